Context: an optimization exercise on an open-source flow, tuned for small area. The choices shown serve that exercise and are no tape-out recipe. RTL that was checked went through simulation tests only; none was proved equivalent to the original. Order is by start time. A run may have started before the one above it ended, and the first run may already hold edits. The series may have gaps, and a smaller design here may also do less where the tests do not look. Function not checked in runs 1, 2 and 6 to 8: the RTL went through the layout flow alone. Power and IR drop assume default switching activity.

**design.v**
```verilog
module fb_vin_path (
    input  logic         rstn_i,
    input  logic         vin_clk_i,
    input  logic         vin_hsync_i,
    input  logic         vin_vsync_i,
    input  logic         vin_de_i,
    input  logic         vin_ce_i,
    input  logic [7:0]   vin_r_i,
    input  logic [7:0]   vin_g_i,
    input  logic [7:0]   vin_b_i,
    input  logic [9:0]   vin_width_i,
    input  logic [8:0]   vin_height_i,
    output logic         pack_wr_o,
    output logic [127:0] pack_data_o,
    output logic [9:0]   vin_buf_start_pixel_o,
    output logic [9:0]   vin_buf_start_word_o,
    output logic [8:0]   vin_buf_line_o,
    output logic         vin_buf_data_ready_o,
    output logic         vin_buf_data_flush_o,
    output logic [9:0]   vin_line_length_o,
    output logic [1:0]   vin_frame_slot_o
);
logic       hs1, vs1;
logic [5:0] pos;         
logic       bz;          
logic [8:0] line;        
logic [5:0] spo;         
wire hs_rise  = vin_hsync_i & ~hs1;
wire vs_rise  = vin_vsync_i & ~vs1;
wire acc      = vin_de_i & vin_ce_i;
wire pos_nz   = |pos;
wire burst    = acc & (pos == 6'd47);
wire fl_next  = hs_rise & pos_nz;
wire evt      = burst | fl_next;
wire [5:0] spc = bz ? 6'd0 : spo + 6'd3;
wire [9:0] swc = bz ? 10'd0 : vin_buf_start_word_o + 10'd9;
wire line_inc  = hs_rise & (pos_nz | (~bz & (spo != 6'd61)));
assign vin_buf_start_pixel_o = {spo, 4'b0000};
always_ff @(posedge vin_clk_i or negedge rstn_i) begin
    if (!rstn_i) begin
        hs1 <= 1'b0;
        vs1 <= 1'b0;
        pos <= '0;
        bz <= 1'b1;
        line <= '0;
        spo <= '0;
        vin_buf_start_word_o <= '0;
        vin_buf_line_o <= '0;
        vin_buf_data_ready_o <= 1'b0;
        vin_buf_data_flush_o <= 1'b0;
        vin_line_length_o <= '0;
        vin_frame_slot_o <= '0;
    end else begin
        hs1 <= vin_hsync_i;
        vs1 <= vin_vsync_i;
        vin_buf_data_ready_o <= burst;
        vin_buf_data_flush_o <= fl_next;
        if (hs_rise)
            pos <= '0;
        else if (acc)
            pos <= (pos == 6'd47) ? 6'd0 : pos + 6'd1;
        if (hs_rise)
            bz <= 1'b1;
        else if (burst)
            bz <= 1'b0;
        if (evt) begin
            spo <= spc;
            vin_buf_start_word_o <= swc;
            vin_buf_line_o <= line;
        end
        if (vs_rise)
            line <= '0;
        else if (line_inc)
            line <= line + 9'd1;
        if (line_inc)
            vin_line_length_o <= swc + (pos_nz ? 10'd9 : 10'd0);
        if (vs_rise && (line == vin_height_i))
            vin_frame_slot_o <= (vin_frame_slot_o == 2'd3) ? 2'd1 : vin_frame_slot_o + 2'd1;
    end
end
logic        pw;         
logic [23:0] pix;        
logic [3:0]  align;      
logic        ovf;        
logic [15:0] ovf_data;   
logic        clr;        
wire flush_go = vin_buf_data_flush_o & (align != 4'd0);
wire [3:0] align_next = flush_go ? 4'd0 : (pw ? align + 4'd3 : align);
logic [1:0] rot;
always_comb begin
    case (align_next)
        4'd0, 4'd3, 4'd6, 4'd9, 4'd12, 4'd15: rot = 2'd0;
        4'd1, 4'd4, 4'd7, 4'd10, 4'd13:       rot = 2'd1;
        default:                              rot = 2'd2;
    endcase
end
always_ff @(posedge vin_clk_i or negedge rstn_i) begin
    if (!rstn_i) begin
        pw <= 1'b0;
        align <= '0;
        ovf <= 1'b0;
        pack_wr_o <= 1'b0;
        clr <= 1'b1;
    end else begin
        pw <= acc;
        align <= align_next;
        ovf <= pw & (align > 4'd13);
        pack_wr_o <= (pw & (align >= 4'd13)) | flush_go;
        clr <= 1'b0;
    end
end
always_ff @(posedge vin_clk_i) begin
    case (rot)
        2'd0:    pix <= {vin_r_i, vin_g_i, vin_b_i};
        2'd1:    pix <= {vin_g_i, vin_b_i, vin_r_i};
        default: pix <= {vin_b_i, vin_r_i, vin_g_i};
    endcase
    ovf_data <= pix[23:8];
end
wire [23:0] lane = clr ? 24'd0 : pix;
genvar j;
generate
    for (j = 0; j < 16; j = j + 1) begin : g_byte
        wire we = clr | (pw & (align <= j) & (align + 3 > j));
        if (j < 2) begin : g_wrap
            wire cp = ovf & (align > j);
            always_ff @(posedge vin_clk_i) begin
                if (cp)
                    pack_data_o[j*8 +: 8] <= ovf_data[j*8 +: 8];
                else if (we)
                    pack_data_o[j*8 +: 8] <= lane[(j%3)*8 +: 8];
            end
        end else begin : g_plain
            always_ff @(posedge vin_clk_i) begin
                if (we)
                    pack_data_o[j*8 +: 8] <= lane[(j%3)*8 +: 8];
            end
        end
    end
endgenerate
endmodule
```
**run.sh**
```bash
#!/bin/bash
# synth_recipe.tcl (not shown) runs the flow's synth.tcl, then flattens the netlist and writes it again
# the make line also repeats each setting of config.mk as NAME=value (left out here)
make -C /OpenROAD-flow-scripts/flow DESIGN_CONFIG=/design/flow/config.mk WORK_HOME=/design/flow/orfs CLKGATE_MAP_FILE= SYNTH_SCRIPT=/design/flow/synth_recipe.tcl finish
```
**config.mk**
```make
export PLATFORM = sky130hd
export DESIGN_NAME = fb_vin_path
export DESIGN_NICKNAME = fb_vin_path
export VERILOG_FILES = /design/flow/design.v
export SDC_FILE = /design/flow/constraint.sdc
export NUM_CORES = 4
export LEC_CHECK = 0
export ABC_AREA = 1
export CAP_MARGIN = 20
export CORE_MARGIN = 2
export CORE_UTILIZATION = 40
export SLEW_MARGIN = 20
```
**constraint.sdc**
```tcl
create_clock -name core_clock -period 8.0 [get_ports {vin_clk_i}]
set_input_delay 1.6000 -clock core_clock [delete_from_list [all_inputs] [get_ports {vin_clk_i}]]
set_output_delay 1.6000 -clock core_clock [all_outputs]
set_load 0.01 [all_outputs]
```
==> impl_metrics.csv, run 1 <==
group,metric,value,unit
run_status,run_status,"complete, no violations",
placement,io_buffers,206,
synth,ys_async_sr_fraction,27.9,%
worst_setup_path,reg2reg_to,"pix[16]",
power_and_ir_drop,leakage,5.24,nW
clocking,ctsResizeCount,0,
worst_setup_path,worstSetupPathType,"reg2reg",
timing,worst_pin_slew,0.969,ns
timing,slew_viol_final,0,
job,drv_cap,0,
worst_setup_path,critPathRequiredTime,8.34,ns
synth,synth_cells,866,
die,rows,56,
synth,synth_edf_count,128,
synth,synth_common_cells,"nand2_1 (159), edfxtp_1 (128), nand3_1 (94), inv_1 (92), nor2_1 (66)",
die,die_w,159,microns
synth,yosysSeqAreaShare,65.5,%
worst_setup_path,crit_arrival,4.07,ns
timing,rsz0062_at_grt,"false",
worst_setup_path,rrSetupSlack,4.27,ns
synth,avgSynthCellArea,11.1,sq um
global_route,grt_max_degree,66,
route,drc,0,
die,fp.dieH,159,microns
route,ant_nets,0,
synth,syn_area,9580,sq um
clocking,cts_buffer_depth,3,
synth,yosysMostFrequentCell,"nand2_1",
synth,synthTopCellsByArea,"edfxtp_1 (40%), dfrtp_1 (16%), dfxtp_1 (8.4%)",
global_route,grt_pass1_vias,6649,
power_and_ir_drop,ir_worst_vdd,0.161,mV
global_route,grt_use_total,18.6,%
worst_setup_path,startpoint,"align[0]",
worst_setup_path,start_kind,"flip-flop",
clocking,cts_root_buf,"clkbuf_16",
die,dieArea,25200,sq um
route,drt_iter0_drc,330,
route,post_drt_wl_per_cell,16.6,microns
clocking,post_cts_buffers,0,
synth,yosys.area.top_type,"edfxtp_1",
synth,synth-seq-cells,233,
clocking,clk_pin_slew_worst_paths,0.06,ns
worst_setup_path,cpPeakStageDelay,0.68,ns
synth,synth_top_area_share,40.1,%
worst_setup_path,cp-endpoint,"pix[16]",
timing,fmax,268,MHz
clocking,cts.sinks,233,
route,first_pass_iters,5,
route,vias_per_cell,4.86,
final_layout,num-nets-final,1150,
final_layout,nFillCells,2034,
timing,skew,0.0109,ns
global_route,overflow,0,
worst_setup_path,crit_chain,"inv_1 > ha_1 > nand2_4 > nor2_4 > nor2_4 > a21oi_1 > inv_1 > ha_1 > nand2_1 > nand3_1 > nand2_2 > inv_2 > nand2_1 > nand3_1",
final_layout,finish.utilization,54.2,%
final_layout,drive_gt1_share,8.92,%
synth,synth_warnings,1,
clocking,h-tree-depth,1,
worst_setup_path,reg2reg_depth,14,
clocking,cts_buffers,24,
timing,post-route-period-util,46.6,%
clocking,ctsHoldBuffers,0,
global_route,grt_pass1_wl,37400,microns
timing,period_needed,3.73,ns
placement,place_hpwl,16800,microns
timing,setup_viol,0,
clocking,cts_tree,"done",
timing,hold_viol,0,
worst_setup_path,cp_max_fo,49,
worst_setup_path,r2r-start,"align[0]",
die,initial_core_util,40.8,%
placement,place.gp.congestion,0.896,
global_route,antenna_found_initial,1,
placement,dpl.cell_count,1375,
synth,synth_cell_types,44,
final_layout,stdcell_count,1419,
clocking,clock_latency,0.51,ns
route,vias,6899,
worst_hold_path,min_path_type,"reg2reg",
worst_setup_path,cp-end-kind,"flip-flop",
synth,synth_flop_cell,"edfxtp_1",
final_layout,area_delta_synth_final,32.8,%
die,coreArea,23500,sq um
timing,slew_headroom,35.0,%
route,totalWireLength,23600,microns
timing,setup-tns-final,0,ns
worst_setup_path,critPathSlowestCell,"nand2_2",
die,io_pins,221,
power_and_ir_drop,power.density,320,nW/um^2
==> flip-flops by register name, summed over array words and instances (netlist names) <==
register and count:
align 4, bz 1, clr 1, hs1 1, line 9, ovf 1
ovf_data 16, pack_data_o 128, pack_wr_o 1, pix 24, pos 6, pw 1
spo 6, vin_buf_data_flush_o 1, vin_buf_data_ready_o 1, vin_buf_line_o 9, vin_buf_start_word_o 10, vin_frame_slot_o 2
vin_line_length_o 10, vs1 1
==> worst max-delay path, delay by kind of cell (launching register included) <==
family | cells | cell delay (ns)
AOI/OAI and AO/OA | 1 | 0.29
adders and majority gates | 2 | 0.63
buffers and inverters | 3 | 0.73
DFF | 1 | 0.47
and+or+nand+nor | 8 | 1.44
==> cell type report <==
type | count | area [sq um] | area share (%)
Clock inverter | 16 | 128 | 1.00
Multi-Input combinational cell | 512 | 2800 | 22.0
Tap cell | 319 | 399 | 3.14
Inverter | 96 | 360 | 2.83
Clock buffer | 27 | 633 | 4.98
Sequential cell | 233 | 6270 | 49.3
Timing Repair Buffer | 215 | 2120 | 16.7
Antenna cell | 1 | 2.50 | 0.0197
==> metal layers <==
metal	vias to the layer above	share of wire, %	GRT usage, %
met1	3257	43	24.5
li1	3370	-	-
met2	236	49	32.0
met5	-	0	0
met3	36	5.1	3.03
met4	0	2.6	5.13
==> cells by family after synthesis <==
kind of cell / Yosys count / synth area share, %
compound gates: 90 / 5.44
xor+xnor: 10 / 0.915
fa+ha+maj: 19 / 2.48
buf+inv: 125 / 5.74
flops: 233 / 65.5
mux: 16 / 1.88
other cells: 1 / 0.0392
simple gates: 372 / 18.0
==> power by group <==
group          internal (mW)  switching [mW]  total [mW]
Combinational          0.508           0.741        1.25
Sequential              1.63           0.118        1.75
Clock                  0.631           0.443        1.07
Total                   2.77            1.30        4.07
==> placed cells by master (no fill, tap or decap), types with 3 or more instances in the layout <==
cell	Yosys	routed
a21oi_1	19	19
a31oi_1	4	4
buf_4	5	9
clkbuf_16	0	25
clkdlybuf4s50_1	0	205
clkinv_1	1	8
clkinv_2	0	3
conb_1	1	5
dfrtp_1	63	63
dfxtp_1	40	40
edfxtp_1	128	128
ha_1	19	19
inv_1	92	92
inv_2	3	3
mux2_2	16	16
nand2_1	159	159
nand2_2	4	4
nand2_4	3	3
nand3_1	94	94
nand3_2	15	15
nand4_1	10	10
nor2_1	66	66
nor3_1	9	9
nor3b_1	3	3
o211ai_1	3	3
o21ai_0	47	47
o31ai_1	4	3
xnor2_1	6	6
xor2_1	4	4
==> metrics by stage <==
stage | setup WS (ns) | power, mW | cell area, sq um | hold WS, ns
after floorplan | 5.31 | 2.51 | 9590 | 0.331
after global placement | 3.81 | 3.01 | 11900 | 0.335
after detailed placement | 3.81 | 3.04 | 11900 | 0.335
after CTS | 4.24 | 4.12 | 12700 | 0.347
after global routing | 3.89 | 4.32 | 12700 | 0.354
final | 4.27 | 4.07 | 12700 | 0.348
==> worst min-delay path by stage <==
| stage | startpoint | end | slack, ns | cells past startpoint |
|---|---|---|---|---|
| after floorplan | pix[8] | ovf_data[0] | 0.33 | 0 |
| after global placement | pix[22] | ovf_data[14] | 0.33 | 0 |
| after detailed placement | pix[8] | ovf_data[0] | 0.33 | 0 |
| after CTS | pix[12] | ovf_data[4] | 0.35 | 0 |
| after global routing | pix[14] | ovf_data[6] | 0.35 | 0 |
| final | pix[8] | ovf_data[0] | 0.35 | 0 |
==> run 2, diff against run 1 <==
--- a/design.v
+++ b/design.v
@@ -24,7 +24,6 @@
 logic [5:0] pos;         
 logic       bz;          
 logic [8:0] line;        
-logic [5:0] spo;         
 wire hs_rise  = vin_hsync_i & ~hs1;
 wire vs_rise  = vin_vsync_i & ~vs1;
 wire acc      = vin_de_i & vin_ce_i;
@@ -32,9 +31,10 @@
 wire burst    = acc & (pos == 6'd47);
 wire fl_next  = hs_rise & pos_nz;
 wire evt      = burst | fl_next;
-wire [5:0] spc = bz ? 6'd0 : spo + 6'd3;
 wire [9:0] swc = bz ? 10'd0 : vin_buf_start_word_o + 10'd9;
-wire line_inc  = hs_rise & (pos_nz | (~bz & (spo != 6'd61)));
+wire line_inc  = hs_rise & (pos_nz | (~bz & (vin_buf_start_word_o[5:0] != 6'd55)));
+wire [5:0] sw6 = vin_buf_start_word_o[5:0];
+wire [5:0] spo = sw6 + {sw6[4:0], 1'b0} + {sw6[2:0], 3'b000} + {sw6[0], 5'b00000};
 assign vin_buf_start_pixel_o = {spo, 4'b0000};
 always_ff @(posedge vin_clk_i or negedge rstn_i) begin
     if (!rstn_i) begin
@@ -43,7 +43,6 @@
         pos <= '0;
         bz <= 1'b1;
         line <= '0;
-        spo <= '0;
         vin_buf_start_word_o <= '0;
         vin_buf_line_o <= '0;
         vin_buf_data_ready_o <= 1'b0;
@@ -64,7 +63,6 @@
         else if (burst)
             bz <= 1'b0;
         if (evt) begin
-            spo <= spc;
             vin_buf_start_word_o <= swc;
             vin_buf_line_o <= line;
         end
==> flow/run.sh (new file) <==
#!/bin/bash
set -o pipefail
cp standard.sh standard_sh_copy.log
export BUFFER_PORTS_ARGS="-buffer_cell sky130_fd_sc_hd__buf_1"
export CTS_ARGS="-sink_clustering_enable -repair_clock_nets -dont_use_dummy_load -buf_list {sky130_fd_sc_hd__clkbuf_4 sky130_fd_sc_hd__clkbuf_8}"
bash standard.sh > standard.log 2>&1
==> standard.sh (new file) <==
#!/bin/bash
# synth_recipe.tcl (not shown) runs the flow's synth.tcl, then flattens the netlist and writes it again
# the make line also repeats each setting of config.mk as NAME=value (left out here)
make -C /OpenROAD-flow-scripts/flow DESIGN_CONFIG=/design/flow/config.mk WORK_HOME=/design/flow/orfs CLKGATE_MAP_FILE= SYNTH_SCRIPT=/design/flow/synth_recipe.tcl "${@:-finish}"
removed: run.sh
==> run 2 against run 1 <==
Effect of this change:
- die area is 0.76% higher
- sequential share of layout area increased by 5.2 points
- utilization fell by 6.6 points
- register-to-register slack improved by 0.37 ns
- critical endpoint is now vin_buf_start_pixel_o[9]
- total power shrank 11%
- still clean
- clock skew is 0.034 ns higher
- largest cell class unchanged
- synthesized area increased by 0.78%
- largest power group unchanged
- fmax fell by 20%
==> impl_metrics.csv, run 2 <==
group,metric,value,unit
run_status,run_status,"complete, no violations",
final_layout,drive_gt1_share,11.1,%
route,totalWireLength,22200,microns
timing,post-route-period-util,58.5,%
clocking,cts_tree,"done",
timing,period_needed,4.68,ns
clocking,clock_latency,0.53,ns
final_layout,stdcell_count,1409,
synth,yosys.area.top_type,"edfxtp_1",
die,rows,56,
worst_setup_path,reg2reg_depth,13,
clocking,ctsResizeCount,0,
worst_setup_path,cp-end-kind,"primary output",
worst_setup_path,crit_arrival,3.08,ns
worst_setup_path,r2r-start,"align[0]",
synth,yosysMostFrequentCell,"nand2_1",
route,vias_per_cell,4.85,
worst_setup_path,critPathRequiredTime,6.40,ns
global_route,grt_pass1_wl,35100,microns
clocking,cts_root_buf,"clkbuf_8",
clocking,cts.sinks,227,
timing,setup-tns-final,0,ns
worst_setup_path,cp_max_fo,9,
route,wl_met3,1510,microns
final_layout,multi_input_area,2970,sq um
final_layout,top_register,"pack_data_o",
route,vias,6827,
worst_setup_path,critical_path.top_delay_family,"adder cells",
worst_hold_path,worstHoldEndpoint,"ovf_data[13]",
clocking,h-tree-depth,2,
synth,synthTopCellsByArea,"edfxtp_1 (40%), dfrtp_1 (15%), dfxtp_1 (8.3%)",
synth,synth-seq-cells,227,
final_layout,seq_area,6120,sq um
worst_hold_path,min_path_type,"reg2reg",
worst_hold_path,hp-start,"pix[21]",
worst_hold_path,whs_path_depth,0,
timing,worst_pin_slew,1.05,ns
timing,rsz0062_at_grt,"false",
synth,synth_edf_count,128,
final_layout,final_cell_mix,"buf_1 (205), nand2_1 (137), edfxtp_1 (128)",
route,dr_wl_met2,10000,microns
synth,synth_cells,863,
synth,synth_flop_cell,"edfxtp_1",
power_and_ir_drop,ir_worst_vdd,0.145,mV
timing,slew_viol_final,0,
worst_setup_path,critPathSlowestCell,"fa_1",
route,dr.max_layer_used,"met4",
clocking,clk_pin_slew_worst_paths,0.06,ns
die,dieArea,25400,sq um
final_layout,top_regs,"pack_data_o x128, pix x24, ovf_data x16",
worst_setup_path,worstSetupPathType,"reg2out",
clocking,ctsHoldBuffers,0,
timing,setup_viol,0,
placement,dpl.cell_count,1369,
synth,yosysSeqAreaShare,63.5,%
timing,hold_viol,0,
job,drv_cap,0,
timing,fmax,214,MHz
global_route,grt_max_degree,60,
route,drt-met1-wl,10100,microns
timing,slew_headroom,29.6,%
route,first_pass_iters,5,
die,coreArea,23600,sq um
placement,io_buffers,206,
worst_setup_path,cpPeakStageDelay,0.52,ns
synth,ys_async_sr_fraction,26.0,%
global_route,grt_pass1_vias,6486,
worst_setup_path,cp_num_buf_inv,2,
synth,synth_cell_types,45,
synth,synth_common_cells,"nand2_1 (137), edfxtp_1 (128), nand3_1 (105), inv_1 (94), nor2_1 (59)",
worst_setup_path,crit_chain,"fa_1 > ha_1 > ha_1 > inv_1 > fa_1 > xnor2_1 > xor2_1 > xor2_1 > buf_1",
final_layout,nFillCells,2252,
placement,place.gp.congestion,0.879,
global_route,grt_use_total,17.4,%
power_and_ir_drop,power.density,322,nW/um^2
route,post_drt_wl_per_cell,15.8,microns
timing,skew,0.0450,ns
placement,place_hpwl,15800,microns
power_and_ir_drop,leakage,4.72,nW
clocking,post_cts_buffers,0,
worst_setup_path,reg2reg_to,"pix[2]",
global_route,overflow,0,
final_layout,num-nets-final,1166,
clocking,cts_buffer_depth,3,
die,initial_core_util,40.9,%
final_layout,largest_reg_flops,128,
clocking,cts_buffers,39,
final_layout,final_common_cell,"buf_1",
worst_setup_path,rrSetupSlack,4.64,ns
global_route,antenna_found_initial,0,
synth,synth_warnings,1,
route,drt_iter0_drc,377,
final_layout,area_delta_synth_final,16.4,%
synth,synth_top_area_share,39.8,%
route,drc,0,
worst_setup_path,start_kind,"flip-flop",
synth,syn_area,9650,sq um
route,ant_nets,0,
synth,avgSynthCellArea,11.2,sq um
die,die_w,159,microns
die,fp.dieH,159,microns
die,io_pins,221,
==> run 2: worst register-to-register path, cell delays in order, from the launching register on <==
cell     delay [ns]
dfrtp_1        0.49
inv_2          0.16
ha_1           0.31
nand2_2        0.15
nand2_4        0.15
inv_1          0.05
a21oi_1        0.31
inv_1          0.12
ha_1           0.35
nand2_2        0.10
nand3_4        0.27
nand2_4        0.55
nand3_1        0.19
nand3_2        0.12
==> run 2: where the power goes <==
part | internal [mW] | switching (mW) | leakage [nW] | total, mW
Clock | 0.429 | 0.395 | 0.280 | 0.824
Sequential | 1.60 | 0.134 | 2.44 | 1.74
Combinational | 0.307 | 0.743 | 2.00 | 1.05
==> run 2: worst max-delay path by stage <==
stage                                  startpoint                       end  slack [ns]  cells after the start
after floorplan           vin_buf_start_word_o[0]  vin_buf_start_pixel_o[9]        4.02                      8
after global placement    vin_buf_start_word_o[0]  vin_buf_start_pixel_o[9]        3.85                      9
after detailed placement  vin_buf_start_word_o[0]  vin_buf_start_pixel_o[9]        3.82                      9
after CTS                 vin_buf_start_word_o[0]  vin_buf_start_pixel_o[9]        3.27                      9
after global routing      vin_buf_start_word_o[0]  vin_buf_start_pixel_o[9]        3.09                      9
final                     vin_buf_start_word_o[0]  vin_buf_start_pixel_o[9]        3.32                      9
==> run 2: through the flow <==
| stage | power (mW) | hold WS [ns] | setup slack, ns | instance area, sq um | util (%) |
|---|---|---|---|---|---|
| floorplan | 2.53 | 0.331 | 4.02 | 9670 | - |
| global placement | 2.80 | 0.336 | 3.85 | 10700 | 45.3 |
| detailed placement | 2.81 | 0.337 | 3.82 | 10700 | 45.3 |
| CTS | 3.64 | 0.337 | 3.27 | 11200 | 47.6 |
| global route | 3.84 | 0.350 | 3.09 | 11200 | 47.6 |
| finish | 3.61 | 0.333 | 3.32 | 11200 | 47.6 |
==> run 2: cells by family (layout without fill, tap and decap cells) <==
kind of cell    Yosys count  after routing  share of synthesized area, %
mux                      16             16                          1.87
xor+xnor                 12             12                          1.09
other cells               1              6                        0.0389
flops                   227            227                          63.5
simple gates            375            375                          19.5
fa+ha+maj                26             26                          3.60
compound gates           77             77                          4.40
buf+inv                 129            351                          6.02
==> run 2: cell type report <==
type,instances,share of cell area (%)
Multi-Input combinational cell,511,26.4
Timing Repair Buffer,212,7.30
Inverter,100,3.39
Tap cell,319,3.55
Antenna cell,1,0.0223
Clock buffer,39,4.78
Sequential cell,227,54.5
==> run 2: routing by layer <==
metal  vias up  GRT usage (%)
met5         -              0
met4         0           6.86
met3        45           4.40
met2       225           26.9
met1      3201           23.6
li1       3356              -
==> run 3, diff against run 2 <==
--- a/design.v
+++ b/design.v
@@ -83,15 +83,18 @@
 logic [15:0] ovf_data;   
 logic        clr;        
 wire flush_go = vin_buf_data_flush_o & (align != 4'd0);
-wire [3:0] align_next = flush_go ? 4'd0 : (pw ? align + 4'd3 : align);
-logic [1:0] rot;
+logic [2:0] rsel;
 always_comb begin
-    case (align_next)
-        4'd0, 4'd3, 4'd6, 4'd9, 4'd12, 4'd15: rot = 2'd0;
-        4'd1, 4'd4, 4'd7, 4'd10, 4'd13:       rot = 2'd1;
-        default:                              rot = 2'd2;
+    case (align)
+        4'd0, 4'd3, 4'd6, 4'd9, 4'd12, 4'd15: rsel = 3'b001;
+        4'd1, 4'd4, 4'd7, 4'd10, 4'd13:       rsel = 3'b010;
+        default:                              rsel = 3'b100;
     endcase
+    rsel = rsel & {3{~clr}};
 end
+wire [23:0] lane = ({24{rsel[0]}} & pix)
+                 | ({24{rsel[1]}} & {pix[15:0], pix[23:16]})
+                 | ({24{rsel[2]}} & {pix[7:0], pix[23:8]});
 always_ff @(posedge vin_clk_i or negedge rstn_i) begin
     if (!rstn_i) begin
         pw <= 1'b0;
@@ -101,21 +104,16 @@
         clr <= 1'b1;
     end else begin
         pw <= acc;
-        align <= align_next;
+        align <= flush_go ? 4'd0 : (pw ? align + 4'd3 : align);
         ovf <= pw & (align > 4'd13);
         pack_wr_o <= (pw & (align >= 4'd13)) | flush_go;
         clr <= 1'b0;
     end
 end
 always_ff @(posedge vin_clk_i) begin
-    case (rot)
-        2'd0:    pix <= {vin_r_i, vin_g_i, vin_b_i};
-        2'd1:    pix <= {vin_g_i, vin_b_i, vin_r_i};
-        default: pix <= {vin_b_i, vin_r_i, vin_g_i};
-    endcase
-    ovf_data <= pix[23:8];
+    pix <= {vin_r_i, vin_g_i, vin_b_i};
+    ovf_data <= lane[23:8];
 end
-wire [23:0] lane = clr ? 24'd0 : pix;
 genvar j;
 generate
     for (j = 0; j < 16; j = j + 1) begin : g_byte
==> flow/run.sh (replaced) <==
#!/bin/bash
set -o pipefail
export BUFFER_PORTS_ARGS="-buffer_cell sky130_fd_sc_hd__buf_1"
export CTS_ARGS="-sink_clustering_enable -repair_clock_nets -dont_use_dummy_load -buf_list {sky130_fd_sc_hd__clkbuf_8} -sink_clustering_size 15 -sink_clustering_max_diameter 60"
bash standard.sh > standard.log 2>&1
==> run 3 against run 2 <==
Effect of this change:
- die area shrank 5.1%
- total power grew 1.2%
- design area shrank 6.4%
- count of clock-buffer cells in the layout shrank 19
- sequential cell count is the same
- final cell count shrank 8.2%
- critical path type unchanged
==> impl_metrics.csv, run 3 <==
group,metric,value,unit
run_status,run_status,"complete, no violations",
die,io_pins,221,
synth,yosys.area.top_type,"edfxtp_1",
clocking,cts_buffers,20,
worst_setup_path,critPathRequiredTime,6.40,ns
synth,synth_edf_count,128,
route,ant_nets,0,
global_route,grt_max_degree,60,
final_layout,final_cell_mix,"buf_1 (205), nand2_1 (189), edfxtp_1 (128)",
global_route,grt_pass1_vias,6045,
die,coreArea,22600,sq um
clocking,cts_buffer_depth,3,
final_layout,multi_input_area,2580,sq um
global_route,antenna_found_initial,0,
final_layout,final_common_cell,"buf_1",
worst_setup_path,worstSetupPathType,"reg2out",
clocking,h-tree-depth,1,
clocking,clock_latency,0.52,ns
die,die_w,155,microns
global_route,overflow,0,
worst_setup_path,cp_max_fo,9,
placement,place.gp.congestion,0.897,
timing,fmax,224,MHz
worst_setup_path,crit_arrival,2.87,ns
timing,rsz0062_at_grt,"false",
timing,skew,0.0533,ns
synth,avgSynthCellArea,11.6,sq um
worst_setup_path,reg2reg_to,"pack_data_o[74]",
die,initial_core_util,40.5,%
power_and_ir_drop,ir_worst_vdd,0.149,mV
worst_hold_path,min_path_type,"reg2reg",
final_layout,largest_reg_flops,128,
synth,synth_common_cells,"nand2_1 (189), edfxtp_1 (128), inv_1 (78), dfrtp_1 (57), o21ai_0 (46)",
worst_hold_path,worstHoldEndpoint,"vin_line_length_o[0]",
final_layout,num-nets-final,1083,
final_layout,nFillCells,2125,
route,vias,6374,
synth,synth_cells,788,
final_layout,seq_area,6120,sq um
final_layout,antenna_cells,0,
clocking,clk_pin_slew_worst_paths,0.06,ns
synth,synth-seq-cells,227,
worst_setup_path,reg2reg_depth,12,
worst_hold_path,hp-start,"vin_line_length_o[0]",
die,dieArea,24100,sq um
power_and_ir_drop,leakage,4.31,nW
final_layout,finish.utilization,46.6,%
final_layout,top_regs,"pack_data_o x128, pix x24, ovf_data x16",
route,vias_per_cell,4.93,
synth,syn_area,9140,sq um
synth,synth_flop_cell,"edfxtp_1",
power_and_ir_drop,power.density,348,nW/um^2
timing,worst_pin_slew,1.02,ns
worst_setup_path,cp-end-kind,"primary output",
global_route,grt_use_total,17.8,%
synth,synth_cell_types,49,
timing,slew_headroom,31.3,%
clocking,ctsResizeCount,0,
clocking,post_cts_buffers,0,
synth,synth_warnings,1,
timing,slew_viol_final,0,
timing,post-route-period-util,55.8,%
route,first_pass_iters,4,
route,drt_iter0_drc,394,
timing,setup-tns-final,0,ns
timing,period_needed,4.47,ns
synth,ys_async_sr_fraction,26.0,%
clocking,cts.sinks,227,
clocking,cts_tree,"done",
synth,yosysMostFrequentCell,"nand2_1",
worst_setup_path,r2r-start,"align[0]",
final_layout,drive_gt1_share,8.33,%
synth,synth_top_area_share,42.0,%
job,drv_cap,0,
synth,yosysSeqAreaShare,67.0,%
worst_hold_path,whs_path_depth,2,
placement,place_hpwl,15500,microns
route,totalWireLength,21800,microns
die,rows,55,
route,post_drt_wl_per_cell,16.8,microns
clocking,ctsHoldBuffers,0,
synth,synthTopCellsByArea,"edfxtp_1 (42%), dfrtp_1 (16%), dfxtp_1 (8.8%)",
placement,io_buffers,206,
global_route,grt_pass1_wl,33500,microns
worst_setup_path,start_kind,"flip-flop",
timing,hold_viol,0,
timing,setup_viol,0,
final_layout,top_register,"pack_data_o",
route,drc,0,
worst_setup_path,rrSetupSlack,5.00,ns
final_layout,area_delta_synth_final,15.0,%
die,fp.dieH,155,microns
clocking,cts_root_buf,"clkbuf_8",
==> run 3: cell count changes after synthesis, moves of 7 or more <==
cell      delta
mux2_2      -16
o221ai_2    +13
nand2_1     +52
nand3_1     -73
o221ai_1    +10
inv_1       -16
nand3_2     -32
nor2_1      -18
o21ai_1      -7
o21ai_0      +7
==> run 3: worst max-delay path, stage by stage, from the launching register on <==
cell and delay [ns]:
dfrtp_1 0.50, fa_1 0.54, ha_1 0.29, ha_1 0.14
inv_1 0.05, fa_1 0.38, xnor2_1 0.19, xor2_1 0.15
buf_1 0.16
==> run 3: how the worst max path moves through the flow <==
stage	to	startpoint	cells past startpoint	slack, ns
after floorplan	vin_buf_start_pixel_o[9]	vin_buf_start_word_o[0]	7	4.17
after global placement	vin_buf_start_pixel_o[9]	vin_buf_start_word_o[0]	8	4.06
after detailed placement	vin_buf_start_pixel_o[9]	vin_buf_start_word_o[0]	8	4.02
after CTS	vin_buf_start_pixel_o[9]	vin_buf_start_word_o[0]	8	3.47
after global routing	vin_buf_start_pixel_o[9]	vin_buf_start_word_o[0]	8	3.35
final	vin_buf_start_pixel_o[9]	vin_buf_start_word_o[0]	8	3.53
==> run 3: power breakdown <==
| part | switching [mW] | internal (mW) |
|---|---|---|
| Combinational | 0.878 | 0.312 |
| Sequential | 0.135 | 1.76 |
| Clock | 0.342 | 0.224 |
==> run 3: per-layer routing <==
metal,up-vias,wire length [microns],GRT usage (%)
li1,3111,-,-
met1,3025,9820,24.4
met2,211,10000,29.4
met3,27,1410,3.68
met4,0,506,4.41
met5,-,0,0
==> run 3: kinds of logic (layout without fill, tap and decap cells) <==
family / count (synthesis) / count (layout) / synth area share (%)
and+or+nand+nor: 308 / 308 / 14.8
DFF: 227 / 227 / 67.0
buffers and inverters: 108 / 325 / 5.16
other: 1 / 5 / 0.0410
AOI/OAI and AO/OA: 110 / 110 / 8.58
adders and majority gates: 23 / 23 / 3.39
xor gates and xnor gates: 11 / 11 / 1.05
==> run 3: cell type report <==
type                       instances  area share [%]
sequential                       227            58.2
multi-input combinational        457            24.5
timing repair buffer             215            8.01
tap                              285            3.39
inverter                          90            3.25
clock buffer                      20            2.62
==> run 3: stage by stage <==
stage                     hold slack (ns)  std cells  total power [mW]  area [sq um]  worst slack, ns
after floorplan                     0.479        792              2.64          9160             4.17
after detailed placement            0.464       1274              3.13         10200             4.02
after CTS                           0.482       1294              3.70         10500             3.47
after global routing                0.509       1294              3.89         10500             3.35
after global placement              0.457       1274              3.12         10200             4.06
final                               0.471       1294              3.66         10500             3.53
==> run 4, diff against run 3 <==
--- a/design.v
+++ b/design.v
@@ -114,10 +114,16 @@
     pix <= {vin_r_i, vin_g_i, vin_b_i};
     ovf_data <= lane[23:8];
 end
+wire [3:0]  pos_lo = 4'b0001 << align[1:0];
+wire [3:0]  pos_hi = (4'b0001 << align[3:2]) & {4{pw}};
+wire [15:0] wpos;
 genvar j;
 generate
+    for (j = 0; j < 16; j = j + 1) begin : g_pos
+        assign wpos[j] = pos_lo[j % 4] & pos_hi[j / 4];
+    end
     for (j = 0; j < 16; j = j + 1) begin : g_byte
-        wire we = clr | (pw & (align <= j) & (align + 3 > j));
+        wire we = clr | wpos[j] | ((j >= 1) ? wpos[(j + 15) % 16] : 1'b0) | ((j >= 2) ? wpos[(j + 14) % 16] : 1'b0);
         if (j < 2) begin : g_wrap
             wire cp = ovf & (align > j);
             always_ff @(posedge vin_clk_i) begin
==> flow/run.sh (replaced) <==
#!/bin/bash
# The standard layout (standard.sh) with three changes:
#  - synthesis is synth_recipe.tcl unchanged except that ABC maps the logic
#    with flow/abc_area_map.script (area-oriented amap) instead of ORFS's
#    abc_area.script; registers are mapped before ABC, so they are the same;
#  - the port buffers use the smallest buffer cell;
#  - clock tree synthesis uses clkbuf_8 leaf buffers on clusters of up to
#    15 registers, without dummy loads.
# All of ORFS's output goes to standard.log in this folder.
set -o pipefail
HERE=$(pwd)
{
  head -n 1 synth_recipe.tcl
  cat <<'EOT'
proc abc {args} {
  set i [lsearch $args -script]
  if {$i >= 0} { set args [lreplace $args [expr {$i + 1}] [expr {$i + 1}] $::env(FLOW_ABC_SCRIPT)] }
  yosys abc {*}$args
}
EOT
  tail -n +2 synth_recipe.tcl
} > flow_synth.tcl
sed "s#SYNTH_SCRIPT=[^ ]*#SYNTH_SCRIPT=$HERE/flow_synth.tcl#" standard.sh > flow_standard.sh
export FLOW_ABC_SCRIPT="$HERE/flow/abc_area_map.script"
export BUFFER_PORTS_ARGS="-buffer_cell sky130_fd_sc_hd__buf_1"
export CTS_ARGS="-sink_clustering_enable -repair_clock_nets -dont_use_dummy_load -buf_list {sky130_fd_sc_hd__clkbuf_8} -sink_clustering_size 15 -sink_clustering_max_diameter 60"
bash flow_standard.sh > standard.log 2>&1
==> flow/abc_area_map.script (new file) <==
strash
dc2
dch -f
amap -m
topo
==> run 4 against run 3 <==
Effect of this change:
- worst hold slack improved by 0.012 ns
- clock skew decreased by 0.021 ns
- utilization increased by 1.5 points
- non-clock buffer count increased by 2
- highest routed layer unchanged
- fmax decreased by 2.4%
- wire length decreased by 13%
- synthesized cell count decreased by 22%
- count of clock-buffer cells in the layout decreased by 1
- still clean on timing, DRC and antenna
- global-route usage decreased by 0.94 points
==> impl_metrics.csv, run 4 <==
group,metric,value,unit
run_status,run_status,"complete, no violations",
synth,yosysMostFrequentCell,"edfxtp_1",
worst_setup_path,start_kind,"flip-flop",
timing,fmax,218,MHz
timing,hold_viol,0,
route,drc,0,
route,wl_met3,1570,microns
clocking,cts_root_buf,"clkbuf_8",
synth,synth_flop_cell,"edfxtp_1",
synth,synth_warnings,1,
final_layout,final_cell_mix,"buf_1 (205), edfxtp_1 (128), clkinv_1 (68)",
worst_setup_path,cp_max_fo,9,
die,rows,52,
power_and_ir_drop,power.density,340,nW/um^2
clocking,cts.sinks,227,
worst_hold_path,min_path_type,"reg2reg",
route,dr_wl_met2,8580,microns
worst_setup_path,critPathSlowestCell,"fa_1",
route,drt_iter0_drc,334,
global_route,grt_max_degree,60,
clocking,ctsHoldBuffers,0,
timing,skew,0.0325,ns
final_layout,final_common_cell,"buf_1",
placement,place_hpwl,13400,microns
final_layout,drive_gt1_share,3.90,%
clocking,post_cts_buffers,0,
synth,avgSynthCellArea,13.6,sq um
global_route,grt_pass1_vias,5224,
die,die_w,148,microns
worst_setup_path,crit_arrival,2.98,ns
synth,synth_edf_count,128,
route,dr.max_layer_used,"met4",
worst_setup_path,crit_chain,"fa_1 > ha_1 > ha_1 > clkinv_1 > fa_1 > o31ai_1 > nand2_1 > o21ai_0 > buf_1",
synth,synth-seq-cells,227,
worst_setup_path,cp_num_buf_inv,2,
timing,period_needed,4.58,ns
final_layout,num-nets-final,919,
worst_setup_path,cpPeakStageDelay,0.51,ns
worst_setup_path,critPathRequiredTime,6.40,ns
clocking,ctsResizeCount,0,
worst_setup_path,cp-end-kind,"primary output",
clocking,h-tree-depth,1,
route,ant_nets,0,
global_route,grt_pass1_wl,28700,microns
final_layout,top_regs,"pack_data_o x128, pix x24, ovf_data x16",
global_route,antenna_found_initial,0,
placement,place.gp.congestion,0.741,
die,coreArea,20400,sq um
final_layout,top_register,"pack_data_o",
clocking,cts_buffer_depth,3,
final_layout,largest_reg_flops,128,
synth,syn_area,8350,sq um
timing,slew_viol_final,0,
clocking,clock_latency,0.52,ns
synth,synth_top_area_share,46.0,%
timing,slew_headroom,38.8,%
timing,worst_pin_slew,0.918,ns
synth,synth_cells,612,
clocking,cts_buffers,19,
route,vias_per_cell,5.00,
power_and_ir_drop,ir_worst_vdd,0.121,mV
synth,synth_common_cells,"edfxtp_1 (128), clkinv_1 (68), dfrtp_1 (57), o21ai_0 (54), nand2_1 (50)",
die,io_pins,221,
worst_setup_path,critical_path.top_delay_family,"adder cells",
power_and_ir_drop,fin_total_pwr,3.33,mW
synth,yosysSeqAreaShare,73.3,%
timing,rsz0062_at_grt,"false",
timing,post-route-period-util,57.2,%
clocking,clk_pin_slew_worst_paths,0.07,ns
final_layout,area_delta_synth_final,17.2,%
timing,setup_viol,0,
global_route,overflow,0,
worst_setup_path,worstSetupPathType,"reg2out",
synth,yosys.area.top_type,"edfxtp_1",
placement,io_buffers,206,
route,drt-met1-wl,8210,microns
global_route,grt_use_total,16.9,%
die,fp.dieH,148,microns
route,post_drt_wl_per_cell,16.9,microns
timing,setup-tns-final,0,ns
route,vias,5593,
power_and_ir_drop,leakage,3.59,nW
die,initial_core_util,41.0,%
synth,synthTopCellsByArea,"edfxtp_1 (46%), dfrtp_1 (17%), dfxtp_1 (9.6%)",
synth,synth_cell_types,40,
synth,ys_async_sr_fraction,26.0,%
clocking,cts_tree,"done",
route,first_pass_iters,6,
route,totalWireLength,18900,microns
job,drv_cap,0,
die,dieArea,22000,sq um
[run 4: changes by cell type after synthesis, sizes merged, moves of 13 or more]
cell    delta
nand4     -13
nand3     -28
o221ai    -23
inv       -89
clkinv    +67
nand2    -151
a222oi    +24
[run 4: worst min-delay path: cells and delay by family, from the launching register on]
family	cells	cell delay, ns
AO/OA/AOI/OAI	1	0.06
flip-flops	1	0.35
AND/OR/NAND/NOR	1	0.04
[run 4: worst paths after layout]
kind	start	end	slack (ns)	depth (start not counted)
max	vin_buf_start_word_o[0]	vin_buf_start_pixel_o[9]	3.42	9
min	vin_buf_line_o[4]	vin_buf_line_o[4]	0.48	2
max reg2reg	align[0]	pack_data_o[48]	5.04	7
min reg2reg	vin_buf_line_o[4]	vin_buf_line_o[4]	0.48	2
max in group asynchronous	rstn_i	vin_buf_start_word_o[8]	6.26	2
min in group asynchronous	rstn_i	align[0]	1.23	2
[run 4: per-layer routing]
layer / vias up / GRT usage (%)
met5: - / 0
met2: 224 / 26.5
met1: 2602 / 23.6
met3: 38 / 4.26
met4: 0 / 4.76
li1: 2729 / -
[run 4: logic make-up after synthesis]
logic type / count (synthesis) / synth area share [%]
xor+xnor: 1 / 0.105
simple gates: 130 / 6.67
compound gates: 159 / 12.9
flops: 227 / 73.3
buf+inv: 73 / 3.51
fa+ha+maj: 21 / 3.42
other cells: 1 / 0.0449
[run 4: layout make-up]
class                   instances  area [sq um]
fillers                      1901         10600
flip-flops and latches        227          6120
multi-input cells             316          1950
repair buffers                217           857
well taps                     270           338
clock buffers                  19           262
inverters                      68           255
diodes                          1          2.50
[run 4: power breakdown]
part	internal, mW	total [mW]	switching (mW)
clock network	0.214	0.549	0.335
registers	1.74	1.87	0.123
logic	0.253	0.914	0.661
[run 4: per-stage QoR]
stage	instances	worst slack (ns)	hold slack (ns)	util, %	cell area [sq um]
2_1_floorplan	616	4.10	0.467	-	8360
3_3_place_gp	1098	3.90	0.462	46.8	9520
3_5_place_dp	1098	3.81	0.468	46.8	9520
4_1_cts	1117	3.37	0.484	48.0	9780
5_1_grt	1117	3.19	0.497	48.0	9780
6_report	1118	3.42	0.483	48.1	9790
==> run 5, diff against run 4 <==
--- a/config.mk
+++ b/config.mk
@@ -9,4 +9,5 @@
 export CAP_MARGIN = 20
 export CORE_MARGIN = 2
 export CORE_UTILIZATION = 40
+export GPL_TIMING_DRIVEN = 0
 export SLEW_MARGIN = 20
==> run 5 against run 4 <==
Effect of this change:
- still clean
- worst setup slack worse by 0.039 ns
- register-to-register slack worse by 0.51 ns
- die area stayed put
- worst hold slack better by 0.010 ns
- total power is 0.88% higher
- wire length is 2.9% higher
- fmax is 0.85% lower
- synthesized cell count stayed put
- synthesized area stayed put
- critical path depth stayed put
- largest cell class unchanged
==> impl_metrics.csv, run 5 <==
group,metric,value,unit
final_layout,antenna_cells,0,
worst_setup_path,rrSetupSlack,4.53,ns
clocking,cts_root_buf,"clkbuf_8",
synth,yosysSeqAreaShare,73.3,%
worst_setup_path,cp_max_fo,9,
timing,worst_pin_slew,0.910,ns
power_and_ir_drop,power.density,341,nW/um^2
route,post_drt_wl_per_cell,17.4,microns
timing,slew_viol_final,0,
worst_hold_path,hp-start,"vin_line_length_o[6]",
timing,slew_headroom,38.9,%
final_layout,final_common_cell,"buf_1",
clocking,cts_buffer_depth,3,
route,totalWireLength,19500,microns
global_route,grt_pass1_vias,5295,
route,drt_iter0_drc,407,
synth,ys_async_sr_fraction,26.0,%
worst_hold_path,whs_path_depth,2,
placement,io_buffers,206,
final_layout,top_register,"pack_data_o",
global_route,grt_pass1_wl,29400,microns
timing,setup-tns-final,0,ns
clocking,cts_tree,"done",
clocking,h-tree-depth,1,
global_route,overflow,0,
placement,dpl.cell_count,1101,
final_layout,final_cell_mix,"buf_1 (205), edfxtp_1 (128), clkinv_1 (68)",
clocking,clk_pin_slew_worst_paths,0.08,ns
die,io_pins,221,
placement,place.gp.congestion,0.757,
synth,synth-seq-cells,227,
timing,hold_viol,0,
worst_setup_path,cp-end-kind,"primary output",
synth,synthTopCellsByArea,"edfxtp_1 (46%), dfrtp_1 (17%), dfxtp_1 (9.6%)",
die,dieArea,22000,sq um
timing,setup_viol,0,
final_layout,top_regs,"pack_data_o x128, pix x24, ovf_data x16",
die,rows,52,
global_route,grt_use_total,17.3,%
route,ant_nets,0,
final_layout,multi_input_area,1960,sq um
clocking,clock_latency,0.52,ns
synth,synth_common_cells,"edfxtp_1 (128), clkinv_1 (68), dfrtp_1 (57), o21ai_0 (54), nand2_1 (50)",
global_route,antenna_found_initial,0,
timing,rsz0062_at_grt,"false",
synth,synth_warnings,1,
route,first_pass_iters,6,
worst_setup_path,worstSetupPathType,"reg2out",
die,fp.dieH,148,microns
timing,fmax,217,MHz
clocking,cts.sinks,227,
final_layout,nFillCells,1902,
clocking,post_cts_buffers,0,
job,drv_cap,0,
die,coreArea,20400,sq um
clocking,cts_buffers,20,
route,vias,5674,
synth,synth_cell_types,40,
die,die_w,148,microns
run_status,run_status,"complete, no violations",
synth,avgSynthCellArea,13.6,sq um
clocking,ctsHoldBuffers,0,
final_layout,largest_reg_flops,128,
final_layout,seq_area,6120,sq um
power_and_ir_drop,leakage,3.63,nW
synth,yosys.area.top_type,"edfxtp_1",
synth,synth_cells,612,
power_and_ir_drop,ir_worst_vdd,0.112,mV
worst_setup_path,critPathRequiredTime,6.40,ns
worst_setup_path,crit_arrival,3.02,ns
route,drc,0,
timing,skew,0.0424,ns
global_route,grt_max_degree,30,
placement,place_hpwl,14100,microns
worst_setup_path,r2r-start,"pos[0]",
route,vias_per_cell,5.06,
timing,period_needed,4.62,ns
die,initial_core_util,41.0,%
worst_setup_path,reg2reg_depth,13,
timing,holdWs,0.494,ns
final_layout,stdcell_count,1121,
timing,post-route-period-util,57.7,%
synth,syn_area,8350,sq um
synth,synth_flop_cell,"edfxtp_1",
worst_setup_path,reg2reg_to,"line[8]",
worst_setup_path,start_kind,"flip-flop",
clocking,ctsResizeCount,0,
final_layout,drive_gt1_share,4.58,%
synth,synth_top_area_share,46.0,%
worst_hold_path,worstHoldEndpoint,"vin_line_length_o[6]",
final_layout,area_delta_synth_final,18.1,%
synth,synth_edf_count,128,
worst_hold_path,min_path_type,"reg2reg",
final_layout,num-nets-final,923,
synth,yosysMostFrequentCell,"edfxtp_1",
-- run 5: cell count changes in the layout (fill, tap and decap cells not counted), sizes merged --
| cell | delta |
|---|---|
| buf | +4 |
| diode | -1 |
-- run 5: final cells by class --
type	count	share of cell area, %
multi-input cells	316	19.8
flip-flops and latches	227	62.1
inverters	68	2.59
well taps	270	3.43
plain buffers	5	0.381
clock buffers	20	2.79
repair buffers	215	8.87
-- run 5: cell families (layout without fill, tap and decap cells) --
| logic type | count (synthesis) | count (layout) | synth area share [%] |
|---|---|---|---|
| AOI/OAI and AO/OA | 159 | 159 | 12.9 |
| xor gates and xnor gates | 1 | 1 | 0.105 |
| adders and majority gates | 21 | 21 | 3.42 |
| buffers and inverters | 73 | 308 | 3.51 |
| DFF | 227 | 227 | 73.3 |
| other | 1 | 5 | 0.0449 |
| and+or+nand+nor | 130 | 130 | 6.67 |
-- run 5: through the flow --
step                      cell area [sq um]  power, mW  worst slack (ns)  utilization (%)
after detailed placement               9590       2.83              3.55             47.1
after global placement                 9480       2.81              3.03             46.5
after CTS                              9860       3.40              3.33             48.4
after floorplan                        8360       2.39              4.10                -
after global routing                   9860       3.56              3.19             48.4
final                                  9860       3.36              3.38             48.4
-- run 5: per-layer routing --
| layer | part of all wire (%) | vias to the layer above | global-route usage [%] |
|---|---|---|---|
| li1 | - | 2739 | - |
| met1 | 43 | 2682 | 23.1 |
| met2 | 46 | 218 | 28.1 |
| met3 | 8.2 | 35 | 4.54 |
| met4 | 2.7 | 0 | 4.86 |
| met5 | 0 | - | 0 |
-- run 5: worst max-delay path by stage --
stage | from | end
2_1_floorplan | vin_buf_start_word_o[0] | vin_buf_start_pixel_o[9]
3_3_place_gp | vin_de_i | vin_buf_start_word_o[0]
3_5_place_dp | vin_hsync_i | line[8]
4_1_cts | vin_buf_start_word_o[0] | vin_buf_start_pixel_o[9]
5_1_grt | vin_buf_start_word_o[0] | vin_buf_start_pixel_o[9]
6_report | vin_buf_start_word_o[0] | vin_buf_start_pixel_o[9]
-- run 5: power by group --
part / switching [mW] / total, mW / internal, mW / leakage [nW]
clock: 0.340 / 0.564 / 0.224 / 0.144
sequential: 0.125 / 1.87 / 1.74 / 2.43
combinational: 0.670 / 0.924 / 0.255 / 1.06
-- run 5: worst max-delay path: stages (launching register included) --
cell	delay, ns
dfrtp_1	0.50
fa_1	0.52
ha_1	0.30
ha_1	0.15
clkinv_1	0.07
fa_1	0.41
o31ai_1	0.25
nand2_1	0.07
o21ai_0	0.08
buf_1	0.17
==> run 6, diff against run 5 <==
--- a/design.v
+++ b/design.v
@@ -32,6 +32,9 @@
 wire fl_next  = hs_rise & pos_nz;
 wire evt      = burst | fl_next;
 wire [9:0] swc = bz ? 10'd0 : vin_buf_start_word_o + 10'd9;
+wire [9:0] sw_next = evt ? swc : vin_buf_start_word_o;
+logic [9:0] len9;
+assign vin_line_length_o = len9 + 10'd9;
 wire line_inc  = hs_rise & (pos_nz | (~bz & (vin_buf_start_word_o[5:0] != 6'd55)));
 wire [5:0] sw6 = vin_buf_start_word_o[5:0];
 wire [5:0] spo = sw6 + {sw6[4:0], 1'b0} + {sw6[2:0], 3'b000} + {sw6[0], 5'b00000};
@@ -47,7 +50,7 @@
         vin_buf_line_o <= '0;
         vin_buf_data_ready_o <= 1'b0;
         vin_buf_data_flush_o <= 1'b0;
-        vin_line_length_o <= '0;
+        len9 <= 10'h3f7;
         vin_frame_slot_o <= '0;
     end else begin
         hs1 <= vin_hsync_i;
@@ -62,8 +65,8 @@
             bz <= 1'b1;
         else if (burst)
             bz <= 1'b0;
+        vin_buf_start_word_o <= sw_next;
         if (evt) begin
-            vin_buf_start_word_o <= swc;
             vin_buf_line_o <= line;
         end
         if (vs_rise)
@@ -71,7 +74,7 @@
         else if (line_inc)
             line <= line + 9'd1;
         if (line_inc)
-            vin_line_length_o <= swc + (pos_nz ? 10'd9 : 10'd0);
+            len9 <= sw_next;
         if (vs_rise && (line == vin_height_i))
             vin_frame_slot_o <= (vin_frame_slot_o == 2'd3) ? 2'd1 : vin_frame_slot_o + 2'd1;
     end
--- a/config.mk
+++ b/config.mk
@@ -6,8 +6,7 @@
 export NUM_CORES = 4
 export LEC_CHECK = 0
 export ABC_AREA = 1
-export CAP_MARGIN = 20
+export CAP_MARGIN = 5
 export CORE_MARGIN = 2
 export CORE_UTILIZATION = 40
-export GPL_TIMING_DRIVEN = 0
-export SLEW_MARGIN = 20
+export SLEW_MARGIN = 5
==> run 6 against run 5 <==
Effect of this change:
- wire length down 5.9%
- total power down 3.0%
- global-route usage down 1.1 points
- worst setup slack worse by 0.21 ns
- via count down 2.3%
- critical path depth up 1
- synthesized area down 0.28%
- critical endpoint unchanged
- largest cell class unchanged
- highest routed layer unchanged
==> impl_metrics.csv, run 6 <==
group,metric,value,unit
global_route,grtUsageMet2,25.6,%
worst_setup_path,critPathRequiredTime,6.40,ns
die,coreArea,20300,sq um
route,post_drt_wl_per_cell,16.4,microns
synth,avgSynthCellArea,13.6,sq um
clocking,ctsResizeCount,0,
timing,worst_pin_slew,0.899,ns
worst_setup_path,cp_max_fo,6,
timing,period_needed,4.83,ns
synth,yosysSeqAreaShare,73.7,%
power_and_ir_drop,ir_worst_vdd,0.108,mV
clocking,cts.sinks,227,
route,drc,0,
final_layout,largest_reg_flops,128,
clocking,h-tree-depth,1,
timing,rsz0062_at_grt,"false",
worst_setup_path,cpPeakStageDelay,0.55,ns
die,dieArea,22000,sq um
clocking,clk_pin_slew_worst_paths,0.08,ns
worst_setup_path,cp_num_buf_inv,3,
final_layout,area_delta_synth_final,17.3,%
global_route,use_met3,4.29,%
route,first_pass_iters,8,
clocking,post_cts_buffers,0,
worst_setup_path,critPathSlowestCell,"fa_1",
synth,synth-seq-cells,227,
final_layout,top_regs,"pack_data_o x128, pix x24, ovf_data x16",
global_route,grt_pass1_wl,27600,microns
job,drv_cap,0,
timing,setup_viol,0,
power_and_ir_drop,leakage,3.57,nW
global_route,grt_max_degree,60,
timing,holdWs,0.492,ns
timing,slew_headroom,40.1,%
worst_hold_path,whs_path_depth,2,
synth,synth_top_area_share,46.2,%
synth,synth_edf_count,128,
synth,synth_flop_cell,"edfxtp_1",
timing,post-route-period-util,60.4,%
timing,skew,0.0261,ns
final_layout,num-nets-final,917,
synth,synthTopCellsByArea,"edfxtp_1 (46%), dfrtp_1 (14%), dfxtp_1 (9.6%)",
worst_setup_path,crit_chain,"clkinv_1 > fa_1 > clkinv_1 > ha_1 > fa_1 > a21oi_1 > xor2_1 > nor2_1 > a21oi_1 > buf_1",
global_route,met1_usage,22.1,%
synth,synth_cells,611,
run_status,run_status,"complete, no violations",
timing,hold_viol,0,
route,totalWireLength,18300,microns
clocking,cts_root_buf,"clkbuf_8",
worst_setup_path,worst-path-stages,10,
route,vias_per_cell,4.97,
die,fp.dieH,148,microns
global_route,grt.busiest_layer,"met2",
die,initial_core_util,41.0,%
worst_setup_path,cp-end-kind,"primary output",
route,ant_nets,0,
route,drt_iter0_drc,347,
synth,yosysMostFrequentCell,"edfxtp_1",
clocking,cts_buffers,20,
final_layout,final_cell_mix,"buf_1 (205), edfxtp_1 (128), clkinv_1 (78)",
synth,synth_common_cells,"edfxtp_1 (128), clkinv_1 (78), o21ai_0 (58), nand2_1 (51), dfrtp_1 (48)",
placement,io_buffers,206,
clocking,cts_buffer_depth,3,
placement,place.gp.congestion,0.817,
timing,worst_slack,3.17,ns
worst_setup_path,reg2reg_depth,12,
final_layout,drive_gt1_share,4.96,%
worst_setup_path,worstSetupPathType,"reg2out",
worst_setup_path,critical_path.top_delay_family,"adder cells",
synth,syn_area,8330,sq um
synth,synth_warnings,1,
placement,place_area,9490,sq um
timing,fmax,207,MHz
final_layout,antenna_cells,0,
global_route,overflow,0,
worst_setup_path,crit_arrival,3.23,ns
global_route,grt_use_total,16.2,%
clocking,cts_tree,"done",
route,vias,5544,
worst_setup_path,start_kind,"flip-flop",
clocking,ctsHoldBuffers,0,
global_route,grt_pass1_vias,5053,
die,die_w,148,microns
power_and_ir_drop,power.density,333,nW/um^2
clocking,clock_latency,0.51,ns
placement,place_hpwl,13100,microns
placement,post-place-ws,3.64,ns
worst_hold_path,min_path_type,"reg2reg",
final_layout,top_register,"pack_data_o",
die,io_pins,221,
die,rows,52,
global_route,antenna_found_initial,0,
final_layout,fin_area,9770,sq um
timing,setup-tns-final,0,ns
synth,ys_async_sr_fraction,26.0,%
timing,slew_viol_final,0,
synth,yosys.area.top_type,"edfxtp_1",
synth,synth_cell_types,39,
final_layout,nFillCells,1864,
final_layout,final_common_cell,"buf_1",
## run 6: cell count changes after synthesis, sizes merged, moves of 4 or more
cell | previous run | this run
a21oi | 26 | 20
a22o | 5 | 1
dfrtp | 57 | 48
clkinv | 68 | 78
nor2 | 45 | 40
dfstp | 2 | 11
o21ai | 54 | 58
## run 6: cells by family after synthesis
| kind of cell | synth area share, % |
|---|---|
| flip-flops | 73.7 |
| adder cells (fa/ha/maj) | 3.28 |
| AO/OA/AOI/OAI | 12.3 |
| XOR/XNOR | 0.210 |
| buffers and inverters | 3.97 |
| AND/OR/NAND/NOR | 6.54 |
| other | 0.0450 |
## run 6: final timing paths
path | to | from | slack [ns]
min in group asynchronous | align[2] | rstn_i | 1.25
setup reg to reg | line[8] | vin_buf_start_word_o[0] | 4.61
setup / recovery | vin_buf_start_pixel_o[9] | vin_buf_start_word_o[1] | 3.17
max in group asynchronous | vin_frame_slot_o[1] | rstn_i | 6.24
hold / removal | vin_buf_line_o[5] | vin_buf_line_o[5] | 0.49
hold reg to reg | vin_buf_line_o[5] | vin_buf_line_o[5] | 0.49
## run 6: layout make-up
| class | count | area [sq um] | share of cell area (%) |
|---|---|---|---|
| repair buffers | 216 | 850 | 8.70 |
| clock buffers | 20 | 275 | 2.82 |
| inverters | 78 | 293 | 3.00 |
| flip-flops and latches | 227 | 6130 | 62.8 |
| well taps | 270 | 338 | 3.46 |
| multi-input cells | 305 | 1880 | 19.2 |
## run 6: tightest hold or removal path, stage by stage, from the launching register on
cell	delay [ns]
dfrtp_1	0.35
nand2_1	0.04
o21ai_0	0.06
## run 6: layer usage
layer	vias up	part of all wire, %
met5	-	0
met4	0	2.3
met3	28	9.3
met2	227	44
met1	2595	44
li1	2694	-
## run 6: report_power, final
group | internal, mW | switching, mW
Combinational | 0.234 | 0.629
Sequential | 1.72 | 0.111
Clock | 0.224 | 0.335
Total | 2.18 | 1.08
## run 6: through the flow
stage	power, mW	instances	utilization (%)
2_1_floorplan	2.33	615	-
3_3_place_gp	2.73	1096	46.8
3_5_place_dp	2.74	1096	46.8
4_1_cts	3.31	1116	48.1
5_1_grt	3.46	1116	48.1
6_report	3.26	1116	48.1
==> run 7, diff against run 6 <==
--- a/flow/run.sh
+++ b/flow/run.sh
@@ -4,8 +4,8 @@
 #    with flow/abc_area_map.script (area-oriented amap) instead of ORFS's
 #    abc_area.script; registers are mapped before ABC, so they are the same;
 #  - the port buffers use the smallest buffer cell;
-#  - clock tree synthesis uses clkbuf_8 leaf buffers on clusters of up to
-#    15 registers, without dummy loads.
+#  - clock tree synthesis uses clkbuf_4 buffers on clusters of up to
+#    10 registers within 40 um, without dummy loads.
 # All of ORFS's output goes to standard.log in this folder.
 set -o pipefail
 HERE=$(pwd)
@@ -23,5 +23,5 @@
 sed "s#SYNTH_SCRIPT=[^ ]*#SYNTH_SCRIPT=$HERE/flow_synth.tcl#" standard.sh > flow_standard.sh
 export FLOW_ABC_SCRIPT="$HERE/flow/abc_area_map.script"
 export BUFFER_PORTS_ARGS="-buffer_cell sky130_fd_sc_hd__buf_1"
-export CTS_ARGS="-sink_clustering_enable -repair_clock_nets -dont_use_dummy_load -buf_list {sky130_fd_sc_hd__clkbuf_8} -sink_clustering_size 15 -sink_clustering_max_diameter 60"
+export CTS_ARGS="-sink_clustering_enable -repair_clock_nets -dont_use_dummy_load -buf_list {sky130_fd_sc_hd__clkbuf_4} -sink_clustering_size 10 -sink_clustering_max_diameter 40"
 bash flow_standard.sh > standard.log 2>&1
--- a/config.mk
+++ b/config.mk
@@ -6,7 +6,8 @@
 export NUM_CORES = 4
 export LEC_CHECK = 0
 export ABC_AREA = 1
-export CAP_MARGIN = 5
+export CAP_MARGIN = 20
 export CORE_MARGIN = 2
-export CORE_UTILIZATION = 40
-export SLEW_MARGIN = 5
+export CORE_UTILIZATION = 60
+export PLACE_DENSITY = 0.75
+export SLEW_MARGIN = 20
==> run 7 against run 6 <==
Effect of this change:
- synthesized cell count unchanged
- synthesized area did not move
- critical path depth stayed put
- still clean
- design area shrank 1.8%
- critical path type unchanged
==> impl_metrics.csv, run 7 <==
group,metric,value,unit
power_and_ir_drop,clockPowerShare,15.2,%
worst_setup_path,critPathSlowestCell,"fa_1",
power_and_ir_drop,power_frac_comb,26.9,%
timing,worst_pin_slew,0.970,ns
die,fp.dieH,122,microns
route,first_pass_iters,12,
global_route,grt_use_total,24.5,%
timing,post-route-period-util,61.8,%
clocking,clk_pin_slew_worst_paths,0.10,ns
die,die_w,122,microns
run_status,run_status,"complete, no violations",
synth,synth_top_area_share,46.2,%
power_and_ir_drop,p_switching,1.08,mW
worst_setup_path,critPathRequiredTime,6.40,ns
timing,setup-tns-final,0,ns
clocking,cts_buffers,28,
clocking,clock_latency,0.61,ns
timing,slew_headroom,35.3,%
worst_hold_path,min_path_type,"reg2reg",
power_and_ir_drop,leakage,3.55,nW
route,drt_iter0_drc,480,
synth,synth_cells,611,
timing,holdWs,0.493,ns
timing,fmax,202,MHz
final_layout,final_cell_mix,"buf_1 (205), edfxtp_1 (128), clkinv_1 (78)",
placement,dpl.cell_count,1006,
clocking,cts_tree,"done",
worst_setup_path,worstSetupPathType,"reg2out",
final_layout,area_delta_synth_final,15.2,%
clocking,cts_root_buf,"clkbuf_4",
clocking,cts.sinks,227,
worst_setup_path,critical_path.top_delay_family,"adder cells",
clocking,ctsResizeCount,0,
synth,avgSynthCellArea,13.6,sq um
clocking,cts_buffer_depth,3,
timing,slew_viol_final,0,
clocking,h-tree-depth,1,
placement,place_hpwl,13500,microns
placement,io_buffers,206,
global_route,grt_pass1_wl,27900,microns
worst_hold_path,worstHoldEndpoint,"vin_buf_line_o[3]",
worst_setup_path,cp-end-kind,"primary output",
worst_hold_path,whs_path_depth,2,
power_and_ir_drop,ir_worst_vdd,0.141,mV
power_and_ir_drop,fin_total_pwr,3.20,mW
route,ant_nets,0,
route,totalWireLength,18400,microns
synth,synthTopCellsByArea,"edfxtp_1 (46%), dfrtp_1 (14%), dfxtp_1 (9.6%)",
worst_setup_path,r2r-start,"vin_buf_start_word_o[0]",
global_route,antenna_found_initial,0,
timing,hold_viol,0,
synth,yosysSeqAreaShare,73.7,%
global_route,grt_max_degree,60,
timing,setup_viol,0,
die,initial_core_util,60.7,%
worst_setup_path,reg2reg_depth,11,
route,drc,0,
timing,period_needed,4.94,ns
synth,synth_warnings,1,
timing,rsz0062_at_grt,"false",
power_and_ir_drop,power.density,333,nW/um^2
die,coreArea,13700,sq um
final_layout,top_regs,"pack_data_o x128, pix x24, ovf_data x16",
final_layout,nFillCells,1008,
route,vias,5860,
synth,ys_async_sr_fraction,26.0,%
worst_setup_path,crit_arrival,3.34,ns
power_and_ir_drop,p_int,2.12,mW
final_layout,top_register,"pack_data_o",
final_layout,largest_reg_flops,128,
route,post_drt_wl_per_cell,17.8,microns
timing,skew,0.0413,ns
global_route,grt_pass1_vias,5443,
synth,synth_common_cells,"edfxtp_1 (128), clkinv_1 (78), o21ai_0 (58), nand2_1 (51), dfrtp_1 (48)",
final_layout,antenna_cells,0,
synth,synth_cell_types,39,
synth,yosysMostFrequentCell,"edfxtp_1",
synth,yosys.area.top_type,"edfxtp_1",
final_layout,drive_gt1_share,5.85,%
power_and_ir_drop,p_seq_share,57.9,%
global_route,overflow,0,
die,rows,43,
worst_setup_path,start_kind,"flip-flop",
worst_setup_path,reg2reg_to,"line[8]",
final_layout,num-nets-final,925,
worst_setup_path,cp_num_buf_inv,3,
worst_setup_path,crit_chain,"clkinv_1 > fa_1 > clkinv_1 > ha_1 > fa_1 > a21oi_1 > xor2_1 > nor2_1 > a21oi_1 > buf_1",
job,drv_cap,0,
worst_setup_path,cp_max_fo,6,
synth,synth_flop_cell,"edfxtp_1",
power_and_ir_drop,swShare,33.7,%
synth,synth-seq-cells,227,
synth,synth_edf_count,128,
route,vias_per_cell,5.67,
final_layout,stdcell_count,1034,
synth,syn_area,8330,sq um
placement,place.gp.congestion,0.878,
final_layout,final_common_cell,"buf_1",
clocking,ctsHoldBuffers,0,
worst_setup_path,cpPeakStageDelay,0.55,ns
clocking,post_cts_buffers,0,
die,dieArea,14800,sq um
worst_setup_path,rrSetupSlack,4.59,ns
worst_hold_path,hp-start,"vin_buf_line_o[3]",
die,io_pins,221,
-- run 7: per-stage QoR --
step                      utilization, %  area, sq um  setup WS, ns
after global routing                69.9         9590          2.79
after detailed placement            68.4         9380          3.68
after global placement              68.4         9380          3.73
final                               69.9         9590          3.06
after CTS                           69.9         9590          3.00
after floorplan                        -         8340          3.88
-- run 7: worst max path at each step --
stage / endpoint / start / depth (start not counted)
3_5_place_dp: vin_buf_start_pixel_o[9] / vin_buf_start_word_o[1] / 10
3_3_place_gp: vin_buf_start_pixel_o[9] / vin_buf_start_word_o[1] / 10
5_1_grt: vin_buf_start_pixel_o[9] / vin_buf_start_word_o[1] / 10
6_report: vin_buf_start_pixel_o[9] / vin_buf_start_word_o[1] / 10
4_1_cts: vin_buf_start_pixel_o[9] / vin_buf_start_word_o[1] / 10
2_1_floorplan: vin_buf_start_pixel_o[9] / vin_buf_start_word_o[1] / 9
-- run 7: area by class of cell --
type                       count  area [sq um]  share of cell area [%]
sequential                   227          6130                    64.0
multi-input combinational    305          1880                    19.6
clock buffer                  28           210                    2.19
tap                          180           225                    2.35
timing repair buffer         216           850                    8.86
inverter                      78           293                    3.05
-- run 7: layer usage --
layer	wire length (microns)	up-vias	global-route usage, %	share of wire (%)
met5	0	-	0	0
met1	7150	2782	31.6	39
met2	9290	313	42.9	50
met3	1520	34	3.70	8.3
li1	-	2731	-	-
met4	442	0	7.83	2.4
-- run 7: cells by family after synthesis --
family	synth area share [%]
flops	73.7
fa+ha+maj	3.28
simple gates	6.54
xor+xnor	0.210
buf+inv	3.97
compound gates	12.3
other cells	0.0450
-- run 7: power groups by stage --
stage / combinational [mW] / sequential (mW) / clock (mW)
floorplan: 0.319 / 2.01 / 0
detailed placement: 0.860 / 1.88 / 0
global placement: 0.839 / 1.86 / 0
finish: 0.860 / 1.85 / 0.486
CTS: 0.862 / 1.85 / 0.501
global route: 0.945 / 1.88 / 0.542
-- run 7: worst min-delay path, delay by kind of cell (launching register included) --
family             cells  cell delay [ns]
AOI/OAI and AO/OA      1             0.06
DFF                    1             0.35
and+or+nand+nor        1             0.05
==> run 8, diff against run 7 <==
--- a/flow/run.sh
+++ b/flow/run.sh
@@ -4,8 +4,8 @@
 #    with flow/abc_area_map.script (area-oriented amap) instead of ORFS's
 #    abc_area.script; registers are mapped before ABC, so they are the same;
 #  - the port buffers use the smallest buffer cell;
-#  - clock tree synthesis uses clkbuf_4 buffers on clusters of up to
-#    10 registers within 40 um, without dummy loads.
+#  - clock tree synthesis uses clkbuf_8 leaf buffers on clusters of up to
+#    15 registers, without dummy loads.
 # All of ORFS's output goes to standard.log in this folder.
 set -o pipefail
 HERE=$(pwd)
@@ -23,5 +23,5 @@
 sed "s#SYNTH_SCRIPT=[^ ]*#SYNTH_SCRIPT=$HERE/flow_synth.tcl#" standard.sh > flow_standard.sh
 export FLOW_ABC_SCRIPT="$HERE/flow/abc_area_map.script"
 export BUFFER_PORTS_ARGS="-buffer_cell sky130_fd_sc_hd__buf_1"
-export CTS_ARGS="-sink_clustering_enable -repair_clock_nets -dont_use_dummy_load -buf_list {sky130_fd_sc_hd__clkbuf_4} -sink_clustering_size 10 -sink_clustering_max_diameter 40"
+export CTS_ARGS="-sink_clustering_enable -repair_clock_nets -dont_use_dummy_load -buf_list {sky130_fd_sc_hd__clkbuf_8} -sink_clustering_size 15 -sink_clustering_max_diameter 60"
 bash flow_standard.sh > standard.log 2>&1
==> run 8 against run 7 <==
Effect of this change:
- register-to-register slack about the same
- worst setup slack improved by 0.12 ns
- sequential power about the same
- worst hold slack got worse by 0.00057 ns
- highest routed layer unchanged
- via count decreased by 0.77%
- wire length increased by 0.23%
- final cell count decreased by 0.87%
- largest power group unchanged
- die area unchanged
- critical path depth unchanged
- total power increased by 2.0%
==> impl_metrics.csv, run 8 <==
group,metric,value,unit
clocking,ctsHoldBuffers,0,
timing,slew_viol_final,0,
die,dieArea,14800,sq um
placement,place.gp.congestion,0.878,
clocking,cts_buffers,19,
global_route,grt_use_total,24.7,%
synth,synth_cell_types,39,
clocking,post_cts_buffers,0,
synth,synth_flop_cell,"edfxtp_1",
worst_setup_path,start_kind,"flip-flop",
power_and_ir_drop,leakage,3.56,nW
synth,synth_cells,611,
final_layout,final_common_cell,"buf_1",
clocking,h-tree-depth,1,
synth,synth_common_cells,"edfxtp_1 (128), clkinv_1 (78), o21ai_0 (58), nand2_1 (51), dfrtp_1 (48)",
route,post_drt_wl_per_cell,18.0,microns
timing,slew_headroom,35.0,%
synth,synth-seq-cells,227,
global_route,grt_pass1_wl,28000,microns
route,drt_iter0_drc,495,
synth,yosysSeqAreaShare,73.7,%
synth,synthTopCellsByArea,"edfxtp_1 (46%), dfrtp_1 (14%), dfxtp_1 (9.6%)",
die,fp.dieH,122,microns
route,vias,5815,
route,vias_per_cell,5.67,
synth,ys_async_sr_fraction,26.0,%
timing,worst_slack,3.18,ns
synth,avgSynthCellArea,13.6,sq um
timing,setup-tns-final,0,ns
timing,post-route-period-util,60.3,%
route,ant_nets,0,
power_and_ir_drop,ir_worst_vdd,0.132,mV
route,totalWireLength,18500,microns
worst_setup_path,rrSetupSlack,4.59,ns
die,rows,43,
final_layout,antenna_cells,0,
clocking,clk_pin_slew_worst_paths,0.09,ns
worst_setup_path,cp-endpoint,"vin_buf_start_pixel_o[9]",
synth,yosys.area.top_type,"edfxtp_1",
job,drv_cap,0,
timing,worst_pin_slew,0.974,ns
timing,skew,0.0226,ns
clocking,cts_tree,"done",
global_route,antenna_found_initial,0,
route,drc,0,
worst_setup_path,reg2reg_to,"line[8]",
route,first_pass_iters,7,
clocking,cts_buffer_depth,3,
power_and_ir_drop,power.density,338,nW/um^2
final_layout,nFillCells,984,
timing,fmax,207,MHz
clocking,clock_latency,0.50,ns
synth,yosysMostFrequentCell,"edfxtp_1",
global_route,grt_pass1_vias,5379,
synth,syn_area,8330,sq um
die,die_w,122,microns
worst_hold_path,min_path_type,"reg2reg",
clocking,cts_root_buf,"clkbuf_8",
final_layout,num-nets-final,916,
run_status,run_status,"complete, no violations",
worst_setup_path,crit_arrival,3.22,ns
worst_setup_path,cp_max_fo,6,
worst_setup_path,worstSetupPathType,"reg2out",
final_layout,final_cell_mix,"buf_1 (205), edfxtp_1 (128), clkinv_1 (78)",
timing,setup_viol,0,
global_route,overflow,0,
clocking,cts.sinks,227,
timing,rsz0062_at_grt,"false",
worst_setup_path,critPathRequiredTime,6.40,ns
final_layout,top_register,"pack_data_o",
worst_setup_path,reg2reg_depth,11,
synth,synth_warnings,1,
timing,period_needed,4.82,ns
placement,io_buffers,206,
synth,synth_top_area_share,46.2,%
final_layout,drive_gt1_share,4.85,%
synth,synth_edf_count,128,
die,coreArea,13700,sq um
timing,hold_viol,0,
final_layout,largest_reg_flops,128,
worst_setup_path,cp-end-kind,"primary output",
placement,post-place-ws,3.68,ns
worst_setup_path,r2r-start,"vin_buf_start_word_o[0]",
die,initial_core_util,60.7,%
clocking,ctsResizeCount,0,
final_layout,area_delta_synth_final,15.8,%
die,io_pins,221,
worst_setup_path,startpoint,"vin_buf_start_word_o[1]",
global_route,grt_max_degree,60,
final_layout,top_regs,"pack_data_o x128, pix x24, ovf_data x16",
placement,place_hpwl,13500,microns
## run 8: cell counts after synthesis
No cell type changed its count.
## run 8: cell families (layout without fill, tap and decap cells)
logic type / Yosys count / in the layout / share of synthesized area [%]
DFF: 227 / 227 / 73.7
AOI/OAI and AO/OA: 152 / 152 / 12.3
and+or+nand+nor: 126 / 126 / 6.54
buffers and inverters: 83 / 313 / 3.97
adders and majority gates: 20 / 20 / 3.28
xor gates and xnor gates: 2 / 2 / 0.210
other: 1 / 5 / 0.0450
## run 8: cell type report
type	instances	area, sq um	share of cell area [%]
clock buffer	19	262	2.71
inverter	78	293	3.04
multi-input combinational	305	1880	19.5
sequential	227	6130	63.6
tap	180	225	2.34
timing repair buffer	216	850	8.81
## run 8: how the worst min path moves through the flow
stage,end,cells after the start,startpoint,slack (ns)
after global placement,vin_buf_line_o[2],2,vin_buf_line_o[2],0.47
after global routing,len9[9],2,len9[9],0.53
after CTS,vin_buf_line_o[3],2,vin_buf_line_o[3],0.50
after detailed placement,vin_buf_line_o[0],2,vin_buf_line_o[0],0.48
after floorplan,pos[5],1,pos[5],0.46
final,vin_buf_line_o[3],2,vin_buf_line_o[3],0.49
## run 8: where the power goes
| group | internal [mW] | total [mW] | leakage (nW) | switching, mW |
|---|---|---|---|---|
| Clock | 0.214 | 0.546 | 0.137 | 0.333 |
| Combinational | 0.234 | 0.862 | 1.02 | 0.628 |
| Sequential | 1.73 | 1.85 | 2.40 | 0.127 |
| Total | 2.17 | 3.26 | 3.56 | 1.09 |
## run 8: metrics by stage
stage | area [sq um] | cells | utilization [%] | hold slack (ns) | total power, mW
2_1_floorplan | 8340 | 615 | - | 0.463 | 2.33
6_report | 9640 | 1025 | 70.3 | 0.492 | 3.26
3_5_place_dp | 9380 | 1006 | 68.4 | 0.477 | 2.74
3_3_place_gp | 9380 | 1006 | 68.4 | 0.467 | 2.70
5_1_grt | 9640 | 1025 | 70.3 | 0.526 | 3.43
4_1_cts | 9640 | 1025 | 70.3 | 0.497 | 3.27
## run 8: critical path, stage by stage, from the launching register on
cell	delay, ns
dfrtp_1	0.47
clkinv_1	0.13
fa_1	0.55
clkinv_1	0.07
ha_1	0.31
fa_1	0.44
a21oi_1	0.19
xor2_1	0.20
nor2_1	0.06
a21oi_1	0.13
buf_1	0.17
## run 8: routing by layer
| metal | track usage, % | share of wire, % | vias to the layer above |
|---|---|---|---|
| met5 | 0 | 0 | - |
| met4 | 7.90 | 2.5 | 0 |
| met3 | 3.23 | 7.4 | 37 |
| met2 | 43.2 | 50 | 284 |
| met1 | 32.4 | 40 | 2795 |
| li1 | - | - | 2699 |
==> run 9, diff against run 8 <==
--- a/design.v
+++ b/design.v
@@ -82,9 +82,9 @@
 logic        pw;         
 logic [23:0] pix;        
 logic [3:0]  align;      
-logic        ovf;        
 logic [15:0] ovf_data;   
 logic        clr;        
+wire ovf = pack_wr_o & (align[3:2] == 2'b00) & (align[1] ^ align[0]);
 wire flush_go = vin_buf_data_flush_o & (align != 4'd0);
 logic [2:0] rsel;
 always_comb begin
@@ -102,13 +102,11 @@
     if (!rstn_i) begin
         pw <= 1'b0;
         align <= '0;
-        ovf <= 1'b0;
         pack_wr_o <= 1'b0;
         clr <= 1'b1;
     end else begin
         pw <= acc;
         align <= flush_go ? 4'd0 : (pw ? align + 4'd3 : align);
-        ovf <= pw & (align > 4'd13);
         pack_wr_o <= (pw & (align >= 4'd13)) | flush_go;
         clr <= 1'b0;
     end
==> run 9 against run 8 <==
Effect of this change:
- still clean on timing, DRC and antenna
- worst hold slack lost 0.0038 ns
- global-route usage up 0.092 points
- fmax increased by 3.5%
- combinational power is 2% higher
- worst setup slack gained 0.16 ns
- utilization up 1.8 points
- register-to-register slack improved by 0.37 ns
- largest cell class unchanged
==> impl_metrics.csv, run 9 <==
group,metric,value,unit
synth,yosysMostFrequentCell,"edfxtp_1",
die,initial_core_util,62.2,%
worst_setup_path,critPathSlowestCell,"fa_1",
timing,hold_viol,0,
route,drt_iter0_drc,462,
job,drv_cap,0,
global_route,antenna_found_initial,0,
synth,yosys.area.top_type,"edfxtp_1",
final_layout,num-nets-final,917,
final_layout,antenna_cells,0,
global_route,grt_use_total,24.8,%
clocking,ctsResizeCount,0,
worst_setup_path,reg2reg_depth,12,
synth,synth_common_cells,"edfxtp_1 (128), clkinv_1 (75), o21ai_0 (54), nand2_1 (50), dfrtp_1 (47)",
final_layout,largest_reg_flops,128,
final_layout,final_cell_mix,"buf_1 (205), edfxtp_1 (128), clkinv_1 (75)",
timing,setup-tns-final,0,ns
final_layout,multi_input_area,1890,sq um
clocking,post_cts_buffers,0,
die,coreArea,13300,sq um
clocking,clk_pin_slew_worst_paths,0.09,ns
clocking,h-tree-depth,1,
die,dieArea,14800,sq um
synth,synth_flop_cell,"edfxtp_1",
route,vias,5751,
final_layout,drive_gt1_share,5.09,%
power_and_ir_drop,power.density,339,nW/um^2
clocking,cts_buffers,19,
timing,slew_viol_final,0,
worst_hold_path,whs_path_depth,2,
placement,place_hpwl,13200,microns
synth,synthTopCellsByArea,"edfxtp_1 (46%), dfrtp_1 (14%), dfxtp_1 (9.7%)",
die,rows,42,
worst_setup_path,worstSetupPathType,"reg2out",
route,drc,0,
worst_setup_path,crit_arrival,3.06,ns
timing,worst_pin_slew,1.09,ns
timing,post-route-period-util,58.2,%
run_status,run_status,"complete, no violations",
timing,setup_viol,0,
clocking,cts_root_buf,"clkbuf_8",
worst_setup_path,start_kind,"flip-flop",
placement,place.gp.congestion,0.897,
final_layout,seq_area,6110,sq um
timing,fmax,215,MHz
final_layout,top_regs,"pack_data_o x128, pix x24, ovf_data x16",
worst_hold_path,min_path_type,"reg2reg",
global_route,overflow,0,
worst_setup_path,worst-path-stages,8,
worst_setup_path,cp-end-kind,"primary output",
placement,place_area,9360,sq um
final_layout,top_register,"pack_data_o",
worst_setup_path,critical_path.top_delay_family,"adder cells",
route,ant_nets,0,
clocking,cts_tree,"done",
global_route,grt_pass1_vias,5642,
timing,period_needed,4.66,ns
timing,rsz0062_at_grt,"false",
synth,synth_edf_count,128,
synth,synth_cells,610,
worst_setup_path,cpPeakStageDelay,0.55,ns
clocking,ctsHoldBuffers,0,
global_route,grt_max_degree,59,
route,post_drt_wl_per_cell,17.9,microns
power_and_ir_drop,leakage,3.57,nW
synth,avgSynthCellArea,13.6,sq um
synth,synth-seq-cells,226,
worst_setup_path,cp_num_buf_inv,1,
route,totalWireLength,18200,microns
final_layout,final_common_cell,"buf_1",
route,vias_per_cell,5.63,
synth,synth_top_area_share,46.3,%
synth,syn_area,8300,sq um
timing,slew_headroom,27.4,%
synth,ys_async_sr_fraction,25.7,%
clocking,cts.sinks,226,
synth,synth_warnings,1,
clocking,cts_buffer_depth,3,
final_layout,area_delta_synth_final,15.9,%
clocking,clock_latency,0.49,ns
worst_setup_path,critPathRequiredTime,6.40,ns
die,io_pins,221,
synth,synth_cell_types,41,
die,fp.dieH,122,microns
die,die_w,122,microns
final_layout,nFillCells,952,
final_layout,fin_area,9620,sq um
global_route,grt_pass1_wl,28400,microns
worst_setup_path,cp_max_fo,10,
power_and_ir_drop,ir_worst_vdd,0.130,mV
worst_setup_path,crit_chain,"fa_1 > ha_1 > ha_1 > fa_1 > a21oi_1 > nor2_1 > a21oi_1 > buf_1",
timing,skew,0.0307,ns
power_and_ir_drop,fin_total_pwr,3.26,mW
route,first_pass_iters,7,
placement,io_buffers,206,
synth,yosysSeqAreaShare,73.6,%
[run 9: cell types whose count changed in the layout (fill, tap and decap cells not counted), sizes merged, moves of 2 or more]
cell / delta
o21a: -2
o21ai: -4
a21oi: +8
nor2: +5
clkinv: -3
[run 9: layout make-up]
class / count / area share, %
well taps: 176 / 2.29
inverters: 75 / 2.93
clock buffers: 19 / 2.72
repair buffers: 217 / 8.91
multi-input cells: 308 / 19.6
flip-flops and latches: 226 / 63.5
[run 9: final timing paths]
path                                               from                        to  slack [ns]
worst max-delay path            vin_buf_start_word_o[0]  vin_buf_start_pixel_o[9]        3.34
worst min-delay path                  vin_buf_line_o[8]         vin_buf_line_o[8]        0.49
worst max register to register                   pos[0]                   len9[9]        4.96
worst min register to register        vin_buf_line_o[8]         vin_buf_line_o[8]        0.49
max in group asynchronous                        rstn_i         vin_buf_line_o[0]        6.24
min in group asynchronous                        rstn_i                   line[8]        1.24
[run 9: cells by family (layout without fill, tap and decap cells)]
group | count (synthesis) | in the layout | share of synthesized area [%]
DFF | 226 | 226 | 73.6
xor gates and xnor gates | 1 | 1 | 0.106
buffers and inverters | 80 | 311 | 3.85
other | 1 | 5 | 0.0452
AOI/OAI and AO/OA | 153 | 153 | 12.3
and+or+nand+nor | 128 | 128 | 6.61
adders and majority gates | 21 | 21 | 3.44
[run 9: metrics by stage]
stage          hold WS, ns  worst slack [ns]  cells  utilization [%]
6_report             0.488              3.34   1021             72.1
5_1_grt              0.493              3.21   1021             72.1
4_1_cts              0.489              3.32   1021             72.1
3_5_place_dp         0.468              3.77   1002             70.1
3_3_place_gp         0.463              3.87   1002             70.1
2_1_floorplan        0.463              4.07    614                -
[run 9: power by group]
group	switching, mW	total (mW)	internal, mW	leakage (nW)
combinational	0.636	0.876	0.240	1.04
clock	0.328	0.541	0.214	0.137
sequential	0.119	1.84	1.72	2.39
[run 9: layer usage]
metal	vias to the layer above	wire (microns)	global-route usage, %
li1	2697	-	-
met1	2741	7050	32.0
met2	279	9020	42.4
met3	34	1790	5.99
met4	0	380	7.11
met5	-	0	0
[run 9: tightest hold or removal path, stage by stage, from the launching register on]
cell     delay (ns)
dfrtp_1        0.35
nand2_1        0.05
o21ai_0        0.06
==> run 10, diff against run 9 <==
--- a/flow/run.sh
+++ b/flow/run.sh
@@ -4,8 +4,8 @@
 #    with flow/abc_area_map.script (area-oriented amap) instead of ORFS's
 #    abc_area.script; registers are mapped before ABC, so they are the same;
 #  - the port buffers use the smallest buffer cell;
-#  - clock tree synthesis uses clkbuf_8 leaf buffers on clusters of up to
-#    15 registers, without dummy loads.
+#  - clock tree synthesis uses clkbuf_4 buffers on clusters of up to
+#    8 registers within 35 um, without dummy loads.
 # All of ORFS's output goes to standard.log in this folder.
 set -o pipefail
 HERE=$(pwd)
@@ -23,5 +23,5 @@
 sed "s#SYNTH_SCRIPT=[^ ]*#SYNTH_SCRIPT=$HERE/flow_synth.tcl#" standard.sh > flow_standard.sh
 export FLOW_ABC_SCRIPT="$HERE/flow/abc_area_map.script"
 export BUFFER_PORTS_ARGS="-buffer_cell sky130_fd_sc_hd__buf_1"
-export CTS_ARGS="-sink_clustering_enable -repair_clock_nets -dont_use_dummy_load -buf_list {sky130_fd_sc_hd__clkbuf_8} -sink_clustering_size 15 -sink_clustering_max_diameter 60"
+export CTS_ARGS="-sink_clustering_enable -repair_clock_nets -dont_use_dummy_load -buf_list {sky130_fd_sc_hd__clkbuf_4} -sink_clustering_size 8 -sink_clustering_max_diameter 35"
 bash flow_standard.sh > standard.log 2>&1
==> run 10 against run 9 <==
Effect of this change:
- largest power group unchanged
- largest cell class unchanged
- die area is the same
- clock power grew 2%
- synthesized area is the same
- synthesized cell count is the same
- first-iteration DRC count grew 9.1%
- wire length grew 1.2%
- register-to-register slack is essentially flat
==> impl_metrics.csv, run 10 <==
group,metric,value,unit
run_status,run_status,"complete, no violations",
synth,synthTopCellsByArea,"edfxtp_1 (46%), dfrtp_1 (14%), dfxtp_1 (9.7%)",
worst_setup_path,crit_arrival,3.14,ns
timing,setup_viol,0,
synth,synth_top_area_share,46.3,%
clocking,cts.sinks,226,
worst_setup_path,cp_num_buf_inv,1,
clocking,cts_buffer_depth,3,
synth,yosys.area.top_type,"edfxtp_1",
worst_setup_path,startpoint,"vin_buf_start_word_o[0]",
synth,yosysMostFrequentCell,"edfxtp_1",
clocking,post_cts_buffers,0,
synth,synth_cells,610,
clocking,ctsResizeCount,0,
global_route,grtUsageMet2,42.4,%
final_layout,top_regs,"pack_data_o x128, pix x24, ovf_data x16",
timing,slew_headroom,26.8,%
job,drv_cap,0,
global_route,overflow,0,
timing,post-route-period-util,59.3,%
synth,synth_edf_count,128,
power_and_ir_drop,swShare,33.6,%
die,io_pins,221,
die,initial_core_util,62.2,%
timing,fmax,211,MHz
timing,skew,0.0470,ns
worst_setup_path,crit_chain,"fa_1 > ha_1 > ha_1 > fa_1 > a21oi_1 > nor2_1 > a21oi_1 > buf_1",
clocking,clk_pin_slew_worst_paths,0.08,ns
placement,place_hpwl,13200,microns
final_layout,final_cell_mix,"buf_1 (205), edfxtp_1 (128), clkinv_1 (75)",
worst_setup_path,cp-end-kind,"primary output",
worst_setup_path,start_kind,"flip-flop",
timing,period_needed,4.74,ns
global_route,use_met3,7.12,%
global_route,met1_usage,32.1,%
global_route,grt_pass1_vias,5762,
synth,synth_flop_cell,"edfxtp_1",
clocking,clock_latency,0.60,ns
route,drc,0,
clocking,cts_tree,"done",
die,rows,42,
timing,slew_viol_final,0,
final_layout,largest_reg_flops,128,
route,first_pass_iters,6,
clocking,cts_buffers,36,
synth,avgSynthCellArea,13.6,sq um
synth,synth_warnings,1,
placement,place.gp.congestion,0.897,
timing,setup-tns-final,0,ns
final_layout,top_register,"pack_data_o",
power_and_ir_drop,ir_worst_vdd,0.130,mV
synth,synth_common_cells,"edfxtp_1 (128), clkinv_1 (75), o21ai_0 (54), nand2_1 (50), dfrtp_1 (47)",
power_and_ir_drop,power.density,340,nW/um^2
final_layout,num-nets-final,934,
worst_setup_path,cpPeakStageDelay,0.55,ns
clocking,cts_root_buf,"clkbuf_4",
die,coreArea,13300,sq um
power_and_ir_drop,p_seq_share,56.4,%
die,dieArea,14800,sq um
synth,syn_area,8300,sq um
route,totalWireLength,18500,microns
final_layout,finish.utilization,72.1,%
final_layout,final_common_cell,"buf_1",
clocking,ctsHoldBuffers,0,
power_and_ir_drop,clockPowerShare,16.9,%
route,drt_iter0_drc,504,
power_and_ir_drop,power_frac_comb,26.7,%
worst_setup_path,worstSetupPathType,"reg2out",
route,vias_per_cell,5.66,
global_route,grt.busiest_layer,"met2",
power_and_ir_drop,p_int,2.17,mW
worst_hold_path,min_path_type,"reg2reg",
route,post_drt_wl_per_cell,17.8,microns
worst_setup_path,critPathRequiredTime,6.40,ns
global_route,antenna_found_initial,0,
clocking,h-tree-depth,2,
final_layout,drive_gt1_share,6.96,%
global_route,grt_max_degree,59,
timing,hold_viol,0,
final_layout,area_delta_synth_final,16.0,%
die,die_w,122,microns
die,fp.dieH,122,microns
worst_setup_path,critPathSlowestCell,"fa_1",
power_and_ir_drop,leakage,3.60,nW
synth,synth-seq-cells,226,
worst_setup_path,cp_max_fo,10,
synth,yosysSeqAreaShare,73.6,%
global_route,grt_use_total,25.6,%
worst_hold_path,hp-start,"vin_buf_line_o[8]",
global_route,grt_pass1_wl,28900,microns
power_and_ir_drop,p_switching,1.10,mW
route,vias,5877,
timing,worst_pin_slew,1.09,ns
placement,io_buffers,206,
synth,ys_async_sr_fraction,25.7,%
worst_setup_path,r2r-start,"pos[0]",
final_layout,antenna_cells,0,
timing,rsz0062_at_grt,"false",
synth,synth_cell_types,41,
worst_setup_path,critical_path.top_delay_family,"adder cells",
route,ant_nets,0,
[run 10: cell count changes in the layout (fill, tap and decap cells not counted), sizes merged]
| cell | before | now |
|---|---|---|
| clkbuf | 20 | 37 |
[run 10: cells by family (layout without fill, tap and decap cells)]
family,count (synthesis),after routing,synth area share [%]
flip-flops,226,226,73.6
AO/OA/AOI/OAI,153,153,12.3
AND/OR/NAND/NOR,128,128,6.61
buffers and inverters,80,328,3.85
adder cells (fa/ha/maj),21,21,3.44
other,1,5,0.0452
XOR/XNOR,1,1,0.106
[run 10: cell type report]
type                    instances  area, sq um
clock buffers                  36          270
repair buffers                217          857
inverters                      75          282
well taps                     176          220
fillers                       954         3720
multi-input cells             308         1890
flip-flops and latches        226         6110
[run 10: worst paths after layout]
kind | to | slack [ns] | cells after the start
worst max-delay path | vin_buf_start_pixel_o[9] | 3.26 | 8
worst min register to register | vin_buf_line_o[8] | 0.48 | 2
max in group asynchronous | vin_buf_line_o[7] | 6.34 | 2
min in group asynchronous | vin_frame_slot_o[1] | 1.13 | 2
worst min-delay path | vin_buf_line_o[8] | 0.48 | 2
worst max register to register | len9[8] | 4.96 | 13
[run 10: worst reg2reg max path, delay by kind of cell, from the launching register on]
family	cells	cell delay, ns
fa+ha+maj	1	0.23
compound gates	4	0.71
buf+inv	1	0.23
flops	1	0.40
simple gates	7	1.39
[run 10: power by group through the flow]
stage	Sequential, mW	Clock, mW	Combinational (mW)
floorplan	2.02	0	0.328
global placement	1.85	0	0.855
detailed placement	1.87	0	0.878
CTS	1.85	0.572	0.879
global route	1.88	0.622	0.965
finish	1.84	0.554	0.872
[run 10: stage by stage]
step	hold WS, ns	total power, mW	setup slack (ns)	instances	instance area, sq um
2_1_floorplan	0.463	2.35	4.07	614	8310
3_3_place_gp	0.463	2.71	3.87	1002	9360
3_5_place_dp	0.468	2.75	3.77	1002	9360
4_1_cts	0.487	3.30	3.21	1038	9630
5_1_grt	0.506	3.47	3.08	1038	9630
6_report	0.485	3.27	3.26	1038	9630
[run 10: metal layers]
layer / vias up / part of all wire (%)
met1: 2800 / 39
met5: - / 0
met4: 0 / 2.7
li1: 2746 / -
met3: 40 / 9.8
met2: 291 / 49
==> run 11, diff against run 10 <==
==> flow/run.sh (replaced) <==
#!/bin/bash
# The standard layout (standard.sh) with three changes:
#  - synthesis is synth_recipe.tcl unchanged except that ABC maps the logic
#    with flow/abc_area_map.script (area-oriented amap) instead of ORFS's
#    abc_area.script, and does not use the weak _0 cells that have the same
#    area as their _1 versions; registers are mapped before ABC, so they
#    are the same;
#  - the port buffers use the smallest buffer cell;
#  - clock tree synthesis uses clkbuf_8 leaf buffers on clusters of up to
#    15 registers, without dummy loads.
# All of ORFS's output goes to standard.log in this folder.
set -o pipefail
HERE=$(pwd)
{
  head -n 1 synth_recipe.tcl
  cat <<'EOT'
proc abc {args} {
  set i [lsearch $args -script]
  if {$i >= 0} { set args [lreplace $args [expr {$i + 1}] [expr {$i + 1}] $::env(FLOW_ABC_SCRIPT)] }
  foreach c {o21ai_0 a21boi_0 and2_0 or2_0 o311ai_0} { lappend args -dont_use sky130_fd_sc_hd__$c }
  yosys abc {*}$args
}
EOT
  tail -n +2 synth_recipe.tcl
} > flow_synth.tcl
sed "s#SYNTH_SCRIPT=[^ ]*#SYNTH_SCRIPT=$HERE/flow_synth.tcl#" standard.sh > flow_standard.sh
export FLOW_ABC_SCRIPT="$HERE/flow/abc_area_map.script"
export BUFFER_PORTS_ARGS="-buffer_cell sky130_fd_sc_hd__buf_1"
export CTS_ARGS="-sink_clustering_enable -repair_clock_nets -dont_use_dummy_load -buf_list {sky130_fd_sc_hd__clkbuf_8} -sink_clustering_size 15 -sink_clustering_max_diameter 60"
bash flow_standard.sh > standard.log 2>&1
==> run 11 against run 10 <==
Effect of this change:
- die area did not move
- combinational power rose by 0.6%
- wire length decreased by 1.5%
- design area shrank 0.71%
- sequential share of layout area up 0.46 points
- largest cell class unchanged
- highest routed layer unchanged
==> impl_metrics.csv, run 11 <==
group,metric,value,unit
route,drc,0,
worst_setup_path,critPathRequiredTime,6.40,ns
clocking,cts_tree,"done",
route,first_pass_iters,9,
synth,synth_cell_types,41,
worst_setup_path,worstSetupPathType,"reg2out",
clocking,ctsResizeCount,0,
run_status,run_status,"complete, no violations",
clocking,cts_buffers,19,
worst_setup_path,cp-end-kind,"primary output",
route,totalWireLength,18200,microns
final_layout,area_delta_synth_final,15.2,%
timing,fmax,216,MHz
global_route,grt_pass1_vias,5394,
synth,synth_top_area_share,46.3,%
synth,synth_edf_count,128,
timing,period_needed,4.64,ns
final_layout,num-nets-final,909,
timing,setup_viol,0,
final_layout,multi_input_area,1890,sq um
route,ant_nets,0,
final_layout,drive_gt1_share,4.18,%
route,vias,5786,
route,post_drt_wl_per_cell,17.9,microns
die,dieArea,14800,sq um
global_route,overflow,0,
synth,yosysMostFrequentCell,"edfxtp_1",
synth,synth-seq-cells,226,
timing,setup-tns-final,0,ns
global_route,antenna_found_initial,0,
timing,rsz0062_at_grt,"false",
clocking,clock_latency,0.49,ns
job,drv_cap,0,
timing,post-route-period-util,58.0,%
final_layout,top_register,"pack_data_o",
clocking,h-tree-depth,1,
placement,place.gp.congestion,0.892,
synth,yosysSeqAreaShare,73.6,%
worst_hold_path,min_path_type,"reg2reg",
synth,synthTopCellsByArea,"edfxtp_1 (46%), dfrtp_1 (14%), dfxtp_1 (9.7%)",
clocking,post_cts_buffers,0,
timing,slew_headroom,27.8,%
final_layout,seq_area,6110,sq um
synth,synth_flop_cell,"edfxtp_1",
global_route,grt_pass1_wl,27500,microns
worst_setup_path,start_kind,"flip-flop",
synth,ys_async_sr_fraction,25.7,%
clocking,clk_pin_slew_worst_paths,0.09,ns
final_layout,final_cell_mix,"buf_1 (205), edfxtp_1 (128), clkinv_1 (75)",
power_and_ir_drop,power.density,342,nW/um^2
synth,syn_area,8300,sq um
timing,worst_pin_slew,1.08,ns
timing,skew,0.0328,ns
final_layout,antenna_cells,0,
synth,avgSynthCellArea,13.6,sq um
final_layout,top_regs,"pack_data_o x128, pix x24, ovf_data x16",
power_and_ir_drop,ir_worst_vdd,0.143,mV
final_layout,final_common_cell,"buf_1",
die,fp.dieH,122,microns
global_route,grt_use_total,24.3,%
route,drt_iter0_drc,574,
clocking,ctsHoldBuffers,0,
placement,place_hpwl,13100,microns
die,initial_core_util,62.2,%
clocking,cts.sinks,226,
synth,synth_warnings,1,
timing,slew_viol_final,0,
clocking,cts_buffer_depth,3,
die,rows,42,
synth,synth_cells,610,
route,vias_per_cell,5.71,
synth,yosys.area.top_type,"edfxtp_1",
worst_setup_path,cp_max_fo,10,
global_route,grt_max_degree,59,
placement,io_buffers,206,
final_layout,largest_reg_flops,128,
timing,hold_viol,0,
power_and_ir_drop,fin_total_pwr,3.27,mW
die,io_pins,221,
synth,synth_common_cells,"edfxtp_1 (128), clkinv_1 (75), o21ai_1 (54), nand2_1 (50), dfrtp_1 (47)",
final_layout,nFillCells,960,
worst_setup_path,crit_arrival,3.04,ns
clocking,cts_root_buf,"clkbuf_8",
die,die_w,122,microns
die,coreArea,13300,sq um
power_and_ir_drop,leakage,3.54,nW
[run 11: cells by family after synthesis]
| kind of cell | count (synthesis) | share of synthesized area (%) |
|---|---|---|
| DFF | 226 | 73.6 |
| buffers and inverters | 80 | 3.85 |
| AOI/OAI and AO/OA | 153 | 12.3 |
| adders and majority gates | 21 | 3.44 |
| other | 1 | 0.0452 |
| and+or+nand+nor | 128 | 6.61 |
| xor gates and xnor gates | 1 | 0.106 |
[run 11: path summary, 6_finish.rpt]
kind	from	to	slack (ns)	cells after the start
worst min register to register	vin_buf_line_o[8]	vin_buf_line_o[8]	0.49	2
worst max register to register	pos[0]	len9[9]	4.94	12
min in group asynchronous	rstn_i	vin_buf_start_word_o[6]	1.23	2
worst max-delay path	vin_buf_start_word_o[0]	vin_buf_start_pixel_o[9]	3.36	8
max in group asynchronous	rstn_i	line[3]	6.27	2
worst min-delay path	vin_buf_line_o[8]	vin_buf_line_o[8]	0.49	2
[run 11: cell type report]
class / instances / area share, %
timing repair buffer: 209 / 8.34
sequential: 226 / 63.9
inverter: 75 / 2.95
tap: 176 / 2.30
multi-input combinational: 308 / 19.8
clock buffer: 19 / 2.74
[run 11: metrics by stage]
stage | instance area (sq um) | utilization (%) | hold slack, ns | cells | worst slack, ns
after CTS | 9560 | 71.6 | 0.500 | 1013 | 3.34
after global placement | 9300 | 69.6 | 0.470 | 994 | 3.82
final | 9560 | 71.6 | 0.492 | 1013 | 3.36
after global routing | 9560 | 71.6 | 0.525 | 1013 | 3.16
after floorplan | 8310 | - | 0.463 | 614 | 4.05
after detailed placement | 9300 | 69.6 | 0.478 | 994 | 3.79
[run 11: report_power, final]
group	internal [mW]	leakage (nW)	switching, mW
clock network	0.213	0.137	0.328
logic	0.239	1.01	0.638
registers	1.73	2.39	0.126
total	2.18	3.54	1.09
[run 11: routing by layer]
metal  up-vias  track usage [%]  routed length [microns]
met5         -                0                        0
met4         0             6.61                      391
met3        34             5.24                     1680
met2       284             42.1                     9020
met1      2772             31.3                     7090
li1       2696                -                        -
[run 11: worst max-delay path, cell delays in order (launching register included)]
cell and delay [ns]:
dfrtp_1 0.52, fa_1 0.53, ha_1 0.32, ha_1 0.22, fa_1 0.40, a21oi_1 0.18
nor2_1 0.07, a21oi_1 0.14, buf_1 0.18
==> run 12, diff against run 11 <==
==> flow/run.sh (replaced) <==
#!/bin/bash
# The standard layout (standard.sh) with three changes:
#  - synthesis is synth_recipe.tcl unchanged except that adders are left to
#    ABC instead of being mapped to the platform's adder cells first
#    (ADDER_MAP_FILE empty), ABC maps the logic with
#    flow/abc_area_map.script (area-oriented amap) instead of ORFS's
#    abc_area.script, and ABC does not use the weak _0 cells that have the
#    same area as their _1 versions; registers are mapped before ABC, so
#    they are the same;
#  - the port buffers use the smallest buffer cell;
#  - clock tree synthesis uses clkbuf_8 leaf buffers on clusters of up to
#    15 registers, without dummy loads.
# All of ORFS's output goes to standard.log in this folder.
set -o pipefail
HERE=$(pwd)
{
  head -n 1 synth_recipe.tcl
  cat <<'EOT'
proc abc {args} {
  set i [lsearch $args -script]
  if {$i >= 0} { set args [lreplace $args [expr {$i + 1}] [expr {$i + 1}] $::env(FLOW_ABC_SCRIPT)] }
  foreach c {o21ai_0 a21boi_0 and2_0 or2_0 o311ai_0} { lappend args -dont_use sky130_fd_sc_hd__$c }
  yosys abc {*}$args
}
EOT
  tail -n +2 synth_recipe.tcl
} > flow_synth.tcl
sed "s#SYNTH_SCRIPT=[^ ]*#SYNTH_SCRIPT=$HERE/flow_synth.tcl ADDER_MAP_FILE=#" standard.sh > flow_standard.sh
export FLOW_ABC_SCRIPT="$HERE/flow/abc_area_map.script"
export BUFFER_PORTS_ARGS="-buffer_cell sky130_fd_sc_hd__buf_1"
export CTS_ARGS="-sink_clustering_enable -repair_clock_nets -dont_use_dummy_load -buf_list {sky130_fd_sc_hd__clkbuf_8} -sink_clustering_size 15 -sink_clustering_max_diameter 60"
bash flow_standard.sh > standard.log 2>&1
==> flow/abc_area_map.script (replaced) <==
strash
dc2
dc2
dch -f
amap -m -F 10 -A 10
topo
==> run 12 against run 11 <==
Effect of this change:
- still clean
- sequential cell count unchanged
- via count decreased by 1.8%
- die area shrank 2.9%
- global-route usage is 0.77 points higher
- synthesized area shrank 3.0%
- synthesized cell count down 3.3%
- clock skew rose by 0.017 ns
==> impl_metrics.csv, run 12 <==
group,metric,value,unit
timing,fmax,227,MHz
timing,setup-tns-final,0,ns
global_route,grt_use_total,25.0,%
synth,yosysSeqAreaShare,75.9,%
final_layout,nFillCells,949,
synth,synth-seq-cells,226,
final_layout,top_register,"pack_data_o",
synth,synth_flop_cell,"edfxtp_1",
power_and_ir_drop,ir_worst_vdd,0.243,mV
synth,synthTopCellsByArea,"edfxtp_1 (48%), dfrtp_1 (15%), dfxtp_1 (10%)",
job,drv_cap,0,
worst_setup_path,crit_chain,"buf_1 > nor2b_1 > clkinv_1 > a31oi_1 > a31oi_1 > buf_4 > nor2_1 > clkinv_1 > nor2_1 > clkinv_1 > nor4_1 > clkinv_1 > nor2_1 > clkinv_1 > nor3_1 > nor2_1 > a21oi_1 > nor2_1",
synth,ys_async_sr_fraction,25.7,%
placement,place_area,9060,sq um
worst_setup_path,cp_max_fo,15,
route,drc,0,
clocking,ctsResizeCount,0,
timing,setup_viol,0,
clocking,h-tree-depth,1,
final_layout,multi_input_area,1660,sq um
timing,skew,0.0494,ns
clocking,post_cts_buffers,0,
clocking,cts_buffer_depth,3,
synth,avgSynthCellArea,13.6,sq um
timing,period_needed,4.41,ns
final_layout,area_delta_synth_final,15.9,%
worst_setup_path,cpPeakStageDelay,0.51,ns
placement,place_hpwl,12700,microns
route,vias,5683,
clocking,clock_latency,0.50,ns
timing,rsz0062_at_grt,"false",
clocking,cts_tree,"done",
final_layout,largest_reg_flops,128,
route,totalWireLength,17700,microns
die,rows,42,
global_route,grt_pass1_vias,5423,
route,post_drt_wl_per_cell,17.8,microns
final_layout,num-nets-final,872,
placement,post-place-ws,3.09,ns
final_layout,seq_area,6110,sq um
timing,slew_viol_final,0,
synth,synth_edf_count,128,
final_layout,drive_gt1_share,4.63,%
worst_hold_path,min_path_type,"reg2reg",
clocking,clk_pin_slew_worst_paths,0.08,ns
final_layout,fin_area,9330,sq um
die,io_pins,221,
worst_setup_path,start_kind,"primary input",
final_layout,final_common_cell,"buf_1",
synth,synth_cell_types,43,
worst_setup_path,critPathSlowestCell,"nor2b_1",
worst_setup_path,crit_arrival,4.77,ns
global_route,grt_pass1_wl,28000,microns
worst_setup_path,worstSetupPathType,"in2reg",
power_and_ir_drop,leakage,3.44,nW
route,first_pass_iters,6,
global_route,overflow,0,
route,vias_per_cell,5.70,
power_and_ir_drop,power.density,378,nW/um^2
synth,synth_warnings,1,
run_status,run_status,"complete, no violations",
placement,place.gp.congestion,0.961,
worst_setup_path,cp-end-kind,"flip-flop",
final_layout,top_regs,"pack_data_o x128, pix x24, ovf_data x16",
placement,io_buffers,206,
clocking,cts_root_buf,"clkbuf_8",
clocking,cts_buffers,19,
final_layout,final_cell_mix,"buf_1 (205), edfxtp_1 (128), nor2_1 (84)",
global_route,grt_max_degree,59,
die,dieArea,14400,sq um
die,fp.dieH,120,microns
timing,worst_slack,3.59,ns
synth,yosys.area.top_type,"edfxtp_1",
timing,worst_pin_slew,0.972,ns
synth,synth_cells,590,
synth,yosysMostFrequentCell,"edfxtp_1",
timing,post-route-period-util,55.2,%
global_route,antenna_found_initial,0,
timing,hold_viol,0,
timing,holdWs,0.493,ns
die,die_w,120,microns
synth,synth_top_area_share,47.8,%
final_layout,antenna_cells,0,
final_layout,stdcell_count,997,
clocking,cts.sinks,226,
die,initial_core_util,61.0,%
timing,slew_headroom,34.8,%
synth,syn_area,8050,sq um
die,coreArea,13200,sq um
clocking,ctsHoldBuffers,0,
synth,synth_common_cells,"edfxtp_1 (128), nor2_1 (84), clkinv_1 (69), dfrtp_1 (47), a21oi_1 (44)",
placement,dpl.cell_count,976,
worst_setup_path,critPathRequiredTime,8.36,ns
route,ant_nets,0,
route,drt_iter0_drc,653,
run 12: final cells by class:
type | instances | area share [%]
Clock buffer | 19 | 2.80
Inverter | 69 | 2.78
Multi-Input combinational cell | 294 | 17.8
Sequential cell | 226 | 65.5
Tap cell | 176 | 2.36
Timing Repair Buffer | 213 | 8.81
run 12: worst paths after layout:
| check | slack, ns | cells after the start | startpoint | endpoint |
|---|---|---|---|---|
| hold / removal | 0.49 | 2 | len9[0] | len9[0] |
| setup / recovery | 3.59 | 18 | vin_hsync_i | line[8] |
| max in group asynchronous | 6.26 | 2 | rstn_i | vin_buf_start_word_o[2] |
| hold reg to reg | 0.49 | 2 | len9[0] | len9[0] |
| setup reg to reg | 4.45 | 17 | hs1 | line[8] |
| min in group asynchronous | 1.23 | 2 | rstn_i | line[4] |
run 12: layer usage:
metal	global-route usage [%]	vias up	routed length (microns)
met1	32.1	2702	6780
met2	42.9	306	9020
met5	0	-	0
met4	8.09	0	339
li1	-	2648	-
met3	5.42	27	1600
run 12: cell families after synthesis:
| group | Yosys count | share of synthesized area (%) |
|---|---|---|
| AOI/OAI and AO/OA | 155 | 13.2 |
| xor gates and xnor gates | 1 | 0.109 |
| buffers and inverters | 74 | 3.68 |
| DFF | 226 | 75.9 |
| other | 1 | 0.0466 |
| and+or+nand+nor | 133 | 7.06 |
run 12: where the power goes:
group          leakage (nW)  switching [mW]  internal (mW)
registers              2.37           0.154           1.75
logic                 0.940           0.753          0.325
clock network         0.137           0.324          0.213
total                  3.44            1.23           2.29
run 12: critical path: cells and delay by family:
| family | cells | cell delay, ns |
|---|---|---|
| buf+inv | 7 | 0.99 |
| compound gates | 3 | 0.45 |
| simple gates | 8 | 1.72 |
run 12: stage by stage:
stage                     utilization [%]  total power, mW
after floorplan                         -             2.55
after global placement               68.7             2.96
after detailed placement             68.7             3.01
after CTS                            70.7             3.54
after global routing                 70.7             3.73
final                                70.7             3.52
==> run 13, diff against run 12 <==
--- a/design.v
+++ b/design.v
@@ -124,7 +124,8 @@
         assign wpos[j] = pos_lo[j % 4] & pos_hi[j / 4];
     end
     for (j = 0; j < 16; j = j + 1) begin : g_byte
-        wire we = clr | wpos[j] | ((j >= 1) ? wpos[(j + 15) % 16] : 1'b0) | ((j >= 2) ? wpos[(j + 14) % 16] : 1'b0);
+        wire we = clr | wpos[j] | ((j >= 1) ? wpos[(j + 15) % 16] : 1'b0)
+                      | ((j >= 2) ? wpos[(j + 14) % 16] : 1'b0);
         if (j < 2) begin : g_wrap
             wire cp = ovf & (align > j);
             always_ff @(posedge vin_clk_i) begin
==> run 13 against run 12 <==
Effect of this change:
- register-to-register slack barely moved
- clock skew is the same
- die area stayed put
- via count is the same
==> impl_metrics.csv, run 13 <==
group,metric,value,unit
worst_setup_path,worstSetupPathType,"in2reg",
placement,place_hpwl,12700,microns
synth,synth_cells,590,
synth,syn_area,8050,sq um
final_layout,drive_gt1_share,4.63,%
clocking,cts_buffers,19,
run_status,run_status,"complete, no violations",
route,vias_per_cell,5.70,
route,post_drt_wl_per_cell,17.8,microns
die,initial_core_util,61.0,%
worst_setup_path,critPathSlowestCell,"nor2b_1",
timing,skew,0.0494,ns
route,dr_wl_met2,9020,microns
synth,yosys.area.top_type,"edfxtp_1",
timing,fmax,227,MHz
final_layout,final_common_cell,"buf_1",
worst_setup_path,cp_max_fo,15,
global_route,grt_use_total,25.0,%
worst_setup_path,reg2reg_depth,17,
die,dieArea,14400,sq um
die,fp.dieH,120,microns
route,drt_iter0_drc,653,
clocking,cts_tree,"done",
clocking,clock_latency,0.50,ns
synth,yosysMostFrequentCell,"edfxtp_1",
placement,place.gp.congestion,0.961,
route,ant_nets,0,
worst_setup_path,rrSetupSlack,4.45,ns
final_layout,largest_reg_flops,128,
synth,synth-seq-cells,226,
global_route,antenna_found_initial,0,
timing,rsz0062_at_grt,"false",
synth,avgSynthCellArea,13.6,sq um
worst_setup_path,critPathRequiredTime,8.36,ns
synth,yosysSeqAreaShare,75.9,%
worst_setup_path,crit_arrival,4.77,ns
final_layout,antenna_cells,0,
die,io_pins,221,
die,rows,42,
placement,io_buffers,206,
die,coreArea,13200,sq um
global_route,overflow,0,
worst_setup_path,startpoint,"vin_hsync_i",
worst_hold_path,min_path_type,"reg2reg",
power_and_ir_drop,fin_total_pwr,3.52,mW
power_and_ir_drop,ir_worst_vdd,0.243,mV
clocking,cts_root_buf,"clkbuf_8",
power_and_ir_drop,power.density,378,nW/um^2
clocking,cts.sinks,226,
clocking,ctsHoldBuffers,0,
worst_setup_path,reg2reg_to,"line[8]",
final_layout,num-nets-final,872,
worst_setup_path,cp-endpoint,"line[8]",
route,dr.max_layer_used,"met4",
global_route,grt_pass1_wl,28000,microns
timing,slew_headroom,34.8,%
timing,setup-tns-final,0,ns
route,drt-met1-wl,6780,microns
timing,setup_viol,0,
route,drc,0,
worst_setup_path,cpPeakStageDelay,0.51,ns
synth,synth_top_area_share,47.8,%
clocking,ctsResizeCount,0,
route,first_pass_iters,6,
clocking,h-tree-depth,1,
synth,synth_edf_count,128,
clocking,post_cts_buffers,0,
clocking,clk_pin_slew_worst_paths,0.08,ns
synth,synth_warnings,1,
final_layout,top_regs,"pack_data_o x128, pix x24, ovf_data x16",
route,vias,5683,
synth,synth_flop_cell,"edfxtp_1",
timing,period_needed,4.41,ns
power_and_ir_drop,leakage,3.44,nW
timing,post-route-period-util,55.2,%
clocking,cts_buffer_depth,3,
global_route,grt_pass1_vias,5423,
synth,synthTopCellsByArea,"edfxtp_1 (48%), dfrtp_1 (15%), dfxtp_1 (10%)",
worst_setup_path,r2r-start,"hs1",
route,totalWireLength,17700,microns
timing,hold_viol,0,
worst_setup_path,crit_chain,"buf_1 > nor2b_1 > clkinv_1 > a31oi_1 > a31oi_1 > buf_4 > nor2_1 > clkinv_1 > nor2_1 > clkinv_1 > nor4_1 > clkinv_1 > nor2_1 > clkinv_1 > nor3_1 > nor2_1 > a21oi_1 > nor2_1",
timing,slew_viol_final,0,
route,wl_met3,1600,microns
synth,ys_async_sr_fraction,25.7,%
final_layout,area_delta_synth_final,15.9,%
global_route,grt_max_degree,59,
synth,synth_cell_types,43,
final_layout,top_register,"pack_data_o",
die,die_w,120,microns
worst_setup_path,cp-end-kind,"flip-flop",
worst_setup_path,start_kind,"primary input",
timing,worst_pin_slew,0.972,ns
synth,synth_common_cells,"edfxtp_1 (128), nor2_1 (84), clkinv_1 (69), dfrtp_1 (47), a21oi_1 (44)",
job,drv_cap,0,
final_layout,final_cell_mix,"buf_1 (205), edfxtp_1 (128), nor2_1 (84)",
## run 13: cell counts in the layout (fill, tap and decap cells not counted)
No cell type changed its count.
## run 13: stage by stage
stage	hold WS (ns)	worst slack [ns]	std cells	utilization [%]	cell area [sq um]
3_3_place_gp	0.462	3.27	976	68.7	9060
4_1_cts	0.496	3.61	995	70.7	9320
2_1_floorplan	0.449	3.63	594	-	8060
5_1_grt	0.514	3.15	997	70.7	9330
6_report	0.493	3.59	997	70.7	9330
3_5_place_dp	0.483	3.09	976	68.7	9060
## run 13: cell families after synthesis
| kind of cell | count (synthesis) | synth area share (%) |
|---|---|---|
| AOI/OAI and AO/OA | 155 | 13.2 |
| xor gates and xnor gates | 1 | 0.109 |
| buffers and inverters | 74 | 3.68 |
| DFF | 226 | 75.9 |
| other | 1 | 0.0466 |
| and+or+nand+nor | 133 | 7.06 |
## run 13: worst max-delay path, delay by kind of cell
kind	cells	cell delay, ns
AO/OA/AOI/OAI	3	0.45
buffers and inverters	7	0.99
AND/OR/NAND/NOR	8	1.72
## run 13: worst min path at each step
| stage | startpoint | slack, ns | end | depth (start not counted) |
|---|---|---|---|---|
| floorplan | line[6] | 0.45 | line[6] | 1 |
| global placement | line[6] | 0.46 | line[6] | 1 |
| detailed placement | len9[0] | 0.48 | len9[0] | 2 |
| CTS | len9[0] | 0.50 | len9[0] | 2 |
| global route | line[6] | 0.51 | line[6] | 1 |
| finish | len9[0] | 0.49 | len9[0] | 2 |
## run 13: power breakdown
part / total, mW / internal (mW) / switching (mW)
clock network: 0.537 / 0.213 / 0.324
logic: 1.08 / 0.325 / 0.753
registers: 1.91 / 1.75 / 0.154
total: 3.52 / 2.29 / 1.23
## run 13: cell type report
cell class	count	area, sq um
Timing Repair Buffer	213	822
Multi-Input combinational cell	294	1660
Tap cell	176	220
Fill cell	949	3860
Sequential cell	226	6110
Clock buffer	19	262
Inverter	69	259
## run 13: metal layers
| metal | up-vias | GRT usage (%) |
|---|---|---|
| met3 | 27 | 5.42 |
| met5 | - | 0 |
| li1 | 2648 | - |
| met1 | 2702 | 32.1 |
| met4 | 0 | 8.09 |
| met2 | 306 | 42.9 |
==> run 14, diff against run 13 <==
--- a/design.v
+++ b/design.v
@@ -23,7 +23,7 @@
 logic       hs1, vs1;
 logic [5:0] pos;         
 logic       bz;          
-logic [8:0] line;        
+logic [1:0] lmode;       
 wire hs_rise  = vin_hsync_i & ~hs1;
 wire vs_rise  = vin_vsync_i & ~vs1;
 wire acc      = vin_de_i & vin_ce_i;
@@ -36,6 +36,7 @@
 logic [9:0] len9;
 assign vin_line_length_o = len9 + 10'd9;
 wire line_inc  = hs_rise & (pos_nz | (~bz & (vin_buf_start_word_o[5:0] != 6'd55)));
+wire [8:0] line = (lmode[1] ? 9'd0 : vin_buf_line_o) + {8'd0, lmode[0]};
 wire [5:0] sw6 = vin_buf_start_word_o[5:0];
 wire [5:0] spo = sw6 + {sw6[4:0], 1'b0} + {sw6[2:0], 3'b000} + {sw6[0], 5'b00000};
 assign vin_buf_start_pixel_o = {spo, 4'b0000};
@@ -45,7 +46,7 @@
         vs1 <= 1'b0;
         pos <= '0;
         bz <= 1'b1;
-        line <= '0;
+        lmode <= 2'b00;
         vin_buf_start_word_o <= '0;
         vin_buf_line_o <= '0;
         vin_buf_data_ready_o <= 1'b0;
@@ -70,9 +71,11 @@
             vin_buf_line_o <= line;
         end
         if (vs_rise)
-            line <= '0;
+            lmode <= 2'b10;
         else if (line_inc)
-            line <= line + 9'd1;
+            lmode <= (evt | ~lmode[1]) ? 2'b01 : 2'b11;
+        else if (evt)
+            lmode <= 2'b00;
         if (line_inc)
             len9 <= sw_next;
         if (vs_rise && (line == vin_height_i))
==> run 14 against run 13 <==
Effect of this change:
- critical path type is now reg2out
- synthesized area decreased by 2.0%
- highest routed layer unchanged
- count of clock-buffer cells in the layout is 1 lower
- combinational power decreased by 8%
- largest cell class unchanged
- synthesized cell count shrank 1.2%
- sequential cell count down 7
- worst hold slack better by 0.0051 ns
==> impl_metrics.csv, run 14 <==
group,metric,value,unit
route,post_drt_wl_per_cell,18.0,microns
clocking,post_cts_buffers,0,
placement,place_hpwl,12500,microns
timing,worst_pin_slew,1.13,ns
worst_setup_path,crit_arrival,2.72,ns
worst_setup_path,reg2reg_depth,13,
die,dieArea,14100,sq um
synth,synthXorXnorAreaFrac,0.222,%
global_route,grt_max_degree,52,
global_route,antenna_found_initial,0,
synth,synthTopCellsByArea,"edfxtp_1 (49%), dfrtp_1 (13%), dfxtp_1 (10%)",
route,dr.max_layer_used,"met4",
power_and_ir_drop,fin_total_pwr,3.36,mW
route,wl_met3,1280,microns
power_and_ir_drop,power.density,367,nW/um^2
global_route,overflow,0,
timing,setup-tns-final,0,ns
synth,synth_top_area_share,48.7,%
die,die_w,119,microns
final_layout,top_register,"pack_data_o",
synth,synth_top_family_by_area,"compound AO/OA/AOI/OAI gates",
clocking,ctsResizeCount,0,
route,dr_wl_met2,8670,microns
synth,synth_mux_area_share,0,%
worst_setup_path,start_kind,"flip-flop",
final_layout,finish.utilization,71.9,%
clocking,ctsHoldBuffers,0,
clocking,cts_root_buf,"clkbuf_8",
global_route,grt_pass1_wl,26800,microns
die,rows,41,
worst_setup_path,worstSetupPathType,"reg2out",
clocking,clock_latency,0.48,ns
power_and_ir_drop,ir_worst_vdd,0.156,mV
clocking,h-tree-depth,1,
route,ant_nets,0,
worst_hold_path,whs_path_depth,2,
run_status,run_status,"complete, no violations",
global_route,grt_pass1_vias,5235,
synth,ys_async_sr_fraction,23.3,%
die,fp.dieH,119,microns
die,initial_core_util,62.0,%
route,vias_per_cell,5.69,
timing,fmax,231,MHz
route,first_pass_iters,9,
synth,yosys.area_share.simple,7.06,%
route,totalWireLength,17700,microns
synth,synth_warnings,1,
final_layout,final_common_cell,"buf_1",
route,drt-met1-wl,7180,microns
synth,yosysMostFrequentCell,"edfxtp_1",
final_layout,stdcell_count,983,
placement,io_buffers,206,
synth,yosysSeqAreaShare,75.2,%
route,drc,0,
clocking,clk_pin_slew_worst_paths,0.07,ns
route,vias,5595,
global_route,grt_use_total,24.3,%
job,drv_cap,0,
timing,period_needed,4.32,ns
placement,place_area,8890,sq um
timing,slew_headroom,24.9,%
final_layout,num-nets-final,862,
synth,avgSynthCellArea,13.5,sq um
timing,skew,0.0352,ns
synth,synth_common_cells,"edfxtp_1 (128), nor2_1 (80), clkinv_1 (67), dfrtp_1 (40), dfxtp_1 (40)",
die,coreArea,12700,sq um
placement,dpl.cell_count,965,
synth,synthAdderAreaFrac,0,%
synth,synth_cell_types,40,
synth,synth_edf_count,128,
die,io_pins,221,
final_layout,largest_reg_flops,128,
synth,synth_compound_area_share,13.8,%
timing,hold_viol,0,
clocking,cts_buffer_depth,3,
clocking,cts_tree,"done",
worst_hold_path,min_path_type,"reg2reg",
synth,synth-seq-cells,219,
final_layout,nFillCells,896,
timing,post-route-period-util,54.0,%
worst_setup_path,rrSetupSlack,4.67,ns
synth,syn_area,7890,sq um
worst_setup_path,critPathRequiredTime,6.40,ns
final_layout,area_delta_synth_final,15.9,%
final_layout,fin_area,9140,sq um
final_layout,drive_gt1_share,4.44,%
clocking,cts.sinks,219,
final_layout,antenna_cells,0,
timing,slew_viol_final,0,
synth,synth_cells,583,
timing,rsz0062_at_grt,"false",
timing,setup_viol,0,
worst_setup_path,cp_max_fo,7,
power_and_ir_drop,leakage,3.36,nW
synth,yosys.area.top_type,"edfxtp_1",
worst_setup_path,cp-end-kind,"primary output",
placement,place.gp.congestion,0.909,
final_layout,top_regs,"pack_data_o x128, pix x24, ovf_data x16",
route,drt_iter0_drc,739,
clocking,cts_buffers,18,
final_layout,final_cell_mix,"buf_1 (205), edfxtp_1 (128), nor2_1 (80)",
synth,synth_flop_cell,"edfxtp_1",
## run 14: worst paths after layout
kind | endpoint | startpoint
min in group asynchronous | vin_buf_start_word_o[4] | rstn_i
max | vin_buf_start_pixel_o[9] | vin_buf_start_word_o[2]
min reg2reg | len9[0] | len9[0]
max in group asynchronous | pw | rstn_i
min | len9[0] | len9[0]
max reg2reg | len9[9] | hs1
## run 14: area by class of cell
type                            instances  area [sq um]  area share [%]
Sequential cell                       219          5930            64.9
Inverter                               67           251            2.75
Clock buffer                           18           248            2.71
Timing Repair Buffer                  211           812            8.88
Tap cell                              172           215            2.35
Multi-Input combinational cell        296          1680            18.4
## run 14: stage by stage
stage / hold slack [ns] / worst slack (ns)
final: 0.498 / 3.68
after global routing: 0.534 / 3.43
after CTS: 0.507 / 3.72
after detailed placement: 0.484 / 3.27
after global placement: 0.478 / 3.35
after floorplan: 0.448 / 3.85
## run 14: kinds of logic (layout without fill, tap and decap cells)
logic type,count (synthesis),count (layout)
XOR/XNOR,2,2
buffers and inverters,72,296
AO/OA/AOI/OAI,157,157
flip-flops,219,219
AND/OR/NAND/NOR,132,132
other,1,5
## run 14: layer usage
metal	GRT usage, %	vias up
met5	0	-
met4	9.45	0
met3	3.96	43
met2	41.6	293
met1	31.3	2650
li1	-	2609
## run 14: worst max-delay path, stage by stage (launching register included)
cell	delay, ns
dfrtp_1	0.43
clkinv_1	0.21
o22ai_1	0.37
clkinv_1	0.20
a22oi_1	0.27
nand2_1	0.14
o21ai_1	0.22
o22ai_1	0.11
xor2_1	0.16
buf_1	0.17
## run 14: power by group
group / internal [mW] / switching (mW) / leakage, nW
clock network: 0.203 / 0.311 / 0.129
registers: 1.70 / 0.151 / 2.27
logic: 0.296 / 0.699 / 0.957
total: 2.20 / 1.16 / 3.36

## re-timing with driven ports
The flow's constraints put no driver on any port. The routed layouts listed below were extracted and timed again, unchanged, in two steps.
Step 1: set_driving_cell puts a clkbuf_16 on vin_clk_i and a buf_2 on each other input, an assumption about the parent block.
Step 2 times the ports against the registers' clock, not the clock port: input delays grow and output delays shrink by t, the midpoint of the rising clock arrivals with the driver on.
a / b / c = no drivers / after step 1 / after step 2; a / b = the first two.
run	t, ns	setup WS [ns]	latest minus earliest clock arrival (ns)	worst data-port slew with drivers (ns)
run 1	0.548	4.273 / 4.273 / 3.813	0.015 / 0.015	0.08
run 2	0.550	3.322 / 3.277 / 3.827	0.045 / 0.045	0.07
run 3	0.546	3.533 / 3.490 / 4.037	0.076 / 0.075	0.07
run 4	0.540	3.422 / 3.385 / 3.870	0.033 / 0.032	0.07
run 5	0.534	3.383 / 3.343 / 3.618	0.043 / 0.043	0.06
run 6	0.538	3.169 / 3.128 / 3.666	0.027 / 0.027	0.06
run 7	0.631	3.058 / 3.023 / 3.654	0.047 / 0.047	0.07
run 8	0.530	3.179 / 3.143 / 3.673	0.024 / 0.024	0.07
run 9	0.516	3.342 / 3.303 / 3.807	0.031 / 0.031	0.06
run 10	0.613	3.258 / 3.225 / 3.805	0.048 / 0.047	0.06
run 11	0.514	3.363 / 3.325 / 3.767	0.033 / 0.033	0.07
run 12	0.520	3.588 / 3.605 / 3.086	0.050 / 0.049	0.04
run 13	0.520	3.588 / 3.605 / 3.086	0.050 / 0.049	0.04
run 14	0.499	3.677 / 3.641 / 3.278	0.035 / 0.035	0.06
After both steps every run listed still meets setup and hold.
